Context: an optimization exercise on an open-source flow, tuned for small area. The choices shown serve that exercise and are no tape-out recipe.
RTL that was checked went through simulation tests only; none was proved equivalent to the original.
Runs are listed by start time; runs that overlapped did not see each other's results, and the first one shown may already differ from the original design.
Some runs may be left out. An edit can pass the tests and still lose a function that they never use.
No functional check of the RTL was part of runs 2 and 3.
Power is estimated from default activity; no workload was simulated.

==> flow/design.v <==
module IMM_GEN(input [11:0] imm_in,output [31:0]imm_out); 
    assign imm_out = {{20{imm_in[11]}},imm_in[11:0]};  
endmodule
module ALU(input[31:0] A,B,
input [3:0]Opsel,
output reg [31:0] ALUop,
output zero_flag);
always @(*) begin
case (Opsel)
4'b0000: ALUop=A+B;  
4'b0001: ALUop=A-B;  
4'b0010: ALUop=A<<B;  
4'b0011: ALUop=A>>B;  
4'b0100: ALUop=(A<B) ? 1:0;  
4'b0101: ALUop=(A>B) ? 1:0;  
4'b0110: ALUop=A^B;  
4'b0111: ALUop=A<<<B;  
4'b1000: ALUop=A>>>B;  
4'b1001: ALUop=A&B;  
4'b1010: ALUop=A|B;  
4'b1011: ALUop=~(A&B);  
4'b1100: ALUop=~(A|B);  
4'B1101: ALUop=A*B;  
4'b1110: ALUop=A;  
default: ALUop =32'bx;  
endcase
end 
assign zero_flag=(ALUop == 0)? 1'b1 : 1'b0;  
endmodule
module REGISTER_MEM(input reg_write,clk,reset,
                    input [4:0] rs1,rs2,rd,
                    input [11:0] imm_in,
                    input [6:0] opcode,
                    input [31:0]write_data,
                    output [31:0]data1,
                    output [31:0] data2);
reg [31:0] reg_mem[31:0];
wire [31:0] imm_out;
IMM_GEN IMM_GEN1(.imm_in(imm_in),.imm_out(imm_out));
integer i;
always @(posedge clk or posedge reset) begin
    if (reset) begin
        for (i = 0; i < 32; i = i + 1) begin  
            reg_mem[i] <= i;
        end
    end 
    else if (reg_write) begin
        reg_mem[rd] <= write_data;  
    end
end
assign data1=reg_mem[rs1];
assign  data2 = (opcode==7'b0110011) ? reg_mem[rs2] : imm_out ;             
endmodule
module DATA_MEMORY(input clk,reset,reg_write,
                   input [4:0] rs1,rs2,rd,
                   input [6:0] opcode,
                   input [3:0]Opsel,
                   input [11:0] imm_in,
                   output zero_flag,
                   output reg [31:0] ALU_out);
wire [31:0] data1,data2,write_data;                   
REGISTER_MEM reg_mem1(.rs1(rs1),.rs2(rs2),.imm_in(imm_in),.rd(rd),.opcode(opcode),.reg_write(reg_write),.clk(clk),
                        .reset(reset),.write_data(write_data),.data1(data1),.data2(data2));
ALU ALU1(.A(data1),.B(data2),.Opsel(Opsel),.ALUop(write_data),.zero_flag(zero_flag));
always @(posedge clk) begin
        ALU_out <= write_data; 
    end
endmodule
module CONTROL_UNIT(input [6:0] funct7,
                    input [2:0] funct3,
                    input [6:0]opcode,
                    output reg reg_write,
                    output reg [3:0]Opsel);
always @(funct7 or funct3 or opcode) begin
    reg_write=1;  
    if (opcode==7'b0110011) begin
        reg_write=1;
        case (funct7)
            0:begin
                if (funct3==0)
                    Opsel=4'b0000;  
                else if (funct3==1)
                    Opsel=4'b0001;  
                else if (funct3==2)
                    Opsel=4'b1101;  
                else
                    Opsel=4'b0000;  
                end
            1:begin
                if (funct3==0)
                    Opsel=4'b0010;  
                else if (funct3==1)
                    Opsel=4'b0011;  
                else if (funct3==2) 
                    Opsel=4'b0111;  
                else if (funct3==3)
                    Opsel=4'b1000;  
                else
                    Opsel=4'b0000;  
                end
            2:begin
                if (funct3==0)
                    Opsel=4'b0100;  
                else if (funct3==1)
                    Opsel=4'b0101;  
                else
                    Opsel=4'b0000;  
                end
            3:begin
                if (funct3==0)
                    Opsel=4'b0110;  
                else if (funct3==1)
                    Opsel=4'b1001;  
                else if (funct3==2)
                    Opsel=4'b1010;  
                else if (funct3==3)
                    Opsel=4'b1011;  
                else if (funct3==4)
                    Opsel=4'b1100;  
                else
                    Opsel=4'b0000;  
                end
            default Opsel=4'b0000;  
        endcase
    end
    else if (opcode==7'b0010011) begin
        reg_write=1;
        case (funct3)
            0:begin
                Opsel=4'b0000;  
              end
            1:begin
                Opsel=4'b0100; 
              end
            2:begin
                Opsel=4'b1001; 
              end
            3:begin
                Opsel=4'b1010; 
              end 
            4:begin
                Opsel=4'b0110; 
              end
            5:begin
                Opsel=4'b0010; 
              end
            6:begin
                Opsel=4'b0011; 
              end
            7:begin
                Opsel=4'b1000; 
              end          
            default Opsel=4'b0000; 
        endcase
     end
     else begin
        Opsel=4'b1110;  
     end
end
endmodule
module INST_DECODE(input[31:0] instruction,
                   output reg_write, 
                   output [4:0]rs1,rs2,rd, 
                   output [6:0] opcode,
                   output [3:0] Opsel,
                   output [11:0]imm_out
                   );
wire [2:0]funct3;
wire [6:0]funct7;                   
assign funct7 = instruction[31:25];  
assign rs2 = instruction[24:20];  
assign rs1 = instruction[19:15];  
assign funct3 = instruction[14:12];  
assign rd = instruction[11:7];  
assign opcode = instruction[6:0];  
assign imm_out = instruction[31:20]; 
CONTROL_UNIT CONTROL_UNIT1(.funct7(funct7),.funct3(funct3),.opcode(opcode),.reg_write(reg_write),.Opsel(Opsel));
endmodule
module PC(input clk,reset, output reg [31:0] PCs);
always @(posedge clk or posedge reset) begin
    if (reset == 1) 
        PCs<=32'b0;  
    else
        if (PCs>=81)
            PCs<=32'b0;  
        else
            PCs<=PCs+4;  
    end
endmodule
module INST_FETCH(input clk, reset, input [31:0] imem_data, output [31:0] instruction, output [31:0] PCs);
assign instruction = imem_data;
PC PC1(.clk(clk),.reset(reset),.PCs(PCs));
endmodule
module PROCESSOR(input reset,clk, input [31:0] instr, output [31:0] pc, output reg zero_flag ,output reg [31:0]Write_data);
wire [31:0] instruction;
wire reg_write;
wire [4:0] rs1, rs2, rd;
wire [6:0] opcode;
wire [3:0]Opsel;
wire [11:0] imm_out;
wire [31:0]ALU_out;
wire zero_flags;
always @(*) begin 
    if (reset) begin
        Write_data <= 32'b0;
        zero_flag  <= 1;
    end
    else begin
        Write_data <= ALU_out;
        zero_flag  <= zero_flags;
    end 
end
INST_FETCH INST_FETCH1(.clk(clk),.reset(reset),.imem_data(instr),.instruction(instruction),.PCs(pc));
INST_DECODE INST_DECODE1(.instruction(instruction),.reg_write(reg_write),
                         .rs1(rs1),.rs2(rs2),.rd(rd),.opcode(opcode),.Opsel(Opsel),.imm_out(imm_out));
DATA_MEMORY DATA_MEMORY1(.rs1(rs1),.rs2(rs2),.rd(rd),.opcode(opcode),.Opsel(Opsel),
                        .imm_in(imm_out),.reg_write(reg_write),.clk(clk),.reset(reset),
                        .zero_flag(zero_flags),.ALU_out(ALU_out));                 
endmodule
==> flow/run.sh <==
#!/bin/bash
# synth_recipe.tcl (not shown) runs the flow's synth.tcl, then flattens the netlist and writes it again
# the make line also repeats each setting of config.mk as NAME=value (left out here)
make -C /OpenROAD-flow-scripts/flow DESIGN_CONFIG=/design/flow/config.mk WORK_HOME=/design/flow/orfs CLKGATE_MAP_FILE= SYNTH_SCRIPT=/design/flow/synth_recipe.tcl finish
==> flow/config.mk <==
export PLATFORM = sky130hd
export DESIGN_NAME = PROCESSOR
export DESIGN_NICKNAME = PROCESSOR
export VERILOG_FILES = /design/flow/design.v
export SDC_FILE = /design/flow/constraint.sdc
export NUM_CORES = 8
export LEC_CHECK = 0
export CAP_MARGIN = 20
export CORE_MARGIN = 2
export CORE_UTILIZATION = 35
export SETUP_SLACK_MARGIN = 0.6
export SLEW_MARGIN = 20
==> flow/constraint.sdc <==
create_clock -name core_clock -period 21.0 [get_ports {clk}]
set_input_delay 4.2000 -clock core_clock [delete_from_list [all_inputs] [get_ports {clk}]]
set_output_delay 4.2000 -clock core_clock [all_outputs]
set_load 0.01 [all_outputs]
==> results of run 1 <==
## worst max-delay path: cells and delay by family
kind / cells / cell delay [ns]
simple gates: 7 / 1.87
compound gates: 8 / 2.85
buf+inv: 15 / 2.64
fa+ha+maj: 9 / 4.33
## registers in the layout (all words and copies together), names as in the netlist
signal                         flops
INST_FETCH1.PC1.PCs               30
DATA_MEMORY1.reg_mem1.reg_mem   1024
DATA_MEMORY1.ALU_out              32
## logic make-up (layout without fill, tap and decap cells)
group                      count (synthesis)  after routing  share of synthesized area (%)
adders and majority gates                633            633                           14.0
xor gates and xnor gates                 109            109                           1.21
muxes                                    145            145                           2.04
and+or+nand+nor                         3966           3967                           23.8
other                                      1             69                        0.00476
buffers and inverters                   1461           1517                           7.20
AOI/OAI and AO/OA                       2187           2187                           17.4
DFF                                     1086           1086                           34.4
## path summary, 6_finish.rpt
kind | end | slack (ns) | cells past startpoint
max in group asynchronous | INST_FETCH1.PC1.PCs[2] | 13.11 | 8
setup / recovery | zero_flag | 0.83 | 39
hold reg to reg | DATA_MEMORY1.reg_mem1.reg_mem[31][1] | 0.49 | 2
min in group asynchronous | DATA_MEMORY1.reg_mem1.reg_mem[9][8] | 4.05 | 4
setup reg to reg | DATA_MEMORY1.reg_mem1.reg_mem[16][27] | 9.96 | 37
hold / removal | DATA_MEMORY1.reg_mem1.reg_mem[31][1] | 0.49 | 2
## metrics by stage
stage | instances | setup slack, ns
floorplan | 9614 | -4.19
global placement | 12400 | -0.715
detailed placement | 12400 | -0.438
CTS | 12700 | 0.608
global route | 12700 | 0.962
finish | 12700 | 0.826
## per-layer routing
metal | vias up | wire, um
li1 | 33500 | -
met1 | 41100 | 170000
met2 | 7194 | 199000
met3 | 2340 | 62700
met4 | 34 | 51500
met5 | - | 230
## where the power goes
| group | internal, mW | switching, mW |
|---|---|---|
| clock network | 1.23 | 0.967 |
| logic | 1.69 | 3.03 |
| registers | 2.46 | 0.412 |
## what timing repair did
action	4_1_cts	5_1_grt
setup buffers	6	8
setup endpoints to repair	1	1
pin swaps	1	5
hold buffers	0	0
gates cloned	0	1
endpoints found under the hold margin	0	0
gates resized for setup	31	25
## layout by cell type (no fill, tap or decap), drive strengths merged, types with 32 or more instances in the layout
| master | n |
|---|---|
| mux2i | 48 |
| a211oi | 37 |
| ha | 222 |
| nor2b | 51 |
| clkinv | 34 |
| a221oi | 34 |
| a31oi | 42 |
| clkdlybuf4s50 | 84 |
| nand3 | 848 |
| dfstp | 80 |
| a21oi | 179 |
| o21ai | 1108 |
| nor3 | 72 |
| and3 | 337 |
| a2111oi | 97 |
| xnor2 | 83 |
| dfrtp | 974 |
| a22oi | 336 |
| inv | 622 |
| nand2 | 1524 |
| nand4 | 264 |
| nor4 | 71 |
| o211ai | 59 |
| fa | 410 |
| nor2 | 577 |
| dfxtp | 32 |
| clkbuf | 162 |
| buf | 587 |
| diode | 42 |
| mux2 | 94 |
## cell type report
cell class / instances / share of cell area [%]
clock buffer: 159 / 3.55
timing repair buffer: 675 / 6.35
sequential: 1086 / 30.0
antenna: 42 / 0.116
inverter: 633 / 2.66
tap: 2992 / 4.15
multi-input combinational: 7068 / 52.3
clock inverter: 50 / 0.794
==> notes.md, run 1 <==
* Status: complete, no violations
* Post-DP Area at 85,800 sq um
* DRT antenna net count at 0
* Worst Path Arrival at 15.97 ns
* Ys async rst share at 97.1%
* Layout cells sized above 1 at 12.2%
* CTS tree: yes
* Kind of critical path: input port to primary output
* Buffers on Ports at 96
* Met2 usage at 59.3%
* Slowest stage delay, CP at 0.81 ns
* Largest net degree at the start of global routing at 166
* TritonRoute pass-1 iters at 11
* Cells after synthesis at 9,588
* WP data required at 16.80 ns
* Mapped cell area at 78,800 sq um
* Row count at 174
* Vias in the first global route at 80,100
* DR iter-0 viols at 14,500
* Sequential Area at 27,100 sq um
* Clock-pin slew on the worst setup and hold paths at 0.06 ns
* Grt total ovfl at 0
* DRC at 0
* CTS Buf Count at 111
* Setup-failing EPs final at 0
* CP Launch Type: input port
* Met1 usage at 49.4%
* Worst VDD drop at 0.208 mV
* Max Fanout on Critical Path at 14
* Area contributors post-synth: dfrtp_1 31%, fa_1 10%, nand2_1 7.3%, o21ai_0 6.3%, nand3_1 5.4%
* Design area at 90,200 sq um
* CTS Sinks at 1,086
* Clock Latency Late Sink at 0.84 ns
* Fmax achieved at 0.0496 GHz
* Fin. Hold Viols at 0
* Final period util at 96.1%
* RSZ-0062 raised after global routing: false
* CP endpoint kind: primary output
* Min Hold Slack at 0.493 ns
* Post-DR vias/cell at 6.62
* Hold WC Path Type: flip-flop to flip-flop
* Total Routing Usage GR at 41.2%
* Initial core utilization at 35.1%
* Final min period at 20.17 ns
* Crit path top cell by count: fa_1
* Slew Limit Headroom at 11.7%
* Detail Placement HPWL at 339,000 um
* Max Root-Sink Buffers at 3
* Final nets at 10,200
* HP Start: DATA_MEMORY1.reg_mem1.reg_mem[31][1]
* Post-synth top area share at 31.0%
* Yosys warnings at 7
* Final Max Tran Viols at 0
* Setup TNS at 0 ns
* #FFs+latches synth at 1,086
* Sequential area share after synthesis at 34.4%
* Crit-path slowest cell: a31oi_2
* Die area at 229,000 sq um
* Die X at 478 um
* Most common cell in the netlist: nand2_1
* Total power at 9.79 mW
* Post-synth top cells: 1,523 x nand2_1, 999 x o21ai_0, 974 x dfrtp_1, 848 x nand3_1, 661 x clkbuf_1
* Core Box Area at 224,000 sq um
* Footprint of the multi-input gates at 47,200 sq um
* Routed WL per cell at 38.0 um
* GPL Wtd Cong at 1.11
* Die Y at 478 um
* Initial antenna violation count at 60
* Number of synthesized flops with an enable pin at 0
* Synth cell types at 102
* Clock root cell: clkbuf_16
* Final core area utilization at 40.2%
* Fill cells at 22,800
* Area delta synth->final at 14.6%
* Via count at 84,100
* Met3 track demand over resource at 13.7%
* RR Startpoint: DATA_MEMORY1.reg_mem1.reg_mem[3][17]
* Max-Cap Viols at 0
* Final setup skew at 0.0679 ns
* Htree depth at 3
* First-pass GRT wire length at 662,000 um
* Leak at 40.6 nW
* Mean Syn Cell Area at 8.21 sq um
* Drt total wl at 483,000 um
* P per Cell Area at 108 nW/um^2
* Slew @ Worst Pin at 1.31 ns
* Top_reg_cell synth: dfrtp_1
* Post-synth top area cell: dfrtp_1
* Global routing's busiest layer: met2
* I/O pin count at 99
* Crit path from: instr[19]
--- run 2: outline of the changes from run 1 ---
flow/design.v: 219 -> 4273 lines; modules unchanged: 0
  PROCESSOR: edited, 26 -> 4235 lines, shown in part
  c_a222oi: new, 3 lines
  c_a22oi: new, 3 lines
  c_fa: new, 4 lines
  c_ha: new, 4 lines
  c_mux2: new, 3 lines
  c_mux4: new, 3 lines
  c_nand2: new, 3 lines
  c_nand3: new, 3 lines
  c_nand4: new, 3 lines
  c_nor3: new, 3 lines
  c_xnor2: new, 3 lines
  c_xor2: new, 3 lines
  removed: IMM_GEN, ALU, REGISTER_MEM, DATA_MEMORY, CONTROL_UNIT, INST_DECODE, PC, INST_FETCH
==> module PROCESSOR, changes in run 2, first 45 of 4261 lines <==
@@ -1,26 +1,4235 @@
-module PROCESSOR(input reset,clk, input [31:0] instr, output [31:0] pc, output reg zero_flag ,output reg [31:0]Write_data);
-wire [31:0] instruction;
-wire reg_write;
-wire [4:0] rs1, rs2, rd;
-wire [6:0] opcode;
-wire [3:0]Opsel;
-wire [11:0] imm_out;
-wire [31:0]ALU_out;
-wire zero_flags;
-always @(*) begin 
-    if (reset) begin
-        Write_data <= 32'b0;
-        zero_flag  <= 1;
-    end
-    else begin
-        Write_data <= ALU_out;
-        zero_flag  <= zero_flags;
-    end 
-end
-INST_FETCH INST_FETCH1(.clk(clk),.reset(reset),.imem_data(instr),.instruction(instruction),.PCs(pc));
-INST_DECODE INST_DECODE1(.instruction(instruction),.reg_write(reg_write),
-                         .rs1(rs1),.rs2(rs2),.rd(rd),.opcode(opcode),.Opsel(Opsel),.imm_out(imm_out));
-DATA_MEMORY DATA_MEMORY1(.rs1(rs1),.rs2(rs2),.rd(rd),.opcode(opcode),.Opsel(Opsel),
-                        .imm_in(imm_out),.reg_write(reg_write),.clk(clk),.reset(reset),
-                        .zero_flag(zero_flags),.ALU_out(ALU_out));                 
+module PROCESSOR(input reset, clk, input [31:0] instr, output [31:0] pc,
+                 output zero_flag, output [31:0] Write_data);
+reg [4:0] pcq;
+always @(posedge clk or posedge reset)
+    if (reset) pcq <= 5'd0;
+    else if (pcq >= 5'd21) pcq <= 5'd0;
+    else pcq <= pcq + 5'd1;
+assign pc = {25'b0, pcq, 2'b00};
+wire [6:0] opcode = instr[6:0];
+wire [4:0] rd  = instr[11:7];
+wire [2:0] f3  = instr[14:12];
+wire [4:0] rs1 = instr[19:15];
+wire [4:0] rs2 = instr[24:20];
+wire [6:0] f7  = instr[31:25];
+wire [31:0] imm = {{20{instr[31]}}, instr[31:20]};
+wire isR = (opcode == 7'b0110011);
+wire isI = (opcode == 7'b0010011);
+wire rSub  = isR & (f7 == 7'd0) & (f3 == 3'd1);
+wire rMul  = isR & (f7 == 7'd0) & (f3 == 3'd2);
==> module c_a222oi as of run 2 <==
module c_a222oi(input A1, A2, B1, B2, C1, C2, output Y);
assign Y = ~((A1&A2)|(B1&B2)|(C1&C2));
endmodule
==> module c_a22oi as of run 2 <==
module c_a22oi(input A1, A2, B1, B2, output Y);
assign Y = ~((A1&A2)|(B1&B2));
endmodule
==> module c_fa as of run 2 <==
module c_fa(input A, B, CIN, output COUT, SUM);
assign COUT = (A&B)|(A&CIN)|(B&CIN);
assign SUM = A^B^CIN;
endmodule
==> module c_ha as of run 2 <==
module c_ha(input A, B, output COUT, SUM);
assign COUT = A&B;
assign SUM = A^B;
endmodule
==> module c_mux2 as of run 2 <==
module c_mux2(input A0, A1, S, output X);
assign X = S ? A1 : A0;
endmodule
==> module c_mux4 as of run 2 <==
module c_mux4(input A0, A1, A2, A3, S0, S1, output X);
assign X = S1 ? (S0 ? A3 : A2) : (S0 ? A1 : A0);
endmodule
==> module c_nand2 as of run 2 <==
module c_nand2(input A, B, output Y);
assign Y = ~(A&B);
endmodule
==> module c_nand3 as of run 2 <==
module c_nand3(input A, B, C, output Y);
assign Y = ~(A&B&C);
endmodule
==> module c_nand4 as of run 2 <==
module c_nand4(input A, B, C, D, output Y);
assign Y = ~(A&B&C&D);
endmodule
==> module c_nor3 as of run 2 <==
module c_nor3(input A, B, C, output Y);
assign Y = ~(A|B|C);
endmodule
==> module c_xnor2 as of run 2 <==
module c_xnor2(input A, B, output Y);
assign Y = ~(A^B);
endmodule
==> module c_xor2 as of run 2 <==
module c_xor2(input A, B, output X);
assign X = A^B;
endmodule
removed: flow/run.sh
==> flow/flow/run.sh (new file) <==
#!/bin/bash
# The standard layout flow with one change to synthesis: the design's c_<gate> leaf modules
# are mapped one-to-one onto the library cells of the same function (flow/map_cells.tcl, run as
# ORFS's SYNTH_CANONICALIZE_TCL hook) instead of being flattened and re-mapped by ABC.
set -euo pipefail
bash standard.sh SYNTH_CANONICALIZE_TCL="$PWD/flow/map_cells.tcl" finish > standard_flow.log 2>&1
==> flow/flow/map_cells.tcl (new file) <==
# Map the design's c_<gate> leaf modules one-to-one onto the sky130_fd_sc_hd cells of the same
# function and pin names, so that synthesis keeps them as they are.
foreach {c lib} {
  a222oi a222oi_1  a22oi a22oi_1  a21oi a21oi_1  o21ai o21ai_0
  nand2 nand2_1  nand3 nand3_1  nand4 nand4_1  nor2 nor2_1  nor3 nor3_1  nor4 nor4_1
  inv inv_1  xor2 xor2_1  xnor2 xnor2_1  mux2 mux2_1  mux2i mux2i_1  mux4 mux4_2
  fa fa_1  ha ha_1
} {
  yosys chtype -map c_$c sky130_fd_sc_hd__$lib
}
yosys hierarchy -top $::env(DESIGN_NAME)
==> flow/standard.sh (new file) <==
#!/bin/bash
# synth_recipe.tcl (not shown) runs the flow's synth.tcl, then flattens the netlist and writes it again
# the make line also repeats each setting of config.mk as NAME=value (left out here)
make -C /OpenROAD-flow-scripts/flow DESIGN_CONFIG=/design/flow/config.mk WORK_HOME=/design/flow/orfs CLKGATE_MAP_FILE= SYNTH_SCRIPT=/design/flow/synth_recipe.tcl "${@:-finish}"
==> run 2 against run 1 <==
Still clean. Worst hold slack better by 0.0083 ns. Clock skew increased by 0.0074 ns. Critical path depth up 7. Global-route usage fell by 14 points. Power decreased by 45%. Critical path type unchanged. Largest cell class is now sequential cells.
==> notes.md, run 2 <==
* Status: complete, no violations
* R2R Setup Slk at 9.41 ns (-0.55 ns)
* RSZ-0062 raised after global routing: false
* Crit path top cell by count: fa_1
* Die Y at 408 um (-15%)
* Detail Placement HPWL at 161,000 um (-53%)
* Sequential area share after synthesis at 56.5% (+22 points)
* Via count at 46,300 (-45%)
* CP Launch Type: input port
* CP top delay family: adder cells
* Drt total wl at 241,000 um (-50%)
* P per Cell Area at 79.3 nW/um^2 (-27%)
* GPL Wtd Cong at 1.02 (-7.9%)
* RR Startpoint: valid[23]
* Psw at 1.58 mW (-64%)
* Die X at 408 um (-15%)
* Max Fanout on Critical Path at 28 (+14)
* Worst Path Arrival at 15.85 ns (-0.12 ns)
* Htree depth at 3 (unchanged)
* Row count at 148 (-15%)
* Fin worst setup slack at 0.952 ns (+0.126 ns)
* Max Root-Sink Buffers at 3 (unchanged)
* Leak at 23.2 nW (-43%)
* Setup TNS at 0 ns (unchanged)
* Post-DR vias/cell at 6.91 (+4.4%)
* Largest net degree at the start of global routing at 39 (-77%)
* Largest family of logic cells by synthesized area: compound AO/OA/AOI/OAI gates
* Setup-failing EPs final at 0 (unchanged)
* R2R depth at 42 (+14%)
* Mapped cell area at 57,200 sq um (-27%)
* Multiplexer area fraction after synthesis at 2.00% (-0.041 points)
* Critical path buffers and inverters at 8 (-7)
* Cts hold-fix bufs at 0 (unchanged)
* Seq pwr share at 48.4% (+19 points)
* Most common cell in the netlist: edfxtp_1
* Area contributors post-synth: edfxtp_1 54%, a222oi_1 12%, fa_1 8.3%, xnor2_1 4.9%, a22oi_1 3.7%
* Fmax achieved at 0.0499 GHz (+0.63%)
* Clock Latency Late Sink at 0.74 ns (-0.10 ns)
* Worst VDD drop at 0.0681 mV (-67%)
* Logic pwr share at 17.3% (-31 points)
* Slew @ Worst Pin at 1.15 ns (-0.158 ns)
* Initial core utilization at 35.2% (+0.075 points)
* Cells after synthesis at 3,877 (-60%)
* DRT antenna net count at 0 (unchanged)
* CTS Sinks at 1,093 (+0.64%)
* Vias in the first global route at 44,200 (-45%)
* Crit-path slowest cell: clkdlybuf4s50_1
* Slew Limit Headroom at 23.5% (+12 points)
* First-pass GRT wire length at 332,000 um (-50%)
* Setup crit end: zero_flag
* Final period util at 95.5% (-0.60 points)
* Post-synth top area share at 53.7% (+23 points)
* Final core area utilization at 42.1% (+1.8 points)
* Top_reg_cell synth: edfxtp_1
* Worst slack, placed at 0.0681 ns (+0.506 ns)
* CTS Buf Count at 105 (-5.4%)
* Max-Cap Viols at 0 (unchanged)
* Final min period at 20.05 ns (-0.126 ns)
* Post-synthesis simple-gate area fraction at 6.88% (-17 points)
* Clk network pwr share at 34.3% (+12 points)
* Yosys warnings at 1 (-6)
* DRC at 0 (unchanged)
* Commonest non-fill, non-tap cell in the layout: edfxtp_1
* Compound-gate portion of the synthesized area at 17.8% (+0.44 points)
* Final nets at 4,790 (-53%)
* Post-synth top area cell: edfxtp_1
* Buffers on Ports at 71 (-26%)
* Mean Syn Cell Area at 14.8 sq um (+80%)
* XOR/XNOR share of the synthesized area at 5.51% (+4.3 points)
* Clock-pin slew on the worst setup and hold paths at 0.07 ns (about the same)
* TritonRoute pass-1 iters at 15 (+4)
* Routed WL per cell at 35.9 um (-5.5%)
* Crit path from: instr[23]
* Grt total ovfl at 0 (unchanged)
* Post-synth top cells: 1,024 x edfxtp_1, 708 x a222oi_1, 319 x xnor2_1, 284 x a22oi_1, 236 x fa_1
* CTS tree: yes
* Die area at 167,000 sq um (-27%)
* WP data required at 16.80 ns (about the same)
* DR iter-0 viols at 12,400 (-14%)
* Hold WC Path Type: flip-flop to flip-flop
* WP depth at 46 (+18%)
* Clock root cell: clkbuf_16
* CP endpoint kind: primary output
* Final setup skew at 0.0752 ns (+0.00735 ns)
* Area delta synth->final at 19.5%
* Internal power at 3.84 mW (-29%)
* Most frequent cells in the layout: 1,024 x edfxtp_1, 708 x a222oi_1, 342 x buf_4
* Layout cells sized above 1 at 16.8% (+4.7 points)
* Slowest stage delay, CP at 0.59 ns (-0.22 ns)
* Core Box Area at 163,000 sq um (-27%)
* Sw Share at 29.2% (-16 points)
* Final Max Tran Viols at 0 (unchanged)
* I/O pin count at 99 (unchanged)
* Post-Synth Adder-Cell Area at 10.3% (-3.7 points)
* Kind of critical path: input port to primary output
* #FFs+latches synth at 1,093 (+0.64%)
* Fin. Hold Viols at 0 (unchanged)
* Number of synthesized flops with an enable pin at 1,024 (+1,024)
* Initial antenna violation count at 16 (-73%)
* Reg-to-Reg End: q0[0]
* Ys async rst share at 3.39% (-94 points)
* Synth cell types at 72 (-29%)
* Total Routing Usage GR at 27.5% (-14 points)
## run 2: cell count changes in the layout (fill, tap and decap cells not counted), sizes merged, moves of 698 or more
cell / delta
edfxtp: +1024
nand3: -824
dfrtp: -937
nand2: -1433
o21ai: -1076
a222oi: +698
## run 2: cell type report
type	instances	area, sq um
antenna	4	10.0
clock buffer	134	2780
clock inverter	64	587
fill	14800	94200
inverter	70	263
multi-input combinational	2679	25100
sequential	1093	32300
tap	2175	2720
timing repair buffer	479	4600
## run 2: power groups by stage
stage / clock, mW / combinational (mW) / sequential (mW)
floorplan: 0 / 0.394 / 2.66
global placement: 0 / 0.883 / 2.66
detailed placement: 0 / 0.888 / 2.67
CTS: 1.87 / 0.892 / 2.62
global route: 1.95 / 0.958 / 2.63
finish: 1.86 / 0.939 / 2.62
## run 2: routing by layer
layer	global-route usage, %	wire length (um)	share of wire, %	up-vias
li1	-	-	-	18400
met1	37.2	88800	37	23300
met2	39.6	101000	42	4058
met3	9.84	38200	16	610
met4	12.3	12600	5.3	12
met5	0	70	0.029	-
## run 2: cell families after synthesis
kind of cell    Yosys count
buf+inv                 131
mux                      70
other cells               1
fa+ha+maj               328
simple gates            751
xor+xnor                360
compound gates         1143
flops                  1093
## run 2: worst min-delay path by stage
stage             start  endpoint  depth (start not counted)
2_1_floorplan  valid[1]  valid[1]                          1
3_3_place_gp     pcq[4]    pcq[3]                          1
3_5_place_dp     pcq[4]    pcq[3]                          1
4_1_cts          pcq[4]    pcq[3]                          1
5_1_grt          pcq[4]    pcq[3]                          1
6_report         pcq[4]    pcq[3]                          1
## run 2: stage by stage
step           total power, mW  hold slack [ns]  instances  instance area (sq um)
6_report                  5.42            0.501       6698                  68400
5_1_grt                   5.54            0.537       6694                  68400
4_1_cts                   5.38            0.500       6681                  68000
3_5_place_dp              3.55            0.505       6483                  64500
3_3_place_gp              3.55            0.494       6482                  64500
2_1_floorplan             3.05            0.484       3903                  57400
## run 2: timing repair
item	4_1_cts	5_1_grt
pin swaps	7	21
gates resized for setup	21	47
buffers inserted	0	6
endpoints found under the setup margin	1	1
cloned	0	6
## run 2: worst register-to-register path: cells and delay by family, from the launching register on
kind	cells	cell delay [ns]
AO/OA/AOI/OAI	11	2.39
adder cells (fa/ha/maj)	10	3.60
XOR/XNOR	1	0.15
AND/OR/NAND/NOR	15	3.45
flip-flops	1	0.53
buffers and inverters	5	1.12
==> run 3: too many edits to list; what changed since run 2 <==
flow/design.v: 4273 -> 3847 lines; modules unchanged: 11
  PROCESSOR: edited, 4235 -> 3810 lines, shown in part
  c_or2: new, 3 lines
  removed: c_ha
==> module PROCESSOR, changes in run 3, first 52 of 2824 lines <==
@@ -73,22 +73,109 @@
 wire [31:0] resn;
 wire [4:0] sh = B[4:0];
 wire shBig = |B[31:5];
-wire [15:0] one, two, neg;
+wire [15:0] one, two, m1, rg, rp;
+wire [16:0] rc;
 genvar gj;
-generate for (gj = 0; gj < 16; gj = gj + 1) begin : booth
-    wire bm1 = (gj == 0) ? 1'b0 : B[2*gj-1];
-    wire b0 = B[2*gj];
-    wire b1 = B[2*gj+1];
-    wire mOne = b0 ^ bm1;
-    wire mTwo = (b1 & ~b0 & ~bm1) | (~b1 & b0 & bm1);
-    wire mNeg = b1 & ~(b0 & bm1);
+generate for (gj = 0; gj < 16; gj = gj + 1) begin : rec
+    assign rg[gj] = B[2*gj+1] & B[2*gj];
+    assign rp[gj] = B[2*gj+1] & ~B[2*gj];
+end endgenerate
+assign rc[0] = 1'b0;
+wire rG1_1 = rg[1] | (rp[1] & rg[0]);
+wire rP1_1 = rp[1] & rp[0];
+wire rG1_3 = rg[3] | (rp[3] & rg[2]);
+wire rP1_3 = rp[3] & rp[2];
+wire rG1_5 = rg[5] | (rp[5] & rg[4]);
+wire rP1_5 = rp[5] & rp[4];
+wire rG1_7 = rg[7] | (rp[7] & rg[6]);
+wire rP1_7 = rp[7] & rp[6];
+wire rG1_9 = rg[9] | (rp[9] & rg[8]);
+wire rP1_9 = rp[9] & rp[8];
+wire rG1_11 = rg[11] | (rp[11] & rg[10]);
+wire rP1_11 = rp[11] & rp[10];
+wire rG1_13 = rg[13] | (rp[13] & rg[12]);
+wire rP1_13 = rp[13] & rp[12];
+wire rG1_15 = rg[15] | (rp[15] & rg[14]);
+wire rP1_15 = rp[15] & rp[14];
+wire rG2_2 = rg[2] | (rp[2] & rG1_1);
+wire rP2_2 = rp[2] & rP1_1;
+wire rG2_3 = rG1_3 | (rP1_3 & rG1_1);
+wire rP2_3 = rP1_3 & rP1_1;
+wire rG2_6 = rg[6] | (rp[6] & rG1_5);
+wire rP2_6 = rp[6] & rP1_5;
+wire rG2_7 = rG1_7 | (rP1_7 & rG1_5);
+wire rP2_7 = rP1_7 & rP1_5;
+wire rG2_10 = rg[10] | (rp[10] & rG1_9);
+wire rP2_10 = rp[10] & rP1_9;
+wire rG2_11 = rG1_11 | (rP1_11 & rG1_9);
+wire rP2_11 = rP1_11 & rP1_9;
+wire rG2_14 = rg[14] | (rp[14] & rG1_13);
+wire rP2_14 = rp[14] & rP1_13;
+wire rG2_15 = rG1_15 | (rP1_15 & rG1_13);
+wire rP2_15 = rP1_15 & rP1_13;
==> module c_or2 as of run 3 <==
module c_or2(input A, B, output X);
assign X = A|B;
endmodule
--- a/flow/config.mk
+++ b/flow/config.mk
@@ -7,6 +7,6 @@
 export LEC_CHECK = 0
 export CAP_MARGIN = 20
 export CORE_MARGIN = 2
-export CORE_UTILIZATION = 35
-export SETUP_SLACK_MARGIN = 0.6
+export CORE_UTILIZATION = 50
+export SETUP_SLACK_MARGIN = 0.2
 export SLEW_MARGIN = 20
==> run 3 against run 2 <==
Power grew 29%. Register-to-register slack gained 0.08 ns. Die area shrank 31%. Critical path type unchanged. Sequential cell count is the same. Via count grew 2.7%. Highest routed layer unchanged. Final cell count shrank 12%. Clock-buffer cell count shrank 8. Synthesized cell count shrank 3.1%. Area after synthesis shrank 1.8%. Maximum frequency shrank 3.1%.
==> notes.md, run 3 <==
* Die Y at 339 um (-17%)
* Area contributors post-synth: edfxtp_1 55%, a222oi_1 17%, fa_1 8.4%, nand4_1 2.2%, dfrtp_1 1.6%
* Synth cell types at 84 (+17%)
* Max Fanout on Critical Path at 13 (-54%)
* Largest net degree at the start of global routing at 55 (+41%)
* Final min period at 20.68 ns (+0.634 ns)
* Fin worst setup slack at 0.318 ns (-0.634 ns)
* DRC at 0 (unchanged)
* Die area at 115,000 sq um (-31%)
* Htree depth at 3 (unchanged)
* Hold WC Path Type: flip-flop to flip-flop
* Clock-pin slew on the worst setup and hold paths at 0.06 ns (about the same)
* Final Max Tran Viols at 0 (unchanged)
* Fmax achieved at 0.0484 GHz (-3.1%)
* P per Cell Area at 105 nW/um^2 (+33%)
* Post-DR vias/cell at 8.11 (+17%)
* Layout cells sized above 1 at 18.6% (+1.7 points)
* Total power at 6.98 mW (+29%)
* Buffers on Ports at 71 (unchanged)
* Crit path from: instr[0]
* Fin. Hold Viols at 0 (unchanged)
* Detail Placement HPWL at 162,000 um (+1.1%)
* Commonest non-fill, non-tap cell in the layout: edfxtp_1
* Sequential area share after synthesis at 57.5% (+1.0 points)
* Worst Path Arrival at 16.48 ns (+0.63 ns)
* CTS tree: yes
* Leak at 21.0 nW (-9.2%)
* RSZ-0062 raised after global routing: false
* Setup-failing EPs final at 0 (unchanged)
* Fill cells at 8,785 (-41%)
* First-pass GRT wire length at 338,000 um (+1.6%)
* Area delta synth->final at 18.0%
* Mean Syn Cell Area at 15.0 sq um (+1.3%)
* Crit-path slowest cell: or4b_4
* Worst slack, placed at -0.678 ns (-0.746 ns)
* Clock Latency Late Sink at 0.72 ns (-0.02 ns)
* GPL Wtd Cong at 1.04 (+1.7%)
* Grt total ovfl at 0 (unchanged)
* Initial antenna violation count at 14 (-2)
* Die X at 339 um (-17%)
* I/O pin count at 99 (unchanged)
* Post-synth top area cell: edfxtp_1
* Yosys warnings at 1 (unchanged)
* Max Root-Sink Buffers at 3 (unchanged)
* Slew Limit Headroom at 23.1% (-0.36 points)
* Routed WL per cell at 41.7 um (+16%)
* HP Start: pcq[4]
* Final period util at 98.5% (+3.0 points)
* Crit path top cell by count: fa_1
* Mapped cell area at 56,200 sq um (-1.8%)
* Number of synthesized flops with an enable pin at 1,024 (unchanged)
* Via count at 47,500 (+2.7%)
* Cells after synthesis at 3,757 (-3.1%)
* DR iter-0 viols at 14,000 (+12%)
* Setup TNS at 0 ns (unchanged)
* Kind of critical path: input port to primary output
* Vias in the first global route at 44,900 (+1.6%)
* Most frequent cells in the layout: 1,024 x edfxtp_1, 965 x a222oi_1, 349 x buf_4
* CP endpoint kind: primary output
* Most common cell in the netlist: edfxtp_1
* Worst VDD drop at 0.155 mV (+130%)
* RR Startpoint: valid[1]
* Final setup skew at 0.0236 ns (-0.0516 ns)
* Max-Cap Viols at 0 (unchanged)
* CP Launch Type: input port
* Slowest stage delay, CP at 0.68 ns (+0.09 ns)
* Min Hold Slack at 0.507 ns (+0.00582 ns)
* WP data required at 16.80 ns (about the same)
* Top_reg_cell synth: edfxtp_1
* #FFs+latches synth at 1,093 (unchanged)
* Cts hold-fix bufs at 0 (unchanged)
* Slew @ Worst Pin at 1.15 ns (+0.00534 ns)
* CTS Buf Count at 107 (+1.9%)
* Status: complete, no violations
* TritonRoute pass-1 iters at 19 (+4)
* Initial core utilization at 50.6% (+15 points)
* DRT antenna net count at 0 (unchanged)
* Total Routing Usage GR at 40.9% (+13 points)
* Clock root cell: clkbuf_16
* Drt total wl at 245,000 um (+1.6%)
* Final nets at 4,581 (-4.4%)
* Core Box Area at 111,000 sq um (-32%)
* Row count at 122 (-18%)
* Post-synth top area share at 54.7% (+1.0 points)
* Post-synth top cells: 1,024 x edfxtp_1, 965 x a222oi_1, 236 x fa_1, 199 x nand4_1, 143 x inv_1
* CTS Sinks at 1,093 (unchanged)
* Ys async rst share at 3.39% (unchanged)
==> run 3: cell types whose count changed after synthesis, sizes merged, moves of 11 or more <==
cell,before,now
a222oi,708,965
a22oi,284,46
clkbuf,27,48
ha,92,26
inv,66,143
nor2,156,139
nor3,125,85
o21a,0,11
o32ai,1,14
or2,34,57
or3,6,20
xnor2,319,64
xor2,41,68
==> run 3: report_power, final <==
group          switching, mW  internal [mW]  total [mW]
logic                   1.56          0.478        2.03
clock network          0.840           1.03        1.87
registers             0.0683           3.01        3.08
total                   2.47           4.52        6.98
==> run 3: path summary, 6_finish.rpt <==
| kind | slack (ns) | endpoint | cells past startpoint |
|---|---|---|---|
| worst max-delay path | 0.32 | zero_flag | 44 |
| worst min-delay path | 0.51 | pcq[3] | 1 |
| worst max register to register | 9.49 | q9[0] | 43 |
| worst min register to register | 0.51 | pcq[3] | 1 |
| max in group asynchronous | 16.13 | valid[6] | 4 |
| min in group asynchronous | 4.48 | valid[2] | 4 |
==> run 3: layout make-up <==
type / count / area, sq um / area share [%]
inverters: 144 / 548 / 0.827
clock buffers: 126 / 2770 / 4.18
repair buffers: 473 / 4390 / 6.63
diodes: 7 / 17.5 / 0.0264
clock inverters: 66 / 572 / 0.863
flip-flops and latches: 1093 / 32300 / 48.8
multi-input cells: 2466 / 23800 / 35.9
well taps: 1488 / 1860 / 2.81
==> run 3: cell families after synthesis <==
family                   share of synthesized area [%]
other                                           0.0134
adder cells (fa/ha/maj)                           8.99
multiplexers                                      2.16
AO/OA/AOI/OAI                                     20.1
flip-flops                                        57.5
buffers and inverters                             1.76
AND/OR/NAND/NOR                                   7.39
XOR/XNOR                                          2.06
==> run 3: repair_timing <==
item / 4_1_cts / 5_1_grt
hold endpoints to repair: 0 / 0
setup endpoints to repair: 1 / 1
cloned: 0 / 4
pin swaps: 7 / 28
resized for setup: 15 / 67
buffers inserted: 3 / 26
==> run 3: worst max-delay path, delay by kind of cell <==
kind | cells | cell delay, ns
AND/OR/NAND/NOR | 19 | 5.24
buffers and inverters | 9 | 2.23
adder cells (fa/ha/maj) | 8 | 3.12
AO/OA/AOI/OAI | 8 | 1.62
==> run 3: per-layer routing <==
| layer | global-route usage, % | wire [um] | up-vias |
|---|---|---|---|
| li1 | - | - | 18400 |
| met1 | 55.6 | 86100 | 23800 |
| met2 | 59.0 | 103000 | 4609 |
| met3 | 14.6 | 40900 | 738 |
| met4 | 18.7 | 14200 | 12 |
| met5 | 0 | 162 | - |
==> run 3: stage by stage <==
step	cell area (sq um)	util [%]	cells
after floorplan	56300	-	3787
after global placement	62200	55.9	5631
after detailed placement	62200	55.9	5631
after CTS	65600	59.0	5826
after global routing	66300	59.6	5859
final	66300	59.6	5863
==> run 4: changes to the inputs <==
--- a/flow/design.v
+++ b/flow/design.v
@@ -6,6 +6,8 @@
     else if (pcq >= 5'd21) pcq <= 5'd0;
     else pcq <= pcq + 5'd1;
 assign pc = {25'b0, pcq, 2'b00};
+wire [31:0] A, B, Ap, P, L;
+wire [31:0] resn;
 wire [6:0] opcode = instr[6:0];
 wire [4:0] rd  = instr[11:7];
 wire [2:0] f3  = instr[14:12];
@@ -45,8 +47,9 @@
 wire opAddLike = ~(opMul | opShift | opLogic);
 wire yEn  = opAddLike & (isR | isI);
 wire yInv = opSub | opCmp;
-wire selP = ~(opShr | opLogic | opCmp);
-wire selR = opShr;
+wire shBig = |B[31:5];
+wire selP = ~(opShr | opLogic | opCmp | (opShl & shBig));
+wire selR = opShr & ~shBig;
 wire selL = opLogic;
 wire [3:0] lut = tXor  ? 4'b0110 :
                  tAnd  ? 4'b1000 :
@@ -57,10 +60,19 @@
 always @(posedge clk or posedge reset)
     if (reset) valid <= 32'd0;
     else valid <= valid | we;
-wire [31:0] decA = 32'd1 << rs1;
-wire [31:0] decB = 32'd1 << rs2;
-wire [31:0] selA = decA & valid;
-wire [31:0] selB = decB & valid & {32{isR}};
+wire [3:0] aLo = 4'd1 << rs1[1:0];
+wire [7:0] aHi = 8'd1 << rs1[4:2];
+wire [3:0] bLo = 4'd1 << rs2[1:0];
+wire [7:0] bHi = 8'd1 << rs2[4:2];
+wire [7:0] bHiR = bHi & {8{isR}};
+wire [31:0] decA, decB, selA, selB;
+genvar gr;
+generate for (gr = 0; gr < 32; gr = gr + 1) begin : dec
+    assign decA[gr] = aLo[gr % 4] & aHi[gr / 4];
+    assign decB[gr] = bLo[gr % 4] & bHi[gr / 4];
+    assign selA[gr] = aLo[gr % 4] & aHi[gr / 4] & valid[gr];
+    assign selB[gr] = bLo[gr % 4] & bHiR[gr / 4] & valid[gr];
+end endgenerate
 wire invA = |(decA & ~valid);
 wire invB = isR & (|(decB & ~valid));
 wire invAn = ~invA;
@@ -69,10 +81,7 @@
 wire [4:0] rs1n = ~rs1;
 wire [4:0] rs2n = ~rs2;
 wire [31:0] immn = ~imm;
-wire [31:0] A, B, Ap, P, L;
-wire [31:0] resn;
 wire [4:0] sh = B[4:0];
-wire shBig = |B[31:5];
 wire [15:0] one, two, m1, rg, rp;
 wire [16:0] rc;
 genvar gj;
@@ -167,7 +176,7 @@
     wire e1 = (v == 2'd1 & ~c) | (v == 2'd0 & c);
     wire e2 = (v == 2'd2 & ~c) | (v == 2'd1 & c);
     wire e3 = (v == 2'd3 & ~c) | (v == 2'd2 & c);
-    wire shRow = opShift & ~shBig & (sh[4:1] == gj);
+    wire shRow = opShift & (sh[4:1] == gj);
     assign one[gj] = (opMul & e1) | (shRow & ~sh[0]) | ((gj == 0) & opAddLike);
     assign two[gj] = (opMul & e2) | (shRow & sh[0]);
     assign m1[gj] = opMul & e3;
@@ -3806,7 +3815,8 @@
 reg [31:0] wdn;
 always @(posedge clk) wdn <= resn;
 assign Write_data = ~(wdn | {32{reset}});
-assign zero_flag = reset | (&resn);
+wire zeroL = ~|L;
+assign zero_flag = reset | ((selP | selR) & zeroP) | (selL & zeroL) | (opCmp & ~cmp) | (opShift & shBig);
 endmodule
 module c_a222oi(input A1, A2, B1, B2, C1, C2, output Y);
 assign Y = ~((A1&A2)|(B1&B2)|(C1&C2));
--- a/flow/config.mk
+++ b/flow/config.mk
@@ -7,6 +7,9 @@
 export LEC_CHECK = 0
 export CAP_MARGIN = 20
 export CORE_MARGIN = 2
-export CORE_UTILIZATION = 50
+export CORE_UTILIZATION = 45
+export CTS_BUF_LIST = sky130_fd_sc_hd__clkbuf_8 sky130_fd_sc_hd__clkbuf_16
+export CTS_CLUSTER_DIAMETER = 80
+export CTS_CLUSTER_SIZE = 25
 export SETUP_SLACK_MARGIN = 0.2
 export SLEW_MARGIN = 20
==> run 4 against run 3 <==
Still clean. Wire length fell by 4.0%. Register-to-register slack barely moved. Via count decreased by 3.0%. First-iteration DRC count grew 3.1%. Clock-buffer cell count is 73 lower. Sequential share of layout area grew 2.5 points. Synthesized cell count shrank 0.77%. Final cell count fell by 1.5%. Non-clock buffer count fell by 106. Area after synthesis is 0.17% higher. Worst hold slack gained 0.0050 ns. Design area decreased by 4.9%. Largest cell class unchanged. Largest power group unchanged.
==> notes.md, run 4 <==
* Status: complete, no violations
* Row count at 129 (+5.7%)
* DRT antenna net count at 0 (unchanged)
* DRC at 0 (unchanged)
* Crit path from: instr[3]
* Final min period at 20.49 ns (-0.189 ns)
* Post-synth top area share at 54.6% (-0.091 points)
* Htree depth at 2 (-1)
* Kind of critical path: input port to primary output
* Crit path top cell by count: fa_1
* Via count at 46,100 (-3.0%)
* RSZ-0062 raised after global routing: false
* Die area at 128,000 sq um (+11%)
* Layout cells sized above 1 at 14.3% (-4.2 points)
* Fmax achieved at 0.0488 GHz (+0.92%)
* Final Max Tran Viols at 0 (unchanged)
* HP Start: pcq[4]
* Post-CTS Setup Inserts at 0 (-3)
* Most common cell in the netlist: edfxtp_1
* Routed WL per cell at 40.7 um (-2.5%)
* Worst VDD drop at 0.0741 mV (-52%)
* Mapped cell area at 56,300 sq um (+0.17%)
* Core Box Area at 124,000 sq um (+12%)
* Slowest stage delay, CP at 0.89 ns (+0.21 ns)
* WP data required at 16.80 ns (about the same)
* Antenna Cells at 0 (-7)
* Worst slack, placed at 0.528 ns (+1.21 ns)
* Die X at 358 um (+5.4%)
* Area contributors post-synth: edfxtp_1 55%, a222oi_1 17%, fa_1 8.4%, nand4_1 2.1%, mux4_2 1.7%
* Clock-pin slew on the worst setup and hold paths at 0.09 ns (+0.03 ns)
* Top_reg_cell synth: edfxtp_1
* Grt total ovfl at 0 (unchanged)
* Clock Latency Late Sink at 0.72 ns (about the same)
* Buffers on Ports at 71 (unchanged)
* Die Y at 358 um (+5.4%)
* RR Startpoint: valid[12]
* Max-Cap Viols at 0 (unchanged)
* DR iter-0 viols at 14,400 (+3.1%)
* Final nets at 4,395 (-4.1%)
* Slew @ Worst Pin at 1.29 ns (+0.135 ns)
* GPL Wtd Cong at 0.999 (-3.5%)
* Synth cell types at 101 (+20%)
* Final period util at 97.6% (-0.90 points)
* Detail Placement HPWL at 155,000 um (-4.6%)
* CTS Sinks at 1,093 (unchanged)
* #FFs+latches synth at 1,093 (unchanged)
* Post-DR vias/cell at 7.99 (-1.5%)
* Commonest non-fill, non-tap cell in the layout: edfxtp_1
* Total Routing Usage GR at 35.7% (-5.2 points)
* Clock root cell: clkbuf_16
* Setup-failing EPs final at 0 (unchanged)
* Initial antenna violation count at 6 (-8)
* CP Launch Type: input port
* Largest net degree at the start of global routing at 65 (+18%)
* Yosys warnings at 1 (unchanged)
* Hold WC Path Type: flip-flop to flip-flop
* Worst Path Arrival at 16.29 ns (-0.19 ns)
* Sequential area share after synthesis at 57.4% (-0.096 points)
* Max Fanout on Critical Path at 11 (-2)
* Ys async rst share at 3.39% (unchanged)
* Initial core utilization at 45.4% (-5.2 points)
* Cells after synthesis at 3,728 (-0.77%)
* Area delta synth->final at 12.1%
* Final setup skew at 0.0441 ns (+0.0205 ns)
* Min Hold Slack at 0.512 ns (+0.00502 ns)
* Number of synthesized flops with an enable pin at 1,024 (unchanged)
* Post-synth top area cell: edfxtp_1
* CTS tree: yes
* First-pass GRT wire length at 327,000 um (-3.0%)
* Fin. Hold Viols at 0 (unchanged)
* Mean Syn Cell Area at 15.1 sq um (+0.95%)
* P per Cell Area at 78.0 nW/um^2 (-26%)
* Max Root-Sink Buffers at 3 (unchanged)
* I/O pin count at 99 (unchanged)
* Fin worst setup slack at 0.507 ns (+0.189 ns)
* Post-synth top cells: 1,024 x edfxtp_1, 964 x a222oi_1, 235 x fa_1, 193 x nand4_1
* TritonRoute pass-1 iters at 21 (+2)
* CTS Buf Count at 52 (-51%)
* Crit-path slowest cell: o32ai_2
* Cts hold-fix bufs at 0 (unchanged)
* CP endpoint kind: primary output
* Fill cells at 10,500 (+20%)
* Vias in the first global route at 44,100 (-1.7%)
* Most frequent cells in the layout: 1,024 x edfxtp_1, 964 x a222oi_1, 291 x buf_4
* Cts repair resizes at 0 (-15)
* Total power at 4.92 mW (-30%)
* Setup TNS at 0 ns (unchanged)
* Slew Limit Headroom at 14.1% (-9.0 points)
* Leak at 19.4 nW (-7.7%)
* Drt total wl at 235,000 um (-4.0%)
[run 4: worst paths after layout]
| check | endpoint | slack, ns | depth (start not counted) |
|---|---|---|---|
| max in group asynchronous | valid[5] | 16.48 | 4 |
| min in group asynchronous | valid[26] | 4.15 | 4 |
| worst max register to register | q8[31] | 9.50 | 33 |
| worst min register to register | pcq[3] | 0.51 | 1 |
| worst max-delay path | zero_flag | 0.51 | 37 |
| worst min-delay path | pcq[3] | 0.51 | 1 |
[run 4: cells by family after synthesis]
group | synth area share, %
flip-flops | 57.4
adder cells (fa/ha/maj) | 8.94
AND/OR/NAND/NOR | 7.41
XOR/XNOR | 1.95
buffers and inverters | 1.70
AO/OA/AOI/OAI | 20.0
multiplexers | 2.58
other | 0.0133
[run 4: cell type report]
cell class	instances	area, sq um	area share (%)
Sequential cell	1093	32300	51.2
Multi-Input combinational cell	2446	23600	37.4
Timing Repair Buffer	367	2990	4.74
Tap cell	1637	2050	3.25
Clock buffer	53	1320	2.09
Inverter	140	526	0.833
Clock inverter	40	258	0.409
[run 4: per-layer routing]
| metal | global-route usage (%) | part of all wire [%] |
|---|---|---|
| met5 | 0.370 | 0.028 |
| met4 | 20.2 | 7.0 |
| met3 | 11.3 | 16 |
| met2 | 51.2 | 42 |
| met1 | 48.1 | 35 |
[run 4: power by group]
part	switching, mW	leakage [nW]	total [mW]	internal, mW
Clock	0.708	0.870	1.18	0.469
Sequential	0.0465	9.84	2.68	2.64
Combinational	0.790	8.68	1.06	0.271
Total	1.54	19.4	4.92	3.38
[run 4: worst max-delay path, delay by kind of cell]
family / cells / cell delay (ns)
AND/OR/NAND/NOR: 12 / 3.51
adder cells (fa/ha/maj): 6 / 2.81
AO/OA/AOI/OAI: 11 / 3.57
buffers and inverters: 6 / 1.70
XOR/XNOR: 2 / 0.45
[run 4: per-stage QoR]
| step | cells | utilization (%) | instance area [sq um] |
|---|---|---|---|
| floorplan | 3758 | - | 56400 |
| global placement | 5683 | 49.6 | 61400 |
| detailed placement | 5683 | 49.6 | 61400 |
| CTS | 5776 | 50.8 | 63000 |
| global route | 5776 | 50.9 | 63100 |
| finish | 5776 | 50.9 | 63100 |
==> run 5: changes to the inputs <==
--- a/flow/design.v
+++ b/flow/design.v
@@ -3745,38 +3745,38 @@
 assign P[29] = pg[29] ^ G5_22;
 assign P[30] = pg[30] ^ G5_23;
 assign P[31] = pg[31] ^ G5_24;
-c_mux4 u3325 (.A0(lut[0]), .A1(lut[1]), .A2(lut[2]), .A3(lut[3]), .S0(A[0]), .S1(B[0]), .X(L[0]));
-c_mux4 u3326 (.A0(lut[0]), .A1(lut[1]), .A2(lut[2]), .A3(lut[3]), .S0(A[1]), .S1(B[1]), .X(L[1]));
-c_mux4 u3327 (.A0(lut[0]), .A1(lut[1]), .A2(lut[2]), .A3(lut[3]), .S0(A[2]), .S1(B[2]), .X(L[2]));
-c_mux4 u3328 (.A0(lut[0]), .A1(lut[1]), .A2(lut[2]), .A3(lut[3]), .S0(A[3]), .S1(B[3]), .X(L[3]));
-c_mux4 u3329 (.A0(lut[0]), .A1(lut[1]), .A2(lut[2]), .A3(lut[3]), .S0(A[4]), .S1(B[4]), .X(L[4]));
-c_mux4 u3330 (.A0(lut[0]), .A1(lut[1]), .A2(lut[2]), .A3(lut[3]), .S0(A[5]), .S1(B[5]), .X(L[5]));
-c_mux4 u3331 (.A0(lut[0]), .A1(lut[1]), .A2(lut[2]), .A3(lut[3]), .S0(A[6]), .S1(B[6]), .X(L[6]));
-c_mux4 u3332 (.A0(lut[0]), .A1(lut[1]), .A2(lut[2]), .A3(lut[3]), .S0(A[7]), .S1(B[7]), .X(L[7]));
-c_mux4 u3333 (.A0(lut[0]), .A1(lut[1]), .A2(lut[2]), .A3(lut[3]), .S0(A[8]), .S1(B[8]), .X(L[8]));
-c_mux4 u3334 (.A0(lut[0]), .A1(lut[1]), .A2(lut[2]), .A3(lut[3]), .S0(A[9]), .S1(B[9]), .X(L[9]));
-c_mux4 u3335 (.A0(lut[0]), .A1(lut[1]), .A2(lut[2]), .A3(lut[3]), .S0(A[10]), .S1(B[10]), .X(L[10]));
-c_mux4 u3336 (.A0(lut[0]), .A1(lut[1]), .A2(lut[2]), .A3(lut[3]), .S0(A[11]), .S1(B[11]), .X(L[11]));
-c_mux4 u3337 (.A0(lut[0]), .A1(lut[1]), .A2(lut[2]), .A3(lut[3]), .S0(A[12]), .S1(B[12]), .X(L[12]));
-c_mux4 u3338 (.A0(lut[0]), .A1(lut[1]), .A2(lut[2]), .A3(lut[3]), .S0(A[13]), .S1(B[13]), .X(L[13]));
-c_mux4 u3339 (.A0(lut[0]), .A1(lut[1]), .A2(lut[2]), .A3(lut[3]), .S0(A[14]), .S1(B[14]), .X(L[14]));
-c_mux4 u3340 (.A0(lut[0]), .A1(lut[1]), .A2(lut[2]), .A3(lut[3]), .S0(A[15]), .S1(B[15]), .X(L[15]));
-c_mux4 u3341 (.A0(lut[0]), .A1(lut[1]), .A2(lut[2]), .A3(lut[3]), .S0(A[16]), .S1(B[16]), .X(L[16]));
-c_mux4 u3342 (.A0(lut[0]), .A1(lut[1]), .A2(lut[2]), .A3(lut[3]), .S0(A[17]), .S1(B[17]), .X(L[17]));
-c_mux4 u3343 (.A0(lut[0]), .A1(lut[1]), .A2(lut[2]), .A3(lut[3]), .S0(A[18]), .S1(B[18]), .X(L[18]));
-c_mux4 u3344 (.A0(lut[0]), .A1(lut[1]), .A2(lut[2]), .A3(lut[3]), .S0(A[19]), .S1(B[19]), .X(L[19]));
-c_mux4 u3345 (.A0(lut[0]), .A1(lut[1]), .A2(lut[2]), .A3(lut[3]), .S0(A[20]), .S1(B[20]), .X(L[20]));
-c_mux4 u3346 (.A0(lut[0]), .A1(lut[1]), .A2(lut[2]), .A3(lut[3]), .S0(A[21]), .S1(B[21]), .X(L[21]));
-c_mux4 u3347 (.A0(lut[0]), .A1(lut[1]), .A2(lut[2]), .A3(lut[3]), .S0(A[22]), .S1(B[22]), .X(L[22]));
-c_mux4 u3348 (.A0(lut[0]), .A1(lut[1]), .A2(lut[2]), .A3(lut[3]), .S0(A[23]), .S1(B[23]), .X(L[23]));
-c_mux4 u3349 (.A0(lut[0]), .A1(lut[1]), .A2(lut[2]), .A3(lut[3]), .S0(A[24]), .S1(B[24]), .X(L[24]));
-c_mux4 u3350 (.A0(lut[0]), .A1(lut[1]), .A2(lut[2]), .A3(lut[3]), .S0(A[25]), .S1(B[25]), .X(L[25]));
-c_mux4 u3351 (.A0(lut[0]), .A1(lut[1]), .A2(lut[2]), .A3(lut[3]), .S0(A[26]), .S1(B[26]), .X(L[26]));
-c_mux4 u3352 (.A0(lut[0]), .A1(lut[1]), .A2(lut[2]), .A3(lut[3]), .S0(A[27]), .S1(B[27]), .X(L[27]));
-c_mux4 u3353 (.A0(lut[0]), .A1(lut[1]), .A2(lut[2]), .A3(lut[3]), .S0(A[28]), .S1(B[28]), .X(L[28]));
-c_mux4 u3354 (.A0(lut[0]), .A1(lut[1]), .A2(lut[2]), .A3(lut[3]), .S0(A[29]), .S1(B[29]), .X(L[29]));
-c_mux4 u3355 (.A0(lut[0]), .A1(lut[1]), .A2(lut[2]), .A3(lut[3]), .S0(A[30]), .S1(B[30]), .X(L[30]));
-c_mux4 u3356 (.A0(lut[0]), .A1(lut[1]), .A2(lut[2]), .A3(lut[3]), .S0(A[31]), .S1(B[31]), .X(L[31]));
+c_mux4 u3325 (.A0(lut[0]), .A1(lut[1]), .A2(lut[2]), .A3(lut[3]), .S0(Ap[0]), .S1(B[0]), .X(L[0]));
+c_mux4 u3326 (.A0(lut[0]), .A1(lut[1]), .A2(lut[2]), .A3(lut[3]), .S0(Ap[1]), .S1(B[1]), .X(L[1]));
+c_mux4 u3327 (.A0(lut[0]), .A1(lut[1]), .A2(lut[2]), .A3(lut[3]), .S0(Ap[2]), .S1(B[2]), .X(L[2]));
+c_mux4 u3328 (.A0(lut[0]), .A1(lut[1]), .A2(lut[2]), .A3(lut[3]), .S0(Ap[3]), .S1(B[3]), .X(L[3]));
+c_mux4 u3329 (.A0(lut[0]), .A1(lut[1]), .A2(lut[2]), .A3(lut[3]), .S0(Ap[4]), .S1(B[4]), .X(L[4]));
+c_mux4 u3330 (.A0(lut[0]), .A1(lut[1]), .A2(lut[2]), .A3(lut[3]), .S0(Ap[5]), .S1(B[5]), .X(L[5]));
+c_mux4 u3331 (.A0(lut[0]), .A1(lut[1]), .A2(lut[2]), .A3(lut[3]), .S0(Ap[6]), .S1(B[6]), .X(L[6]));
+c_mux4 u3332 (.A0(lut[0]), .A1(lut[1]), .A2(lut[2]), .A3(lut[3]), .S0(Ap[7]), .S1(B[7]), .X(L[7]));
+c_mux4 u3333 (.A0(lut[0]), .A1(lut[1]), .A2(lut[2]), .A3(lut[3]), .S0(Ap[8]), .S1(B[8]), .X(L[8]));
+c_mux4 u3334 (.A0(lut[0]), .A1(lut[1]), .A2(lut[2]), .A3(lut[3]), .S0(Ap[9]), .S1(B[9]), .X(L[9]));
+c_mux4 u3335 (.A0(lut[0]), .A1(lut[1]), .A2(lut[2]), .A3(lut[3]), .S0(Ap[10]), .S1(B[10]), .X(L[10]));
+c_mux4 u3336 (.A0(lut[0]), .A1(lut[1]), .A2(lut[2]), .A3(lut[3]), .S0(Ap[11]), .S1(B[11]), .X(L[11]));
+c_mux4 u3337 (.A0(lut[0]), .A1(lut[1]), .A2(lut[2]), .A3(lut[3]), .S0(Ap[12]), .S1(B[12]), .X(L[12]));
+c_mux4 u3338 (.A0(lut[0]), .A1(lut[1]), .A2(lut[2]), .A3(lut[3]), .S0(Ap[13]), .S1(B[13]), .X(L[13]));
+c_mux4 u3339 (.A0(lut[0]), .A1(lut[1]), .A2(lut[2]), .A3(lut[3]), .S0(Ap[14]), .S1(B[14]), .X(L[14]));
+c_mux4 u3340 (.A0(lut[0]), .A1(lut[1]), .A2(lut[2]), .A3(lut[3]), .S0(Ap[15]), .S1(B[15]), .X(L[15]));
+c_mux4 u3341 (.A0(lut[0]), .A1(lut[1]), .A2(lut[2]), .A3(lut[3]), .S0(Ap[16]), .S1(B[16]), .X(L[16]));
+c_mux4 u3342 (.A0(lut[0]), .A1(lut[1]), .A2(lut[2]), .A3(lut[3]), .S0(Ap[17]), .S1(B[17]), .X(L[17]));
+c_mux4 u3343 (.A0(lut[0]), .A1(lut[1]), .A2(lut[2]), .A3(lut[3]), .S0(Ap[18]), .S1(B[18]), .X(L[18]));
+c_mux4 u3344 (.A0(lut[0]), .A1(lut[1]), .A2(lut[2]), .A3(lut[3]), .S0(Ap[19]), .S1(B[19]), .X(L[19]));
+c_mux4 u3345 (.A0(lut[0]), .A1(lut[1]), .A2(lut[2]), .A3(lut[3]), .S0(Ap[20]), .S1(B[20]), .X(L[20]));
+c_mux4 u3346 (.A0(lut[0]), .A1(lut[1]), .A2(lut[2]), .A3(lut[3]), .S0(Ap[21]), .S1(B[21]), .X(L[21]));
+c_mux4 u3347 (.A0(lut[0]), .A1(lut[1]), .A2(lut[2]), .A3(lut[3]), .S0(Ap[22]), .S1(B[22]), .X(L[22]));
+c_mux4 u3348 (.A0(lut[0]), .A1(lut[1]), .A2(lut[2]), .A3(lut[3]), .S0(Ap[23]), .S1(B[23]), .X(L[23]));
+c_mux4 u3349 (.A0(lut[0]), .A1(lut[1]), .A2(lut[2]), .A3(lut[3]), .S0(Ap[24]), .S1(B[24]), .X(L[24]));
+c_mux4 u3350 (.A0(lut[0]), .A1(lut[1]), .A2(lut[2]), .A3(lut[3]), .S0(Ap[25]), .S1(B[25]), .X(L[25]));
+c_mux4 u3351 (.A0(lut[0]), .A1(lut[1]), .A2(lut[2]), .A3(lut[3]), .S0(Ap[26]), .S1(B[26]), .X(L[26]));
+c_mux4 u3352 (.A0(lut[0]), .A1(lut[1]), .A2(lut[2]), .A3(lut[3]), .S0(Ap[27]), .S1(B[27]), .X(L[27]));
+c_mux4 u3353 (.A0(lut[0]), .A1(lut[1]), .A2(lut[2]), .A3(lut[3]), .S0(Ap[28]), .S1(B[28]), .X(L[28]));
+c_mux4 u3354 (.A0(lut[0]), .A1(lut[1]), .A2(lut[2]), .A3(lut[3]), .S0(Ap[29]), .S1(B[29]), .X(L[29]));
+c_mux4 u3355 (.A0(lut[0]), .A1(lut[1]), .A2(lut[2]), .A3(lut[3]), .S0(Ap[30]), .S1(B[30]), .X(L[30]));
+c_mux4 u3356 (.A0(lut[0]), .A1(lut[1]), .A2(lut[2]), .A3(lut[3]), .S0(Ap[31]), .S1(B[31]), .X(L[31]));
 c_a222oi u3357 (.A1(selP), .A2(P[1]), .B1(selR), .B2(P[30]), .C1(selL), .C2(L[1]), .Y(resn[1]));
 c_a222oi u3358 (.A1(selP), .A2(P[2]), .B1(selR), .B2(P[29]), .C1(selL), .C2(L[2]), .Y(resn[2]));
 c_a222oi u3359 (.A1(selP), .A2(P[3]), .B1(selR), .B2(P[28]), .C1(selL), .C2(L[3]), .Y(resn[3]));
@@ -3808,7 +3808,7 @@
 c_a222oi u3385 (.A1(selP), .A2(P[29]), .B1(selR), .B2(P[2]), .C1(selL), .C2(L[29]), .Y(resn[29]));
 c_a222oi u3386 (.A1(selP), .A2(P[30]), .B1(selR), .B2(P[1]), .C1(selL), .C2(L[30]), .Y(resn[30]));
 c_a222oi u3387 (.A1(selP), .A2(P[31]), .B1(selR), .B2(P[0]), .C1(selL), .C2(L[31]), .Y(resn[31]));
-wire borrow = (~A[31] & B[31]) | (~(A[31] ^ B[31]) & P[31]);
+wire borrow = (~Ap[31] & B[31]) | (~(Ap[31] ^ B[31]) & P[31]);
 wire zeroP = ~|P;
 wire cmp = opSlt ? borrow : (~borrow & ~zeroP);
 assign resn[0] = ~((selP & P[0]) | (selR & P[31]) | (selL & L[0]) | (opCmp & cmp));
==> flow/flow/run.sh (replaced) <==
#!/bin/bash
# The standard layout flow with two changes:
# - synthesis: the design's c_<gate> leaf modules are mapped one-to-one onto the library cells
#   of the same function (flow/map_cells.tcl, run as ORFS's SYNTH_CANONICALIZE_TCL hook)
#   instead of being flattened and re-mapped by ABC;
# - placement: the buffer put on every input and output port is buf_1 instead of the
#   buffer_ports default.
set -euo pipefail
bash standard.sh SYNTH_CANONICALIZE_TCL="$PWD/flow/map_cells.tcl" \
  BUFFER_PORTS_ARGS="-buffer_cell sky130_fd_sc_hd__buf_1" finish > standard_flow.log 2>&1
--- a/flow/flow/map_cells.tcl
+++ b/flow/flow/map_cells.tcl
@@ -2,7 +2,7 @@
 # function and pin names, so that synthesis keeps them as they are.
 foreach {c lib} {
   a222oi a222oi_1  a22oi a22oi_1  a21oi a21oi_1  o21ai o21ai_0
-  nand2 nand2_1  nand3 nand3_1  nand4 nand4_1  nor2 nor2_1  nor3 nor3_1  nor4 nor4_1
+  or2 or2_0  nand2 nand2_1  nand3 nand3_1  nand4 nand4_1  nor2 nor2_1  nor3 nor3_1  nor4 nor4_1
   inv inv_1  xor2 xor2_1  xnor2 xnor2_1  mux2 mux2_1  mux2i mux2i_1  mux4 mux4_2
   fa fa_1  ha ha_1
 } {
==> run 5 against run 4 <==
Power decreased by 6.2%. Via count increased by 1.0%. Largest cell class unchanged. Register-to-register slack got worse by 0.58 ns. Combinational power decreased by 19%. Wire length increased by 1.4%.
==> notes.md, run 5 <==
* Max Fanout on Critical Path at 18 (+7)
* Die X at 357 um (about the same)
* Crit path top cell by count: fa_1
* P per Cell Area at 74.4 nW/um^2 (-4.7%)
* Post-synth top cells: 1,024 x edfxtp_1, 965 x a222oi_1, 235 x fa_1, 191 x nand4_1, 140 x inv_1
* Fin. Hold Viols at 0 (unchanged)
* Clock Latency Late Sink at 0.71 ns (about the same)
* Crit-path slowest cell: and3_1
* Final Max Tran Viols at 0 (unchanged)
* Hold WC Path Type: flip-flop to flip-flop
* Final period util at 95.4% (-2.1 points)
* Final setup skew at 0.0746 ns (+0.0305 ns)
* CTS Sinks at 1,093 (unchanged)
* Area contributors post-synth: edfxtp_1 55%, a222oi_1 17%, fa_1 8.4%, nand4_1 2.1%, mux4_2 1.7%
* CTS Buf Count at 52 (unchanged)
* Buffers on Ports at 71 (unchanged)
* Setup-failing EPs final at 0 (unchanged)
* Core Box Area at 124,000 sq um (-0.13%)
* Commonest non-fill, non-tap cell in the layout: edfxtp_1
* Die Y at 357 um (about the same)
* Mean Syn Cell Area at 15.1 sq um (about the same)
* Cts repair resizes at 0 (unchanged)
* Post-CTS Setup Inserts at 0 (unchanged)
* Row count at 129 (unchanged)
* Post-synth top area share at 54.7% (+0.089 points)
* Final min period at 20.04 ns (-0.449 ns)
* Min Hold Slack at 0.501 ns (-0.0111 ns)
* Area delta synth->final at 10.5%
* Number of synthesized flops with an enable pin at 1,024 (unchanged)
* Kind of critical path: input port to primary output
* DRT antenna net count at 0 (unchanged)
* First-pass GRT wire length at 330,000 um (+0.86%)
* Layout cells sized above 1 at 12.3% (-2.1 points)
* Routed WL per cell at 41.8 um (+2.7%)
* DRC at 0 (unchanged)
* Slew Limit Headroom at 15.8% (+1.6 points)
* Final nets at 4,330 (-1.5%)
* Ys async rst share at 3.39% (unchanged)
* Via count at 46,600 (+1.0%)
* WP data required at 16.80 ns (about the same)
* Synth cell types at 87 (-14%)
* CTS tree: yes
* Fill cells at 10,500 (-0.82%)
* Grt total ovfl at 0 (unchanged)
* TritonRoute pass-1 iters at 23 (+9.5%)
* Detail Placement HPWL at 153,000 um (-1.0%)
* Fmax achieved at 0.0499 GHz (+2.2%)
* CP Launch Type: input port
* #FFs+latches synth at 1,093 (unchanged)
* Cts hold-fix bufs at 0 (unchanged)
* Yosys warnings at 1 (unchanged)
* Clock root cell: clkbuf_16
* DR iter-0 viols at 14,900 (+3.4%)
* Max Root-Sink Buffers at 3 (unchanged)
* Htree depth at 2 (unchanged)
* Worst slack, placed at 1.36 ns (+0.831 ns)
* Top_reg_cell synth: edfxtp_1
* Fin worst setup slack at 0.956 ns (+0.449 ns)
* Footprint of the multi-input gates at 23,500 sq um (-0.61%)
* Setup TNS at 0 ns (unchanged)
* Most frequent cells in the layout: 1,024 x edfxtp_1, 965 x a222oi_1, 242 x buf_4
* Max-Cap Viols at 0 (unchanged)
* Sequential Area at 32,300 sq um (unchanged)
* Worst Path Arrival at 15.84 ns (-0.45 ns)
* Post-synth top area cell: edfxtp_1
* Initial core utilization at 45.4% (about the same)
* Total power at 4.61 mW (-6.2%)
* CP endpoint kind: primary output
* Most common cell in the netlist: edfxtp_1
* Slew @ Worst Pin at 1.26 ns (-0.0243 ns)
* RSZ-0062 raised after global routing: false
* Clock-pin slew on the worst setup and hold paths at 0.09 ns (about the same)
* Vias in the first global route at 44,300 (+0.38%)
* GPL Wtd Cong at 0.999 (about the same)
* Status: complete, no violations
* I/O pin count at 99 (unchanged)
* Sequential area share after synthesis at 57.5% (+0.093 points)
* Drt total wl at 238,000 um (+1.4%)
* Final core area utilization at 50.1% (-0.75 points)
* Die area at 128,000 sq um (-0.16%)
* Cells after synthesis at 3,722 (-0.16%)
* Largest net degree at the start of global routing at 65 (unchanged)
* Post-DR vias/cell at 8.17 (+2.3%)
* Slowest stage delay, CP at 0.86 ns (-0.03 ns)
* Worst VDD drop at 0.100 mV (+35%)
* Leak at 18.6 nW (-4.0%)
* Mapped cell area at 56,200 sq um (-0.16%)
* Total Routing Usage GR at 36.2% (+0.44 points)
* Initial antenna violation count at 20 (+14)
==> run 5: metal layers <==
layer | wire, um | vias up | global-route usage, %
met5 | 279 | - | 0.852
met4 | 13100 | 20 | 15.7
met3 | 42200 | 951 | 14.1
met2 | 101000 | 4798 | 53.5
met1 | 81200 | 23100 | 47.3
li1 | - | 17700 | -
==> run 5: path summary, 6_finish.rpt <==
path                       cells past startpoint         to      from  slack [ns]
max                                           37  zero_flag  instr[6]        0.96
min                                            1     pcq[3]    pcq[4]        0.50
max reg2reg                                   34      q3[0]  valid[5]        8.92
min reg2reg                                    1     pcq[3]    pcq[4]        0.50
max in group asynchronous                      3  valid[22]     reset       16.33
min in group asynchronous                      3     pcq[4]     reset        4.26
==> run 5: final cells by class <==
class | instances | share of cell area, %
clock buffer | 53 | 2.14
multi-input combinational | 2431 | 37.8
timing repair buffer | 316 | 3.42
sequential | 1093 | 52.1
tap | 1637 | 3.30
clock inverter | 24 | 0.377
inverter | 141 | 0.853
antenna | 6 | 0.0242
==> run 5: cells by family after synthesis <==
group / Yosys count / share of synthesized area [%]
compound gates: 1173 / 20.0
flops: 1093 / 57.5
simple gates: 756 / 7.26
fa+ha+maj: 261 / 8.95
buf+inv: 224 / 1.74
xor+xnor: 131 / 2.06
mux: 83 / 2.51
other cells: 1 / 0.00667
==> run 5: critical path: cells and delay by family <==
| kind | cells | cell delay [ns] |
|---|---|---|
| simple gates | 9 | 3.16 |
| compound gates | 14 | 4.09 |
| buf+inv | 6 | 1.09 |
| xor+xnor | 2 | 0.43 |
| fa+ha+maj | 6 | 2.82 |
==> run 5: report_power, final <==
group | total [mW] | internal [mW] | switching, mW | leakage [nW]
Sequential | 2.57 | 2.53 | 0.0405 | 9.69
Combinational | 0.857 | 0.191 | 0.666 | 8.14
Clock | 1.19 | 0.491 | 0.697 | 0.799
==> run 5: per-stage QoR <==
step,instance area [sq um],cells
after CTS,62000,5694
after detailed placement,60400,5617
after floorplan,56300,3748
after global routing,62000,5695
final,62100,5701
after global placement,60400,5615
## Run 6: large edit since run 5, in outline
flow/design.v: 3857 -> 3970 lines; modules unchanged: 11
  PROCESSOR: edited, 3820 -> 3918 lines, shown in part
  c_and2: new, 3 lines
  c_and2s: new, 3 lines
  c_and3s: new, 3 lines
  c_inv2: new, 3 lines
  c_mux2s: new, 3 lines
  c_nor3s: new, 3 lines
  removed: c_mux2
==> module PROCESSOR, changes in run 6, first 65 of 5992 lines <==
@@ -48,14 +48,14 @@
 wire yEn  = opAddLike & (isR | isI);
 wire yInv = opSub | opCmp;
 wire shBig = |B[31:5];
-wire selP = ~(opShr | opLogic | opCmp | (opShl & shBig));
-wire selR = opShr & ~shBig;
-wire selL = opLogic;
 wire [3:0] lut = tXor  ? 4'b0110 :
                  tAnd  ? 4'b1000 :
                  tOr   ? 4'b1110 :
-                 rNand ? 4'b0111 : 4'b0001;
-wire [31:0] we = 32'd1 << rd;
+                 rNand ? 4'b0111 :
+                 rNor  ? 4'b0001 : 4'b0000;
+wire [3:0] wLo = 4'd1 << rd[1:0];
+wire [7:0] wHi = 8'd1 << rd[4:2];
+wire [31:0] we;  
 reg [31:0] valid;
 always @(posedge clk or posedge reset)
     if (reset) valid <= 32'd0;
@@ -65,15 +65,14 @@
 wire [3:0] bLo = 4'd1 << rs2[1:0];
 wire [7:0] bHi = 8'd1 << rs2[4:2];
 wire [7:0] bHiR = bHi & {8{isR}};
-wire [31:0] decA, decB, selA, selB;
+wire [31:0] decA, decB;
+wire [31:0] selA, selB;
 genvar gr;
 generate for (gr = 0; gr < 32; gr = gr + 1) begin : dec
     assign decA[gr] = aLo[gr % 4] & aHi[gr / 4];
     assign decB[gr] = bLo[gr % 4] & bHi[gr / 4];
-    assign selA[gr] = aLo[gr % 4] & aHi[gr / 4] & valid[gr];
-    assign selB[gr] = bLo[gr % 4] & bHiR[gr / 4] & valid[gr];
 end endgenerate
-wire invA = |(decA & ~valid);
+wire invA = ~|selA;
 wire invB = isR & (|(decB & ~valid));
 wire invAn = ~invA;
 wire invBn = ~invB;
@@ -181,914 +180,886 @@
     assign two[gj] = (opMul & e2) | (shRow & sh[0]);
     assign m1[gj] = opMul & e3;
 end endgenerate
-wire [31:0] Apn = ~Ap;
+wire [31:0] Apn;
 wire [15:0] m1n = ~m1;
 wire c0n = ~(m1[0] | yInv);
-wire [31:0] Yn = ~({32{yEn}} & (B ^ {32{yInv}}));
-wire n_2;
-wire n_4;
-wire n_6;
-wire n_8;
-wire n_10;
-wire n_12;
-wire n_14;
-wire n_16;
-wire n_18;
-wire n_20;
-wire n_22;
-wire n_24;
-wire n_26;
-wire n_28;
-wire n_31;
-wire n_33;
-wire n_35;
==> module c_and2 as of run 6 <==
module c_and2(input A, B, output X);
assign X = A&B;
endmodule
==> module c_and2s as of run 6 <==
module c_and2s(input A, B, output X);
assign X = A&B;
endmodule
==> module c_and3s as of run 6 <==
module c_and3s(input A, B, C, output X);
assign X = A&B&C;
endmodule
==> module c_inv2 as of run 6 <==
module c_inv2(input A, output Y);
assign Y = ~A;
endmodule
==> module c_mux2s as of run 6 <==
module c_mux2s(input A0, A1, S, output X);
assign X = S ? A1 : A0;
endmodule
==> module c_nor3s as of run 6 <==
module c_nor3s(input A, B, C, output Y);
assign Y = ~(A|B|C);
endmodule
==> flow/flow/run.sh (replaced) <==
#!/bin/bash
# The standard layout flow with these changes:
# - synthesis: the design's c_<gate> leaf modules are mapped one-to-one onto the library cells
#   of the same function (flow/map_cells.tcl, run as ORFS's SYNTH_CANONICALIZE_TCL hook)
#   instead of being flattened and re-mapped by ABC;
# - placement: the buffer put on every input and output port is buf_1 instead of the
#   buffer_ports default;
# - clock tree: larger sink clusters driven by clkbuf_8/clkbuf_16, and no dummy loads.
set -euo pipefail
bash standard.sh SYNTH_CANONICALIZE_TCL="$PWD/flow/map_cells.tcl" \
  BUFFER_PORTS_ARGS="-buffer_cell sky130_fd_sc_hd__buf_1" \
  CTS_ARGS="-sink_clustering_enable -repair_clock_nets -buf_list {sky130_fd_sc_hd__clkbuf_8 sky130_fd_sc_hd__clkbuf_16} -sink_clustering_size 28 -sink_clustering_max_diameter 100 -dont_use_dummy_load" \
  finish > standard_flow.log 2>&1
--- a/flow/flow/map_cells.tcl
+++ b/flow/flow/map_cells.tcl
@@ -2,7 +2,7 @@
 # function and pin names, so that synthesis keeps them as they are.
 foreach {c lib} {
   a222oi a222oi_1  a22oi a22oi_1  a21oi a21oi_1  o21ai o21ai_0
-  or2 or2_0  nand2 nand2_1  nand3 nand3_1  nand4 nand4_1  nor2 nor2_1  nor3 nor3_1  nor4 nor4_1
+  or2 or2_0  and2 and2_1  and3 and3_1  and2s and2_4  and3s and3_4  nor3s nor3_2  mux2s mux2_4  inv2 inv_2  nand2 nand2_1  nand3 nand3_1  nand4 nand4_1  nor2 nor2_1  nor3 nor3_1  nor4 nor4_1
   inv inv_1  xor2 xor2_1  xnor2 xnor2_1  mux2 mux2_1  mux2i mux2i_1  mux4 mux4_2
   fa fa_1  ha ha_1
 } {
--- a/flow/config.mk
+++ b/flow/config.mk
@@ -8,8 +8,5 @@
 export CAP_MARGIN = 20
 export CORE_MARGIN = 2
 export CORE_UTILIZATION = 45
-export CTS_BUF_LIST = sky130_fd_sc_hd__clkbuf_8 sky130_fd_sc_hd__clkbuf_16
-export CTS_CLUSTER_DIAMETER = 80
-export CTS_CLUSTER_SIZE = 25
 export SETUP_SLACK_MARGIN = 0.2
 export SLEW_MARGIN = 20
==> run 6 against run 5 <==
Largest power group unchanged. Clock power fell by 14%. Register-to-register slack improved by 0.82 ns. Sequential share of layout area rose by 1.6 points. Power rose by 2.9%. First-iteration DRC count fell by 16%. Critical path type unchanged. Maximum frequency rose by 1.0%. Area after synthesis fell by 0.28%.
==> notes.md, run 6 <==
* Grt total ovfl at 0 (unchanged)
* DR iter-0 viols at 12,500 (-16%)
* CP endpoint kind: primary output
* Layout cells sized above 1 at 12.8% (+0.55 points)
* Vias in the first global route at 40,900 (-7.6%)
* Status: complete, no violations
* RSZ-0062 raised after global routing: false
* Kind of critical path: input port to primary output
* Clock-pin slew on the worst setup and hold paths at 0.10 ns (about the same)
* First-pass GRT wire length at 312,000 um (-5.5%)
* Fin worst setup slack at 1.16 ns (+0.204 ns)
* Post-CTS Setup Inserts at 0 (unchanged)
* Fmax achieved at 0.0504 GHz (+1.0%)
* Final Max Tran Viols at 0 (unchanged)
* Post-DR vias/cell at 8.05 (-1.6%)
* CP Launch Type: input port
* Met2 wire length at 99,700 um (-1.6%)
* Fin. Hold Viols at 0 (unchanged)
* TritonRoute pass-1 iters at 15 (-35%)
* WP depth at 34 (-8.1%)
* Most frequent cells in the layout: 1,024 x edfxtp_1, 933 x a222oi_1, 207 x fa_1
* Ys async rst share at 3.39% (unchanged)
* P per Cell Area at 78.8 nW/um^2 (+6.0%)
* Setup-failing EPs final at 0 (unchanged)
* GPL Wtd Cong at 0.984 (-1.4%)
* Crit-path slowest cell: nor3_2
* CTS Buf Count at 45 (-13%)
* Initial core utilization at 45.3% (-0.067 points)
* Post-synth top cells: 1,024 x edfxtp_1, 933 x a222oi_1, 207 x fa_1, 194 x nand4_1, 103 x inv_1
* Cts repair resizes at 0 (unchanged)
* Drt total wl at 225,000 um (-5.3%)
* Final period util at 94.5% (-0.97 points)
* Area delta synth->final at 7.51%
* Buffers on Ports at 71 (unchanged)
* Max layer used: met5
* Fill cells at 10,700 (+1.9%)
* Initial antenna violation count at 10 (-50%)
* Placed Cells incl. Taps at 5,388 (-4.1%)
* Hold WC Path Type: flip-flop to flip-flop
* Hold Path Depth at 1 (unchanged)
* HP Start: pcq[4]
* Critical path buffers and inverters at 5 (-1)
* R2R depth at 33 (-2.9%)
* RR Startpoint: valid[9]
* Commonest non-fill, non-tap cell in the layout: edfxtp_1
* Crit path top cell by count: fa_1
* CP top delay family: compound AO/OA/AOI/OAI gates
* Worst slack, placed at 1.54 ns (+0.183 ns)
* Mean Syn Cell Area at 15.5 sq um (+2.4%)
* Slew @ Worst Pin at 1.23 ns (-0.0364 ns)
* Die X at 357 um (-0.14%)
* Number of synthesized flops with an enable pin at 1,024 (unchanged)
* Total power at 4.75 mW (+2.9%)
* Crit path from: instr[2]
* DRT antenna net count at 0 (unchanged)
* Max Root-Sink Buffers at 3 (unchanged)
* CTS tree: yes
* Yosys warnings at 1 (unchanged)
* Slew Limit Headroom at 18.2% (+2.4 points)
* Clock root cell: clkbuf_16
* Reg-to-Reg End: q30[0]
* Mapped cell area at 56,000 sq um (-0.28%)
* CTS Sinks at 1,093 (unchanged)
* Slowest stage delay, CP at 0.84 ns (-0.02 ns)
* Htree depth at 2 (unchanged)
* DRT met1 WL at 77,000 um (-5.1%)
* Worst VDD drop at 0.0939 mV (-6.2%)
* Top_reg_cell synth: edfxtp_1
* Row count at 129 (unchanged)
* R2R Setup Slk at 9.74 ns (+0.82 ns)
* Detail Placement HPWL at 140,000 um (-8.9%)
* Sequential area share after synthesis at 57.7% (+0.16 points)
* Met3 wire length at 30,700 um (-27%)
* Setup crit end: zero_flag
* #FFs+latches synth at 1,093 (unchanged)
* Die area at 127,000 sq um (-0.27%)
* Core Box Area at 124,000 sq um (-0.13%)
* Cts hold-fix bufs at 0 (unchanged)
* Max Fanout on Critical Path at 32 (+14)
* Final setup skew at 0.0892 ns (+0.0147 ns)
* Final Non-Filler Cells at 5,439 (-4.6%)
* Routed WL per cell at 41.4 um (-0.77%)
* Max-Cap Viols at 0 (unchanged)
* Setup TNS at 0 ns (unchanged)
* Die Y at 357 um (-0.14%)
* Final min period at 19.84 ns (-0.204 ns)
* Post-synth top area share at 54.9% (+0.15 points)
* Clock Latency Late Sink at 0.66 ns (-0.05 ns)
* WP data required at 16.80 ns (about the same)
* Synth cell types at 93 (+6.9%)
* Area contributors post-synth: edfxtp_1 55%, a222oi_1 17%, fa_1 7.4%, nand4_1 2.2%, mux4_2 1.7%
* Cells after synthesis at 3,623 (-2.7%)
* Post-synth top area cell: edfxtp_1
* Leak at 17.6 nW (-5.6%)
* DRC at 0 (unchanged)
* Worst Path Arrival at 15.64 ns (-0.20 ns)
* Largest net degree at the start of global routing at 44 (-32%)
* Via count at 43,800 (-6.1%)
* Total Routing Usage GR at 34.3% (-1.9 points)
* Most common cell in the netlist: edfxtp_1
* Final nets at 4,066 (-6.1%)
* I/O pin count at 99 (unchanged)
## run 6: layout make-up
class                      instances  area, sq um  share of cell area (%)
timing repair buffer             158          925                    1.54
multi-input combinational       2363        23300                    38.7
inverter                         138          518                   0.860
tap                             1637         2050                    3.40
antenna                            5         12.5                  0.0208
clock buffer                      45         1130                    1.87
sequential                      1093        32300                    53.7
## run 6: worst register-to-register path, delay by kind of cell, from the launching register on
| family | cells | cell delay [ns] |
|---|---|---|
| adder cells (fa/ha/maj) | 6 | 2.86 |
| AND/OR/NAND/NOR | 7 | 2.09 |
| AO/OA/AOI/OAI | 12 | 4.05 |
| buffers and inverters | 3 | 0.56 |
| multiplexers | 4 | 0.78 |
| XOR/XNOR | 1 | 0.17 |
| flip-flops | 1 | 0.43 |
## run 6: power breakdown
group	switching, mW	total (mW)	internal (mW)
Combinational	0.832	1.07	0.240
Clock	0.637	1.02	0.387
Sequential	0.0367	2.65	2.62
Total	1.51	4.75	3.24
## run 6: metrics by stage
stage                     utilization, %  cell area [sq um]  hold WS (ns)
after floorplan                        -              56100         0.481
after global placement              47.8              59100         0.486
after detailed placement            47.8              59100         0.496
after CTS                           48.7              60200         0.513
after global routing                48.7              60200         0.554
final                               48.7              60200         0.507
## run 6: cell families (layout without fill, tap and decap cells)
| kind of cell | Yosys count | after routing | share of synthesized area (%) |
|---|---|---|---|
| AOI/OAI and AO/OA | 1164 | 1164 | 19.8 |
| DFF | 1093 | 1093 | 57.7 |
| and+or+nand+nor | 762 | 762 | 8.88 |
| adders and majority gates | 233 | 233 | 7.98 |
| buffers and inverters | 193 | 341 | 1.50 |
| xor gates and xnor gates | 94 | 94 | 1.47 |
| muxes | 83 | 83 | 2.71 |
| other | 1 | 32 | 0.00669 |
## run 6: worst min-delay path by stage
stage                            to
after floorplan           valid[10]
after global placement       pcq[3]
after detailed placement     pcq[3]
after CTS                    pcq[3]
after global routing         pcq[3]
final                        pcq[3]
## run 6: layer usage
metal	vias to the layer above	track usage (%)
met5	-	0.296
li1	17100	-
met1	22000	43.8
met3	673	8.60
met2	3928	52.5
met4	6	21.4
==> run 7: changes to the inputs <==
--- a/flow/config.mk
+++ b/flow/config.mk
@@ -7,6 +7,6 @@
 export LEC_CHECK = 0
 export CAP_MARGIN = 20
 export CORE_MARGIN = 2
-export CORE_UTILIZATION = 45
+export CORE_UTILIZATION = 40
 export SETUP_SLACK_MARGIN = 0.2
 export SLEW_MARGIN = 20
==> run 7 against run 6 <==
Sequential power barely moved. Maximum frequency is 0.59% higher. Synthesized cell count did not move. Largest cell class unchanged. Highest routed layer unchanged.
==> notes.md, run 7 <==
* DR iter-0 viols at 12,500 (+0.35%)
* Leak at 17.5 nW (-0.18%)
* Final period util at 93.9% (-0.55 points)
* Critical path buffers and inverters at 4 (-1)
* Max Fanout on Critical Path at 32 (unchanged)
* Compound-gate portion of the synthesized area at 19.8% (unchanged)
* Vias in the first global route at 41,500 (+1.3%)
* CTS Buf Count at 46 (+2.2%)
* Cts hold-fix bufs at 0 (unchanged)
* Routed WL per cell at 39.7 um (-4.2%)
* Largest family of logic cells by synthesized area: compound AO/OA/AOI/OAI gates
* #FFs+latches synth at 1,093 (unchanged)
* Via count at 43,900 (+0.41%)
* Kind of critical path: input port to primary output
* Row count at 137 (+6.2%)
* Post-Synth Adder-Cell Area at 7.98% (unchanged)
* Hold WC Path Type: flip-flop to flip-flop
* RR Startpoint: valid[21]
* Worst VDD drop at 0.0935 mV (-0.47%)
* Post-synthesis simple-gate area fraction at 8.88% (unchanged)
* CTS tree: yes
* Buffers on Ports at 71 (unchanged)
* Grt total ovfl at 0 (unchanged)
* Layout cells sized above 1 at 12.7% (-0.13 points)
* Fin. Hold Viols at 0 (unchanged)
* Clock-pin slew on the worst setup and hold paths at 0.10 ns (about the same)
* P per Cell Area at 78.7 nW/um^2 (-0.17%)
* Post-CTS Setup Inserts at 0 (unchanged)
* Crit path top cell by count: fa_1
* CP Launch Type: input port
* Min Hold Slack at 0.516 ns (+0.00914 ns)
* R2R depth at 32 (-3.0%)
* Die X at 378 um (+6.0%)
* TritonRoute pass-1 iters at 15 (unchanged)
* Slew Limit Headroom at 17.2% (-1.0 points)
* Multiplexer area fraction after synthesis at 2.71% (unchanged)
* Post-synth top area cell: edfxtp_1
* Hold Path Depth at 1 (unchanged)
* Drt total wl at 225,000 um (-0.14%)
* Most common cell in the netlist: edfxtp_1
* Ys async rst share at 3.39% (unchanged)
* Detail Placement HPWL at 139,000 um (-0.77%)
* CP endpoint kind: primary output
* DRC at 0 (unchanged)
* WHS Endpoint: pcq[3]
* XOR/XNOR share of the synthesized area at 1.47% (unchanged)
* Yosys warnings at 1 (unchanged)
* Cts repair resizes at 0 (unchanged)
* Number of synthesized flops with an enable pin at 1,024 (unchanged)
* Post-synth top cells: 1,024 x edfxtp_1, 933 x a222oi_1, 207 x fa_1, 194 x nand4_1, 103 x inv_1
* WP data required at 16.80 ns (about the same)
* Final min period at 19.72 ns (-0.116 ns)
* CP top delay family: simple AND/OR/NAND/NOR gates
* CTS Sinks at 1,093 (unchanged)
* Reg-to-Reg End: q6[0]
* Area contributors post-synth: edfxtp_1 55%, a222oi_1 17%, fa_1 7.4%, nand4_1 2.2%, mux4_2 1.7%
* Max-Cap Viols at 0 (unchanged)
* Final Max Tran Viols at 0 (unchanged)
* Worst Path Arrival at 15.52 ns (-0.12 ns)
* Commonest non-fill, non-tap cell in the layout: edfxtp_1
* DRT antenna net count at 0 (unchanged)
* Fmax achieved at 0.0507 GHz (+0.59%)
* Status: complete, no violations
* Slew @ Worst Pin at 1.24 ns (+0.00866 ns)
* Setup TNS at 0 ns (unchanged)
* Slowest stage delay, CP at 0.71 ns (-0.13 ns)
* Mean Syn Cell Area at 15.5 sq um (unchanged)
* Total Routing Usage GR at 30.5% (-3.8 points)
* Max Root-Sink Buffers at 3 (unchanged)
* Post-DR vias/cell at 7.75 (-3.7%)
* Sequential area share after synthesis at 57.7% (unchanged)
* Die area at 143,000 sq um (+12%)
* Setup-failing EPs final at 0 (unchanged)
* R2R Setup Slk at 9.62 ns (-0.12 ns)
* Clock root cell: clkbuf_16
* Top_reg_cell synth: edfxtp_1
* Crit-path slowest cell: and3_4
* Final setup skew at 0.0905 ns (+0.00125 ns)
* Cells after synthesis at 3,623 (unchanged)
* Htree depth at 2 (unchanged)
* Die Y at 378 um (+6.0%)
* Initial core utilization at 40.3% (-5.1 points)
* Largest net degree at the start of global routing at 44 (unchanged)
* Mapped cell area at 56,000 sq um (unchanged)
* Clock Latency Late Sink at 0.68 ns (+0.02 ns)
* RSZ-0062 raised after global routing: false
* Fill cells at 12,500 (+17%)
* Post-synth top area share at 54.9% (unchanged)
* Final nets at 4,059 (-0.17%)
* GPL Wtd Cong at 0.988 (+0.41%)
* Synth cell types at 93 (unchanged)
* Initial antenna violation count at 12 (+2)
* Most frequent cells in the layout: 1,024 x edfxtp_1, 933 x a222oi_1, 207 x fa_1
* Total power at 4.76 mW (+0.27%)
* Area delta synth->final at 7.98%
* First-pass GRT wire length at 312,000 um (about the same)
* Core Box Area at 139,000 sq um (+13%)
* HP Start: pcq[4]
* I/O pin count at 99 (unchanged)
[run 7: changes by cell type in the layout (fill, tap and decap cells not counted), moves of 2 or more]
cell     delta
buf_4       -6
o22ai_1     -2
o22ai_2     +2
o32ai_2     -2
[run 7: power breakdown]
part           switching, mW  leakage, nW  internal [mW]  total (mW)
clock                  0.637        0.567          0.395        1.03
sequential            0.0384         9.76           2.62        2.65
combinational          0.839         7.22          0.236        1.08
total                   1.51         17.5           3.25        4.76
[run 7: cell type report]
| class | count | area, sq um | area share [%] |
|---|---|---|---|
| Sequential cell | 1093 | 32300 | 53.4 |
| Antenna cell | 4 | 10.0 | 0.0165 |
| Clock buffer | 46 | 1150 | 1.90 |
| Timing Repair Buffer | 150 | 861 | 1.42 |
| Tap cell | 1876 | 2350 | 3.88 |
| Inverter | 138 | 518 | 0.856 |
| Multi-Input combinational cell | 2363 | 23300 | 38.5 |
[run 7: how the worst max path moves through the flow]
| stage | from | endpoint | slack [ns] | cells after the start |
|---|---|---|---|---|
| after floorplan | instr[20] | zero_flag | 2.73 | 31 |
| after global placement | instr[20] | zero_flag | 1.58 | 31 |
| after detailed placement | instr[20] | zero_flag | 1.34 | 31 |
| after CTS | instr[20] | zero_flag | 1.33 | 31 |
| after global routing | instr[20] | zero_flag | 0.69 | 31 |
| final | instr[2] | zero_flag | 1.28 | 34 |
[run 7: cell families after synthesis]
group,Yosys count
AO/OA/AOI/OAI,1164
flip-flops,1093
AND/OR/NAND/NOR,762
adder cells (fa/ha/maj),233
buffers and inverters,193
XOR/XNOR,94
multiplexers,83
other,1
[run 7: metal layers]
| metal | global-route usage, % | wire length, um | vias to the layer above |
|---|---|---|---|
| met3 | 8.36 | 31600 | 675 |
| li1 | - | - | 17100 |
| met2 | 45.4 | 97100 | 4006 |
| met4 | 19.9 | 18300 | 6 |
| met5 | 0 | 37 | - |
| met1 | 39.1 | 78000 | 22100 |
[run 7: per-stage QoR]
step	cells	utilization, %	setup slack, ns	area [sq um]
3_3_place_gp	5620	42.6	1.58	59300
3_5_place_dp	5620	42.6	1.34	59300
6_report	5670	43.5	1.28	60500
2_1_floorplan	3649	-	2.73	56100
5_1_grt	5669	43.5	0.688	60500
4_1_cts	5666	43.4	1.33	60500
==> run 8: too many edits to list; what changed since run 7 <==
flow/design.v: 3970 -> 3976 lines; modules unchanged: 16
  PROCESSOR: edited, 3918 -> 3921 lines, shown in part
  c_a22os: new, 3 lines
  c_inv4: new, 3 lines
  removed: c_inv2
==> module PROCESSOR, changes in run 8, first 52 of 1244 lines <==
@@ -7,7 +7,6 @@
     else pcq <= pcq + 5'd1;
 assign pc = {25'b0, pcq, 2'b00};
 wire [31:0] A, B, Ap, P, L;
-wire [31:0] resn;
 wire [6:0] opcode = instr[6:0];
 wire [4:0] rd  = instr[11:7];
 wire [2:0] f3  = instr[14:12];
@@ -1887,69 +1886,69 @@
 wire n_3419;
 wire n_3420;
 reg [31:0] q0;  
-always @(posedge clk) if (we[0]) q0 <= resn;
+always @(posedge clk) if (we[0]) q0 <= res;
 reg [31:0] q1;  
-always @(posedge clk) if (we[1]) q1 <= resn;
+always @(posedge clk) if (we[1]) q1 <= res;
 reg [31:0] q2;  
-always @(posedge clk) if (we[2]) q2 <= resn;
+always @(posedge clk) if (we[2]) q2 <= res;
 reg [31:0] q3;  
-always @(posedge clk) if (we[3]) q3 <= resn;
+always @(posedge clk) if (we[3]) q3 <= res;
 reg [31:0] q4;  
-always @(posedge clk) if (we[4]) q4 <= resn;
+always @(posedge clk) if (we[4]) q4 <= res;
 reg [31:0] q5;  
-always @(posedge clk) if (we[5]) q5 <= resn;
+always @(posedge clk) if (we[5]) q5 <= res;
 reg [31:0] q6;  
-always @(posedge clk) if (we[6]) q6 <= resn;
+always @(posedge clk) if (we[6]) q6 <= res;
 reg [31:0] q7;  
-always @(posedge clk) if (we[7]) q7 <= resn;
+always @(posedge clk) if (we[7]) q7 <= res;
 reg [31:0] q8;  
-always @(posedge clk) if (we[8]) q8 <= resn;
+always @(posedge clk) if (we[8]) q8 <= res;
 reg [31:0] q9;  
-always @(posedge clk) if (we[9]) q9 <= resn;
+always @(posedge clk) if (we[9]) q9 <= res;
 reg [31:0] q10;  
-always @(posedge clk) if (we[10]) q10 <= resn;
+always @(posedge clk) if (we[10]) q10 <= res;
 reg [31:0] q11;  
-always @(posedge clk) if (we[11]) q11 <= resn;
+always @(posedge clk) if (we[11]) q11 <= res;
 reg [31:0] q12;  
-always @(posedge clk) if (we[12]) q12 <= resn;
+always @(posedge clk) if (we[12]) q12 <= res;
 reg [31:0] q13;  
-always @(posedge clk) if (we[13]) q13 <= resn;
==> module c_a22os as of run 8 <==
module c_a22os(input A1, A2, B1, B2, output X);
assign X = (A1&A2)|(B1&B2);
endmodule
==> module c_inv4 as of run 8 <==
module c_inv4(input A, output Y);
assign Y = ~A;
endmodule
==> flow/flow/map_cells.tcl (replaced) <==
# Map the design's c_<gate> leaf modules one-to-one onto the sky130_fd_sc_hd cells of the same
# function and pin names, so that synthesis keeps them as they are.
foreach {c lib} {
  a222oi a222oi_1  a22oi a22oi_1  a21oi a21oi_1  o21ai o21ai_0
  or2 or2_0  and2 and2_1  and3 and3_1  and2s and2_4  and3s and3_4  nor3s nor3_2  mux2s mux2_4  inv2 inv_2  inv4 inv_4  a22os a22o_2  nand2 nand2_1  nand3 nand3_1  nand4 nand4_1  nor2 nor2_1  nor3 nor3_1  nor4 nor4_1
  inv inv_1  xor2 xor2_1  xnor2 xnor2_1  mux2 mux2_1  mux2i mux2i_1  mux4 mux4_2
  fa fa_1  ha ha_1
} {
  yosys chtype -map c_$c sky130_fd_sc_hd__$lib
}
yosys hierarchy -top $::env(DESIGN_NAME)
--- a/flow/config.mk
+++ b/flow/config.mk
@@ -7,6 +7,6 @@
 export LEC_CHECK = 0
 export CAP_MARGIN = 20
 export CORE_MARGIN = 2
-export CORE_UTILIZATION = 40
+export CORE_UTILIZATION = 45
 export SETUP_SLACK_MARGIN = 0.2
 export SLEW_MARGIN = 20
==> run 8 against run 7 <==
Still clean on timing, DRC and antenna. Final cell count is 5.5% lower. Sequential power fell by 2%. Die area down 11%. Power decreased by 7.5%. Highest routed layer unchanged.
==> notes.md, run 8 <==
* Crit path top cell by count: fa_1
* Cells after synthesis at 3,581 (-1.2%)
* Reg-to-Reg End: q23[0]
* Routed WL per cell at 42.3 um (+6.6%)
* Fill cells at 10,700 (-15%)
* Placed Cells incl. Taps at 5,307 (-5.6%)
* Ys async rst share at 3.39% (unchanged)
* Worst VDD drop at 0.0870 mV (-6.9%)
* Fmax achieved at 0.0494 GHz (-2.5%)
* Clock Latency Late Sink at 0.68 ns (about the same)
* Mean Syn Cell Area at 15.6 sq um (+0.67%)
* Detail Placement HPWL at 138,000 um (-0.14%)
* Setup-failing EPs final at 0 (unchanged)
* Via count at 43,600 (-0.84%)
* Hold Path Depth at 1 (unchanged)
* Post-synth top area share at 55.2% (+0.27 points)
* HP Start: pcq[4]
* Design area at 59,500 sq um (-1.7%)
* Initial antenna violation count at 18 (+6)
* R2R depth at 35 (+9.4%)
* CTS tree: yes
* Post-synth top cells: 1,024 x edfxtp_1, 933 x a222oi_1, 207 x fa_1, 146 x nand4_1, 105 x inv_1
* Area contributors post-synth: edfxtp_1 55%, a222oi_1 17%, fa_1 7.4%, mux4_2 1.7%, dfrtp_1 1.7%
* Total power at 4.41 mW (-7.5%)
* Grt total ovfl at 0 (unchanged)
* RR Startpoint: valid[15]
* Post-CTS Setup Inserts at 0 (unchanged)
* CP endpoint kind: primary output
* Sequential area share after synthesis at 58.0% (+0.29 points)
* Final min period at 20.23 ns (+0.506 ns)
* DR iter-0 viols at 12,300 (-1.5%)
* Cts repair resizes at 0 (unchanged)
* Clock root cell: clkbuf_16
* Top_reg_cell synth: edfxtp_1
* Post-synth top area cell: edfxtp_1
* Core Box Area at 123,000 sq um (-11%)
* Largest net degree at the start of global routing at 36 (-18%)
* Yosys warnings at 1 (unchanged)
* WP data required at 16.80 ns (about the same)
* Fin worst setup slack at 0.770 ns (-0.506 ns)
* Max Root-Sink Buffers at 3 (unchanged)
* Commonest non-fill, non-tap cell in the layout: edfxtp_1
* Worst slack, placed at 0.840 ns (-0.498 ns)
* Max Fanout on Critical Path at 14 (-56%)
* Cts hold-fix bufs at 0 (unchanged)
* First-pass GRT wire length at 314,000 um (+0.68%)
* Htree depth at 2 (unchanged)
* Status: complete, no violations
* Worst Path Arrival at 16.03 ns (+0.51 ns)
* Post-DP Area at 58,300 sq um (-1.7%)
* Final Max Tran Viols at 0 (unchanged)
* Total Routing Usage GR at 34.6% (+4.2 points)
* Leak at 17.7 nW (+0.65%)
* Slowest stage delay, CP at 0.80 ns (+0.09 ns)
* Slew Limit Headroom at 23.0% (+5.9 points)
* Kind of critical path: input port to primary output
* P per Cell Area at 74.1 nW/um^2 (-5.9%)
* Clock-pin slew on the worst setup and hold paths at 0.10 ns (about the same)
* Die area at 127,000 sq um (-11%)
* WHS Endpoint: pcq[3]
* Max-Cap Viols at 0 (unchanged)
* Synth cell types at 88 (-5.4%)
* Most common cell in the netlist: edfxtp_1
* CTS Buf Count at 45 (-2.2%)
* Vias in the first global route at 41,200 (-0.63%)
* Most frequent cells in the layout: 1,024 x edfxtp_1, 933 x a222oi_1, 207 x fa_1
* Layout cells sized above 1 at 11.6% (-1.1 points)
* Drt total wl at 227,000 um (+0.66%)
* Final nets at 3,984 (-1.8%)
* Mapped cell area at 55,700 sq um (-0.49%)
* Final setup skew at 0.127 ns (+0.0367 ns)
* TritonRoute pass-1 iters at 23 (+8)
* Final Non-Filler Cells at 5,356 (-5.5%)
* GPL Wtd Cong at 0.973 (-1.5%)
* R2R Setup Slk at 9.35 ns (-0.27 ns)
* Slew @ Worst Pin at 1.15 ns (-0.0814 ns)
* Initial core utilization at 45.2% (+5.0 points)
* Setup TNS at 0 ns (unchanged)
* Crit-path slowest cell: a211oi_1
* Area delta synth->final at 6.66%
* Row count at 129 (-5.8%)
* Hold WC Path Type: flip-flop to flip-flop
* DRT antenna net count at 0 (unchanged)
* Die Y at 356 um (-5.9%)
* CTS Sinks at 1,093 (unchanged)
* Buffers on Ports at 71 (unchanged)
* #FFs+latches synth at 1,093 (unchanged)
* Die X at 356 um (-5.9%)
* CP Launch Type: input port
* Fin. Hold Viols at 0 (unchanged)
* Post-DR vias/cell at 8.13 (+5.0%)
* Final period util at 96.3% (+2.4 points)
* DRC at 0 (unchanged)
* I/O pin count at 99 (unchanged)
* RSZ-0062 raised after global routing: false
* Number of synthesized flops with an enable pin at 1,024 (unchanged)
run 8: cells by family after synthesis:
kind of cell	Yosys count	share of synthesized area (%)
buffers and inverters	191	1.61
muxes	78	2.63
DFF	1093	58.0
xor gates and xnor gates	97	1.52
adders and majority gates	233	8.02
other	1	0.00673
and+or+nand+nor	738	8.55
AOI/OAI and AO/OA	1150	19.7
run 8: where the power goes:
part / internal (mW) / total (mW) / switching (mW)
registers: 2.56 / 2.60 / 0.0349
logic: 0.162 / 0.786 / 0.624
clock network: 0.387 / 1.02 / 0.638
run 8: final cells by class:
cell class / count / area [sq um] / area share [%]
sequential: 1093 / 32300 / 54.3
antenna: 4 / 10.0 / 0.0168
tap: 1637 / 2050 / 3.44
multi-input combinational: 2323 / 22800 / 38.3
inverter: 137 / 594 / 1.00
clock buffer: 45 / 1130 / 1.89
timing repair buffer: 117 / 613 / 1.03
run 8: how the worst max path moves through the flow:
stage / from / to / slack [ns] / cells past startpoint
after global placement: instr[20] / zero_flag / 0.94 / 36
after floorplan: instr[27] / zero_flag / 2.20 / 33
after detailed placement: instr[20] / zero_flag / 0.84 / 36
after CTS: instr[20] / zero_flag / 0.81 / 36
final: instr[20] / zero_flag / 0.77 / 36
after global routing: instr[20] / zero_flag / 0.39 / 36
run 8: stage by stage:
| step | util (%) | hold slack (ns) |
|---|---|---|
| after floorplan | - | 0.481 |
| after global placement | 47.3 | 0.487 |
| after detailed placement | 47.3 | 0.498 |
| after CTS | 48.2 | 0.514 |
| after global routing | 48.2 | 0.553 |
| final | 48.2 | 0.511 |
run 8: critical path, delay by kind of cell:
kind	cells	cell delay (ns)
buffers and inverters	4	1.10
and+or+nand+nor	7	1.33
AOI/OAI and AO/OA	15	4.95
xor gates and xnor gates	2	0.40
muxes	2	1.07
adders and majority gates	6	2.91
run 8: routing by layer:
| layer | global-route usage [%] | share of wire [%] | up-vias |
|---|---|---|---|
| met3 | 9.93 | 15 | 759 |
| met1 | 44.4 | 34 | 22000 |
| met5 | 0 | 0.027 | - |
| met2 | 52.7 | 44 | 4014 |
| li1 | - | - | 16800 |
| met4 | 20.0 | 7.6 | 10 |
==> run 9: changes to the inputs <==
--- a/flow/config.mk
+++ b/flow/config.mk
@@ -7,6 +7,6 @@
 export LEC_CHECK = 0
 export CAP_MARGIN = 20
 export CORE_MARGIN = 2
-export CORE_UTILIZATION = 45
+export CORE_UTILIZATION = 40
 export SETUP_SLACK_MARGIN = 0.2
 export SLEW_MARGIN = 20
==> run 9 against run 8 <==
Largest power group unchanged. Setup slack better by 0.054 ns. Maximum frequency is 0.27% higher. Sequential cell count stayed put. Critical path type unchanged. Clock power hardly changed. Still clean on timing, DRC and antenna. Largest cell class unchanged.
==> notes.md, run 9 <==
* Fin worst setup slack at 0.824 ns (+0.0538 ns)
* CP endpoint kind: primary output
* Number of synthesized flops with an enable pin at 1,024 (unchanged)
* Largest net degree at the start of global routing at 36 (unchanged)
* P per Cell Area at 73.9 nW/um^2 (-0.21%)
* Worst Path Arrival at 15.98 ns (-0.05 ns)
* Reg-to-Reg End: q22[0]
* Crit path top cell by count: fa_1
* Cells after synthesis at 3,581 (unchanged)
* Final min period at 20.18 ns (-0.0538 ns)
* Internal power at 3.12 mW (+0.33%)
* Final Non-Filler Cells at 5,541 (+3.5%)
* Post-synth top area share at 55.2% (unchanged)
* Logic pwr share at 17.8% (about the same)
* Mean Syn Cell Area at 15.6 sq um (unchanged)
* Max-Cap Viols at 0 (unchanged)
* Top_reg_cell synth: edfxtp_1
* Seq pwr share at 58.6% (-0.3 points)
* DRT antenna net count at 0 (unchanged)
* Row count at 136 (+5.4%)
* Vias in the first global route at 41,500 (+0.64%)
* Placed Cells incl. Taps at 5,487 (+3.4%)
* Status: complete, no violations
* Total power at 4.43 mW (+0.56%)
* WP data required at 16.80 ns (about the same)
* Multiplexer area fraction after synthesis at 2.63% (unchanged)
* Synth cell types at 88 (unchanged)
* Most frequent cells in the layout: 1,024 x edfxtp_1, 933 x a222oi_1, 207 x fa_1
* Psw at 1.31 mW (+1.1%)
* Kind of critical path: input port to primary output
* Detail Placement HPWL at 142,000 um (+2.6%)
* Commonest non-fill, non-tap cell in the layout: edfxtp_1
* CTS tree: yes
* Largest family of logic cells by synthesized area: compound AO/OA/AOI/OAI gates
* Leak at 17.8 nW (+0.87%)
* Setup-failing EPs final at 0 (unchanged)
* Clock root cell: clkbuf_16
* Total Routing Usage GR at 31.0% (-3.6 points)
* Layout cells sized above 1 at 12.2% (+0.62 points)
* CP Launch Type: input port
* Die X at 377 um (+6.0%)
* Max Root-Sink Buffers at 3 (unchanged)
* Crit-path slowest cell: o31ai_4
* Core Box Area at 138,000 sq um (+12%)
* Max Fanout on Critical Path at 27 (+13)
* Post-DR vias/cell at 7.83 (-3.7%)
* Area contributors post-synth: edfxtp_1 55%, a222oi_1 17%, fa_1 7.4%, mux4_2 1.7%, dfrtp_1 1.7%
* Drt total wl at 228,000 um (+0.85%)
* Fill cells at 12,400 (+16%)
* Clock Latency Late Sink at 0.68 ns (about the same)
* CTS Buf Count at 46 (+2.2%)
* RR Startpoint: valid[15]
* Most common cell in the netlist: edfxtp_1
* Final nets at 4,009 (+0.63%)
* I/O pin count at 99 (unchanged)
* Setup TNS at 0 ns (unchanged)
* Final Max Tran Viols at 0 (unchanged)
* CTS Sinks at 1,093 (unchanged)
* Final period util at 96.1% (-0.26 points)
* RSZ-0062 raised after global routing: false
* Die Y at 377 um (+6.0%)
* Clock-pin slew on the worst setup and hold paths at 0.10 ns (about the same)
* Compound-gate portion of the synthesized area at 19.7% (unchanged)
* Sequential area share after synthesis at 58.0% (unchanged)
* Post-synth top area cell: edfxtp_1
* Post-DP Area at 58,700 sq um (+0.68%)
* Post-CTS Setup Inserts at 0 (unchanged)
* Routed WL per cell at 41.2 um (-2.5%)
* Slew Limit Headroom at 21.3% (-1.8 points)
* GPL Wtd Cong at 0.995 (+2.3%)
* Clk network pwr share at 23.5% (+0.3 points)
* #FFs+latches synth at 1,093 (unchanged)
* Hold WC Path Type: flip-flop to flip-flop
* Fin. Hold Viols at 0 (unchanged)
* Post-synth top cells: 1,024 x edfxtp_1, 933 x a222oi_1, 207 x fa_1, 146 x nand4_1, 105 x inv_1
* Initial antenna violation count at 14 (-4)
* Design area at 59,900 sq um (+0.77%)
* Yosys warnings at 1 (unchanged)
* Worst VDD drop at 0.0654 mV (-25%)
* Grt total ovfl at 0 (unchanged)
* R2R depth at 35 (unchanged)
* Crit path from: instr[20]
* Slowest stage delay, CP at 1.04 ns (+0.24 ns)
* DR iter-0 viols at 11,900 (-3.0%)
* TritonRoute pass-1 iters at 22 (-4.3%)
* Area delta synth->final at 7.48%
* Fmax achieved at 0.0496 GHz (+0.27%)
* DRC at 0 (unchanged)
* Footprint of the multi-input gates at 22,800 sq um (+0.13%)
* Worst slack, placed at 1.14 ns (+0.298 ns)
* Post-synthesis simple-gate area fraction at 8.55% (unchanged)
* Via count at 43,400 (-0.42%)
* Initial core utilization at 40.4% (-4.8 points)
* Final setup skew at 0.106 ns (-0.0211 ns)
* Post-Synth Adder-Cell Area at 8.02% (unchanged)
* Mapped cell area at 55,700 sq um (unchanged)
* XOR/XNOR share of the synthesized area at 1.52% (unchanged)
* Slew @ Worst Pin at 1.17 ns (+0.0205 ns)
* Setup crit end: zero_flag
* Buffers on Ports at 71 (unchanged)
* R2R Setup Slk at 8.95 ns (-0.40 ns)
* Sequential Area at 32,300 sq um (unchanged)
* Sw Share at 29.6% (+0.17 points)
* Ys async rst share at 3.39% (unchanged)
* First-pass GRT wire length at 316,000 um (+0.64%)
* Die area at 142,000 sq um (+12%)
* Htree depth at 2 (unchanged)
==> run 9: cell counts after synthesis <==
No cell type changed its count.
==> run 9: layer usage <==
layer | wire [um] | GRT usage [%] | share of wire (%)
met3 | 32800 | 9.32 | 14
met2 | 98900 | 46.7 | 43
met4 | 17400 | 18.7 | 7.6
met5 | 79 | 0 | 0.035
met1 | 79300 | 39.4 | 35
==> run 9: power by group through the flow <==
stage | Sequential [mW] | Combinational (mW) | Clock [mW]
after floorplan | 2.62 | 0.401 | 0
after global placement | 2.64 | 0.750 | 0
after detailed placement | 2.64 | 0.753 | 0
after CTS | 2.59 | 0.755 | 1.05
after global routing | 2.60 | 0.809 | 1.11
final | 2.60 | 0.791 | 1.04
==> run 9: how the worst min path moves through the flow <==
stage,startpoint,to,cells past startpoint
detailed placement,pcq[4],pcq[3],1
CTS,pcq[4],pcq[3],1
floorplan,valid[10],valid[10],1
global placement,pcq[4],pcq[3],1
finish,pcq[4],pcq[3],1
global route,pcq[4],pcq[3],1
==> run 9: stage by stage <==
step | utilization, % | hold WS (ns)
floorplan | - | 0.481
global placement | 42.6 | 0.473
detailed placement | 42.6 | 0.493
CTS | 43.4 | 0.506
global route | 43.5 | 0.533
finish | 43.5 | 0.504
==> run 9: logic make-up (layout without fill, tap and decap cells) <==
family | count (synthesis) | after routing
compound gates | 1150 | 1150
xor+xnor | 97 | 97
fa+ha+maj | 233 | 233
buf+inv | 191 | 324
flops | 1093 | 1093
mux | 78 | 78
other cells | 1 | 34
simple gates | 738 | 738
==> run 9: critical path, delay by kind of cell <==
family          cells  cell delay, ns
compound gates      8            2.63
xor+xnor            1            0.22
fa+ha+maj           8            3.00
buf+inv             4            1.02
simple gates       13            4.87
==> run 9: layout make-up <==
cell class | count | share of cell area [%]
sequential | 1093 | 53.9
clock buffer | 46 | 1.92
inverter | 137 | 0.992
timing repair buffer | 141 | 1.36
tap | 1794 | 3.75
antenna | 7 | 0.0292
multi-input combinational | 2323 | 38.0
==> run 9: repair_timing <==
action	4_1_cts	5_1_grt
hold buffers	0	0
gates resized for setup	0	2
endpoints found under the setup margin	0	1
==> run 10: changes to the inputs <==
==> flow/flow/run.sh (replaced) <==
#!/bin/bash
# The standard layout flow with these changes:
# - synthesis: the design's c_<gate> leaf modules are mapped one-to-one onto the library cells
#   of the same function (flow/map_cells.tcl, run as ORFS's SYNTH_CANONICALIZE_TCL hook)
#   instead of being flattened and re-mapped by ABC;
# - floorplan: the constant outputs share one tie cell (SKIP_REPAIR_TIE_FANOUT);
# - placement: the buffer put on every input and output port is buf_1 instead of the
#   buffer_ports default;
# - clock tree: larger sink clusters driven by clkbuf_8/clkbuf_16, and no dummy loads.
set -euo pipefail
bash standard.sh SYNTH_CANONICALIZE_TCL="$PWD/flow/map_cells.tcl" \
  SKIP_REPAIR_TIE_FANOUT=1 \
  BUFFER_PORTS_ARGS="-buffer_cell sky130_fd_sc_hd__buf_1" \
  CTS_ARGS="-sink_clustering_enable -repair_clock_nets -buf_list {sky130_fd_sc_hd__clkbuf_8 sky130_fd_sc_hd__clkbuf_16} -sink_clustering_size 28 -sink_clustering_max_diameter 100 -dont_use_dummy_load" \
  finish > standard_flow.log 2>&1
--- a/flow/config.mk
+++ b/flow/config.mk
@@ -7,6 +7,6 @@
 export LEC_CHECK = 0
 export CAP_MARGIN = 20
 export CORE_MARGIN = 2
-export CORE_UTILIZATION = 40
+export CORE_UTILIZATION = 45
 export SETUP_SLACK_MARGIN = 0.2
 export SLEW_MARGIN = 20
==> run 10 against run 9 <==
Power decreased by 0.41%. First-iteration DRC count increased by 0.95%. Final cell count decreased by 3.5%. Worst hold slack improved by 0.0065 ns. Synthesized cell count unchanged. Clock skew increased by 0.015 ns. Non-clock buffer count decreased by 15. Sequential power about the same. Clock-buffer cell count increased by 1. Critical path depth increased by 3.
==> notes.md, run 10 <==
* Status: complete, no violations
* First-pass GRT wire length at 311,000 um (-1.8%)
* Cts repair resizes at 0 (unchanged)
* Die X at 356 um (-5.7%)
* Setup TNS at 0 ns (unchanged)
* Kind of critical path: input port to primary output
* Core Box Area at 123,000 sq um (-11%)
* RSZ-0062 raised after global routing: false
* Max Fanout on Critical Path at 32 (+19%)
* Clk network pwr share at 23.7% (+0.2 points)
* Layout cells sized above 1 at 11.8% (-0.38 points)
* Footprint of the multi-input gates at 22,600 sq um (-0.59%)
* Clock-pin slew on the worst setup and hold paths at 0.10 ns (about the same)
* Slew @ Worst Pin at 1.23 ns (+0.0565 ns)
* Post-synth top area share at 55.2% (unchanged)
* Sw Share at 29.2% (-0.42 points)
* Htree depth at 2 (unchanged)
* Met2 wire length at 95,300 um (-3.7%)
* GPL Wtd Cong at 1.01 (+1.3%)
* Max-Cap Viols at 0 (unchanged)
* DRC at 0 (unchanged)
* Yosys warnings at 1 (unchanged)
* Most frequent cells in the layout: 1,024 x edfxtp_1, 933 x a222oi_1, 207 x fa_1
* Final min period at 19.97 ns (-0.206 ns)
* Ys async rst share at 3.39% (unchanged)
* P per Cell Area at 74.2 nW/um^2 (+0.32%)
* Die Y at 356 um (-5.7%)
* Die area at 127,000 sq um (-11%)
* Logic pwr share at 17.5% (-0.3 points)
* Row count at 129 (-5.1%)
* Cts hold-fix bufs at 0 (unchanged)
* Final nets at 3,969 (-1.0%)
* Detail Placement HPWL at 136,000 um (-4.3%)
* Final Max Tran Viols at 0 (unchanged)
* Met3 wire length at 34,700 um (+5.8%)
* Leak at 17.6 nW (-0.95%)
* Psw at 1.29 mW (-1.8%)
* Mapped cell area at 55,700 sq um (unchanged)
* Most common cell in the netlist: edfxtp_1
* Setup-failing EPs final at 0 (unchanged)
* Slew Limit Headroom at 17.0% (-4.2 points)
* Drt total wl at 225,000 um (-1.7%)
* RR Startpoint: valid[11]
* TritonRoute pass-1 iters at 20 (-9.1%)
* Total power at 4.41 mW (-0.41%)
* Post-CTS Setup Inserts at 0 (unchanged)
* Final period util at 95.1% (-0.98 points)
* DRT antenna net count at 0 (unchanged)
* I/O pin count at 99 (unchanged)
* Worst Path Arrival at 15.77 ns (-0.21 ns)
* Top_reg_cell synth: edfxtp_1
* Post-DR vias/cell at 8.14 (+4.0%)
* Mean Syn Cell Area at 15.6 sq um (unchanged)
* Clock Latency Late Sink at 0.67 ns (about the same)
* CTS Sinks at 1,093 (unchanged)
* Cells after synthesis at 3,581 (unchanged)
* Crit path from: instr[20]
* Initial core utilization at 45.2% (+4.8 points)
* HP Start: pcq[4]
* Final Non-Filler Cells at 5,345 (-3.5%)
* Grt total ovfl at 0 (unchanged)
* Internal power at 3.12 mW (+0.18%)
* Worst slack, placed at 1.39 ns (+0.248 ns)
* Fmax achieved at 0.0501 GHz (+1.0%)
* Clock root cell: clkbuf_16
* Area contributors post-synth: edfxtp_1 55%, a222oi_1 17%, fa_1 7.4%, mux4_2 1.7%, dfrtp_1 1.7%
* CP endpoint kind: primary output
* Largest net degree at the start of global routing at 35 (-2.8%)
* Crit-path slowest cell: nor3_2
* CP Launch Type: input port
* Fin worst setup slack at 1.03 ns (+0.206 ns)
* CTS Buf Count at 47 (+2.2%)
* Max layer used: met5
* DRT met1 WL at 77,900 um (-1.8%)
* #FFs+latches synth at 1,093 (unchanged)
* Routed WL per cell at 42.0 um (+1.9%)
* WP data required at 16.80 ns (about the same)
* Max Root-Sink Buffers at 3 (unchanged)
* Number of synthesized flops with an enable pin at 1,024 (unchanged)
* Worst VDD drop at 0.0678 mV (+3.7%)
* Area delta synth->final at 6.69%
* Hold WC Path Type: flip-flop to flip-flop
* Sequential Area at 32,300 sq um (unchanged)
* Placed Cells incl. Taps at 5,290 (-3.6%)
* Buffers on Ports at 71 (unchanged)
* Via count at 43,500 (+0.34%)
* Final core area utilization at 48.2% (+4.8 points)
* CTS tree: yes
* Initial antenna violation count at 12 (-2)
* Final setup skew at 0.121 ns (+0.0145 ns)
* Seq pwr share at 58.8% (+0.2 points)
* Slowest stage delay, CP at 0.92 ns (-0.12 ns)
* Total Routing Usage GR at 34.3% (+3.3 points)
* Synth cell types at 88 (unchanged)
* Vias in the first global route at 40,700 (-1.9%)
* Fill cells at 10,600 (-14%)
* Commonest non-fill, non-tap cell in the layout: edfxtp_1
* Post-synth top area cell: edfxtp_1
* DR iter-0 viols at 12,100 (+0.95%)
* R2R Setup Slk at 9.43 ns (+0.48 ns)
* Post-synth top cells: 1,024 x edfxtp_1, 933 x a222oi_1, 207 x fa_1, 146 x nand4_1, 105 x inv_1
* Sequential area share after synthesis at 58.0% (unchanged)
* Fin. Hold Viols at 0 (unchanged)
## run 10: cell counts after synthesis
No cell type changed its count.
## run 10: path summary, 6_finish.rpt
path / to / cells after the start
min in group asynchronous: pcq[4] / 3
setup / recovery: zero_flag / 37
max in group asynchronous: valid[16] / 4
hold reg to reg: pcq[3] / 1
setup reg to reg: q17[27] / 32
hold / removal: pcq[3] / 1
## run 10: worst max-delay path: cells and delay by family
kind	cells	cell delay, ns
and+or+nand+nor	15	5.05
buffers and inverters	5	1.67
adders and majority gates	5	2.30
xor gates and xnor gates	1	0.24
AOI/OAI and AO/OA	11	2.25
## run 10: area by class of cell
class / instances / area share, %
well taps: 1637 / 3.44
inverters: 137 / 0.999
diodes: 8 / 0.0337
clock buffers: 47 / 1.98
repair buffers: 126 / 1.14
flip-flops and latches: 1093 / 54.3
multi-input cells: 2297 / 38.1
## run 10: kinds of logic (layout without fill, tap and decap cells)
group	Yosys count	in the layout	synth area share [%]
and+or+nand+nor	738	738	8.55
AOI/OAI and AO/OA	1150	1150	19.7
other	1	9	0.00673
DFF	1093	1093	58.0
muxes	78	78	2.63
buffers and inverters	191	310	1.61
xor gates and xnor gates	97	97	1.52
adders and majority gates	233	233	8.02
## run 10: per-stage QoR
stage          instance area, sq um  hold WS [ns]
2_1_floorplan                 55700         0.481
3_3_place_gp                  58300         0.485
3_5_place_dp                  58300         0.491
4_1_cts                       59500         0.511
5_1_grt                       59500         0.536
6_report                      59500         0.510
## run 10: power groups by stage
| stage | Combinational, mW | Clock (mW) | Sequential (mW) |
|---|---|---|---|
| 2_1_floorplan | 0.401 | 0 | 2.62 |
| 3_3_place_gp | 0.730 | 0 | 2.64 |
| 3_5_place_dp | 0.735 | 0 | 2.64 |
| 4_1_cts | 0.736 | 1.05 | 2.59 |
| 5_1_grt | 0.790 | 1.12 | 2.60 |
| 6_report | 0.774 | 1.04 | 2.59 |
## run 10: metal layers
layer	GRT usage [%]	up-vias
li1	-	16800
met1	45.1	21900
met2	49.7	4109
met3	10.7	723
met4	20.6	12
met5	0	-

[static timing again, ports no longer ideal]
Ports are ideal in the flow. The routed layouts listed here were re-timed in OpenROAD. Step 1 sets driving cells, clkbuf_16 on the clock port and buf_2 on the other inputs (assumed; they add their load-dependent delay and slew). Step 2 adds t to the input delays and takes it off the output delays; t is the mean of the earliest and latest rising clock arrival at the registers after step 1. Input paths then give back, and output paths get back, about the clock's delay inside the block. a / b / c = ideal / step 1 / step 2; a / b = the first two.
run | shift t [ns] | slack for setup (ns) | slew at the worst register clock pin (ns)
run 1 | 0.881 | 0.826 / 0.807 / 0.807 | 0.08 / 0.08
run 2 | 0.774 | 0.952 / 0.916 / 0.916 | 0.07 / 0.07
run 3 | 0.792 | 0.318 / 0.288 / 0.288 | 0.07 / 0.07
run 4 | 0.780 | 0.507 / 0.480 / 0.480 | 0.11 / 0.11
run 5 | 0.749 | 0.956 / 0.932 / 0.932 | 0.11 / 0.11
run 6 | 0.684 | 1.161 / 1.136 / 1.136 | 0.12 / 0.12
run 7 | 0.703 | 1.276 / 1.238 / 1.238 | 0.11 / 0.11
run 8 | 0.696 | 0.770 / 0.654 / 0.654 | 0.12 / 0.12
run 9 | 0.693 | 0.824 / 0.704 / 0.704 | 0.12 / 0.12
run 10 | 0.679 | 1.031 / 0.911 / 0.911 | 0.12 / 0.12
After both steps every run listed still meets setup and hold.
